This is an optimization exercise on Yosys and OpenROAD, whose aim is small area, not a production implementation. At most, simulation tests tie the RTL to the original design; equivalence was not proved. The runs stand in the order in which they began. Some may have run side by side, so a run need not build on the results above it, and the first need not be the original design. Some runs may be left out. An edit can pass the tests and still lose a function that they never use. Only the layout flow was run in run 2; the RTL was not checked for function there. In runs 5 and 6 the design's own scripts or RTL, not TritonCTS, make the clock network. The clock input has no modelled driver; a real chip could not lean on it and would need a root buffer or a full tree. Power is estimated from default activity; no workload was simulated.

==> run.sh <==
#!/bin/bash
# synth_recipe.tcl (not shown) runs the flow's synth.tcl, then flattens the netlist and writes it again
# the make line also repeats each setting of config.mk as NAME=value (left out here)
make -C /OpenROAD-flow-scripts/flow DESIGN_CONFIG=/design/flow/config.mk WORK_HOME=/design/flow/orfs CLKGATE_MAP_FILE= SYNTH_SCRIPT=/design/flow/synth_recipe.tcl finish
==> config.mk <==
export PLATFORM = sky130hd
export DESIGN_NAME = cosim_top
export DESIGN_NICKNAME = cosim_top
export VERILOG_FILES = /design/flow/design.v
export SDC_FILE = /design/flow/constraint.sdc
export NUM_CORES = 4
export LEC_CHECK = 0
export CAP_MARGIN = 20
export CORE_MARGIN = 2
export CORE_UTILIZATION = 40
export SLEW_MARGIN = 20
==> constraint.sdc <==
create_clock -name core_clock -period 4.0 [get_ports {clk}]
set_input_delay 0.8000 -clock core_clock [delete_from_list [all_inputs] [get_ports {clk}]]
set_output_delay 0.8000 -clock core_clock [all_outputs]
set_load 0.01 [all_outputs]
==> design.v <==
module link_monitor #(
    parameter int FAILS_TO_DOWN = 4,   
    parameter int PASSES_TO_UP = 8,    
    parameter int CNT_WIDTH = 16       
)(
    input  logic        clk,
    input  logic        rst_n,
    input  logic        valid,         
    input  logic        crc_fail,      
    output logic        link_up,       
    output logic [CNT_WIDTH-1:0] total_frames,
    output logic [CNT_WIDTH-1:0] total_crc_fails,
    output logic [CNT_WIDTH-1:0] consec_fails,
    output logic [CNT_WIDTH-1:0] consec_passes
);
    always_ff @(posedge clk) begin
        if (!rst_n) begin
            link_up          <= 1'b1;
            total_frames     <= '0;
            total_crc_fails  <= '0;
            consec_fails     <= '0;
            consec_passes    <= '0;
        end else if (valid) begin
            total_frames <= total_frames + 1'b1;
            if (crc_fail) begin
                total_crc_fails <= total_crc_fails + 1'b1;
                consec_fails    <= consec_fails + 1'b1;
                consec_passes   <= '0;
                if (link_up && (({1'b0, consec_fails} + 32'd1) >= FAILS_TO_DOWN)) begin
                    link_up <= 1'b0;
                end
            end else begin
                consec_passes <= consec_passes + 1'b1;
                consec_fails  <= '0;
                if (!link_up && (({1'b0, consec_passes} + 32'd1) >= PASSES_TO_UP)) begin
                    link_up <= 1'b1;
                end
            end
        end
    end
endmodule
module cosim_top #(
    parameter int FAILS_TO_DOWN = 4,       
    parameter int PASSES_TO_UP = 8,        
    parameter int LFSR_SEED = 32'hDEADBEEF,  
    parameter int CNT_WIDTH = 16           
)(
    input  logic        clk,
    input  logic        rst_n,
    input  logic        valid,             
    input  logic [15:0] crc_fail_prob,     
    input  logic [31:0] lfsr_seed,         
    output logic        link_up,
    output logic        crc_fail,          
    output logic [CNT_WIDTH-1:0] total_frames,
    output logic [CNT_WIDTH-1:0] total_crc_fails,
    output logic [CNT_WIDTH-1:0] consec_fails,
    output logic [CNT_WIDTH-1:0] consec_passes,
    output logic [31:0] lfsr_state         
);
    logic [31:0] lfsr_reg;
    logic        lfsr_feedback;
    assign lfsr_feedback = lfsr_reg[31] ^ lfsr_reg[21] ^ lfsr_reg[1] ^ lfsr_reg[0];
    always_ff @(posedge clk) begin
        if (!rst_n) begin
            lfsr_reg <= (lfsr_seed != 32'd0) ? lfsr_seed : LFSR_SEED;
        end else if (valid) begin
            lfsr_reg <= {lfsr_reg[30:0], lfsr_feedback};
        end
    end
    assign lfsr_state = lfsr_reg;
    logic crc_fail_sampled;
    always_comb begin
        crc_fail_sampled = (lfsr_reg[31:16] < crc_fail_prob);
    end
    always_ff @(posedge clk) begin
        if (!rst_n) begin
            crc_fail <= 1'b0;
        end else if (valid) begin
            crc_fail <= crc_fail_sampled;
        end
    end
    link_monitor #(
        .FAILS_TO_DOWN(FAILS_TO_DOWN),
        .PASSES_TO_UP(PASSES_TO_UP),
        .CNT_WIDTH(CNT_WIDTH)
    ) u_link_monitor (
        .clk            (clk),
        .rst_n          (rst_n),
        .valid          (valid),
        .crc_fail       (crc_fail_sampled),   
        .link_up        (link_up),
        .total_frames   (total_frames),
        .total_crc_fails(total_crc_fails),
        .consec_fails   (consec_fails),
        .consec_passes  (consec_passes)
    );
endmodule
==> PnR_summary.wiki, run 1 <==
{| class="wikitable"
! Metric !! Value
|-
| Worst clock skew || 0.00453 ns
|-
| Top cells by area in the synthesized netlist || sky130_fd_sc_hd__dfxtp_1 25%, sky130_fd_sc_hd__edfxtp_1 18%, sky130_fd_sc_hd__ha_1 4.5%
|-
| Remaining global-route overflow || 0
|-
| 1st-iter DRT viols || 167
|-
| First-pass GRT wire length || ~23000 µm
|-
| Die Outline Area || between 0.01 and 0.015 mm²
|-
| Total number of H-tree levels || 3
|-
| Endpoint arrival time on the critical path || between 3 and 4 ns
|-
| Placed Instances || about 850
|-
| Initial antenna violation count || 0
|-
| Finished Cell Area || a little over 0.007 mm²
|-
| DRC viols || 0
|-
| Via count || approximately 4800
|-
| Row count || 41
|-
| Pre-CTS setup slack || 0.343 ns
|-
| CORE AREA || about 0.013 mm²
|-
| HPWL after detailed placement || roughly 10000 µm
|-
| Final min period || between 3 and 4 ns
|-
| Final worst slack || about 0.70 ns
|-
| Crit path max fanout || 32
|-
| Actual slew at the worst max-slew pin || between 0.6 and 0.7 ns
|-
| Post-DRT Antenna Nets || 0
|-
| Total wire length || 14300 µm
|-
| Placer Congestion || 0.835
|-
| Clock latency of the later-clocked register in the worst-skew pair || ~0.35 ns
|-
| Final cell utilization of the core || 0.567
|-
| Clock Sink Count || 98
|-
| Bufs on Longest Clock Path || 2
|-
| Post-cts gate resize count || 0
|-
| Total negative setup slack || 0 ns
|-
| Number of global-route vias before repair || ~4500
|-
| Fraction of synthesis flops using an asynchronous set or reset pin || 0
|-
| Number of buffers inserted during clock tree synthesis || 9
|-
| Most instantiated cells after synthesis || 66 x sky130_fd_sc_hd__dfxtp_1, 44 x sky130_fd_sc_hd__nand2_1, 32 x sky130_fd_sc_hd__edfxtp_1, 30 x sky130_fd_sc_hd__a21oi_1, 30 x sky130_fd_sc_hd__clkbuf_1
|-
| Largest register FFs || 32
|-
| Share of synthesized area occupied by flip-flops and latches || 0.436
|-
| Count of hold-fix buffers inserted at cts || 0
|-
| Flops & latches, synth || 98
|-
| Ports || roughly 150
|-
| Post-Syn Nets || 630
|-
| Max transition margin || 0.539
|-
| Element type at the critical path start || input pin
|-
| Number of hold violations in the final report || 0
|-
| Share of cells above drive strength 1 || 0.0630
|-
| Cell area after synthesis || 0.00523 mm²
|-
| Post-Layout Cell Count || 870
|-
| Max Fclk || just over 300 MHz
|-
| TritonCTS clock tree || yes
|-
| Areal power density over the cells || 327 mW/mm²
|-
| Maximum number of pins on one net before global-route repair || 61
|-
| Critical path class || in -> reg
|-
| Critical path endpoint category || register
|-
| Tightest Hold Check Type || reg -> reg
|-
| Post-synth EDFFs || 32
|-
| Cell type with the highest aggregate area in the netlist || sky130_fd_sc_hd__dfxtp_1
|-
| Count of buffers inserted at the top-level ports || 148
|-
| Buffers inserted by post-CTS timing repair || 0
|-
| Avg Vias per Cell || about 5.5
|-
| Max-cap violations || 0
|-
| Total inserted antenna cells || 0
|-
| Total Nets Final || 763
|-
| Share of the clock period used by the worst path || 0.826
|-
| GR Util All Layers || 0.203
|-
| Total iterations of the first detailed-routing run || 4
|-
| Leakage power || 2.48 nW
|-
| Setup repair after global routing missed its margin || no
|-
| Area after detailed placement || between 0.006 and 0.007 mm²
|-
| Max-slew violations || 0
|-
| Effective utilization at floorplan || 0.413
|-
| Die extent in y || ~120 µm
|-
| Synthesized instance count || 560
|-
| Number of distinct standard cells referenced by the synthesized netlist || 57
|-
| # setup viols final || 0
|-
| Clock root buffer master || sky130_fd_sc_hd__clkbuf_16
|-
| Area share of the largest cell type after synthesis || 0.253
|-
| Area growth, synth to finish || 37.2%
|-
| Overall die width || ~120 µm
|-
| DR WL/cell || around 16 µm
|-
| CP Data Required Time || 4.27 ns
|-
| Main synth FF type || sky130_fd_sc_hd__dfxtp_1
|-
| IR Drop Worst-Case VDD || about 0.16 mV
|-
| Clock Pin Slew Worst Setup and Hold Paths || approximately 0.07 ns
|-
| Yosys Warn Count || 2
|-
| Status || complete, no violations
|-
| Most frequently used cell type in the post-synthesis netlist || sky130_fd_sc_hd__dfxtp_1
|-
| Avg Inst Size Synth || slightly above 9 µm²
|}
-- stage by stage --
step | hold slack, ns | total power (W)
4_1_cts | 0.451 | 0.00237
5_1_grt | 0.507 | 0.00244
2_1_floorplan | 0.467 | 0.00130
3_5_place_dp | 0.437 | 0.00149
3_3_place_gp | 0.432 | 0.00149
6_report | 0.450 | 0.00235
-- report_power, final --
group	switching, W	internal [W]	total [W]
Clock	0.000378	0.000498	0.000875
Sequential	0.0000394	0.00108	0.00112
Combinational	0.000166	0.000187	0.000352
-- worst max-delay path, stage by stage --
cell                              delay (ns)
sky130_fd_sc_hd__clkdlybuf4s50_1        0.46
sky130_fd_sc_hd__inv_1                  0.05
sky130_fd_sc_hd__ha_1                   0.30
sky130_fd_sc_hd__a21oi_1                0.14
sky130_fd_sc_hd__o21ai_1                0.08
sky130_fd_sc_hd__a221oi_1               0.60
sky130_fd_sc_hd__o211ai_1               0.20
sky130_fd_sc_hd__buf_4                  0.26
sky130_fd_sc_hd__or4_1                  0.51
sky130_fd_sc_hd__a21oi_1                0.16
-- kinds of logic after synthesis --
kind of cell / after synthesis / synth area share
AND/OR/NAND/NOR: 205 / 0.214
AO/OA/AOI/OAI: 140 / 0.190
flip-flops: 98 / 0.436
buffers and inverters: 59 / 0.0438
XOR/XNOR: 26 / 0.0435
adder cells (fa/ha/maj): 19 / 0.0454
multiplexers: 13 / 0.0275
-- cell usage in the layout (no fill, tap or decap), drive strengths merged, types with 15 or more instances in the layout --
cell type	instances
a21oi	30
clkdlybuf4s50	148
dfxtp	66
edfxtp	32
ha	19
inv	25
nand2	44
nand3	21
nand4	18
nor2	28
nor4	20
o21ai	23
o22a	25
o31ai	17
xnor2	15
-- area by class of cell --
type | instances | area [µm²]
Timing Repair Buffer | 158 | 1570
Multi-Input combinational cell | 403 | 2730
Fill cell | 1168 | 5490
Clock inverter | 2 | 15.0
Tap cell | 172 | 215
Sequential cell | 98 | 2280
Clock buffer | 14 | 285
Inverter | 23 | 86.3
-- layer usage --
layer / wire (µm) / GRT usage / vias to the layer above
met4: 214 / 0.0730 / 0
met5: 0 / 0 / -
met2: 6690 / 0.328 / 115
li1: - / - / 2395
met1: 6750 / 0.271 / 2299
met3: 657 / 0.0376 / 15
-- final timing paths --
check                                       from                           endpoint  slack, ns  cells after the start
worst min register to register          crc_fail                           crc_fail       0.45                      2
worst max register to register      lfsr_reg[21]  u_link_monitor.total_crc_fails[9]       1.21                      7
worst min-delay path                    crc_fail                           crc_fail       0.45                      2
worst max-delay path            crc_fail_prob[2]  u_link_monitor.total_crc_fails[9]       0.70                     10
==> run 2: changes to the inputs <==
==> design.v (replaced) <==
module link_monitor #(
    parameter int FAILS_TO_DOWN = 4,   
    parameter int PASSES_TO_UP = 8,    
    parameter int CNT_WIDTH = 16       
)(
    input  logic        clk,
    input  logic        rst_n,
    input  logic        valid,         
    input  logic        fail,          
    output logic        link_up,       
    output logic        crc_fail,      
    output logic [CNT_WIDTH-1:0] total_frames,
    output logic [CNT_WIDTH-1:0] total_crc_fails,
    output logic [CNT_WIDTH-1:0] consec_fails,
    output logic [CNT_WIDTH-1:0] consec_passes
);
    logic [CNT_WIDTH-1:0] run_n;       
    logic [CNT_WIDTH-1:0] run;
    assign run = ~run_n;
    logic [CNT_WIDTH:0] tf_c, tcf_c, run_c;
    assign tf_c[0]  = valid;
    assign tcf_c[0] = valid & fail;
    assign run_c[0] = valid;
    for (genvar i = 0; i < CNT_WIDTH; i++) begin : g_carry
        assign tf_c[i+1]  = tf_c[i]  & total_frames[i];
        assign tcf_c[i+1] = tcf_c[i] & total_crc_fails[i];
        assign run_c[i+1] = run_c[i] & run[i];
    end
    logic restart;
    assign restart = valid & (fail ^ crc_fail);
    logic [CNT_WIDTH-1:0] run_next;
    assign run_next = restart ? CNT_WIDTH'(1) : run ^ run_c[CNT_WIDTH-1:0];
    logic go_down, go_up;
    assign go_down = fail &  crc_fail &  link_up & (run[$clog2(FAILS_TO_DOWN)-1:0] == FAILS_TO_DOWN-1);
    assign go_up   = !fail & !crc_fail & !link_up & (run[$clog2(PASSES_TO_UP)-1:0] == PASSES_TO_UP-1);
    always_ff @(posedge clk) begin
        if (!rst_n) begin
            link_up          <= 1'b1;
            crc_fail         <= 1'b0;
            total_frames     <= '0;
            total_crc_fails  <= '0;
            run_n            <= '1;
        end else begin
            total_frames    <= total_frames ^ tf_c[CNT_WIDTH-1:0];
            total_crc_fails <= total_crc_fails ^ tcf_c[CNT_WIDTH-1:0];
            run_n           <= ~run_next;
            crc_fail        <= valid ? fail : crc_fail;
            link_up         <= valid ? ((link_up & !go_down) | go_up) : link_up;
        end
    end
    assign consec_fails  = crc_fail ? run : '0;
    assign consec_passes = crc_fail ? '0 : run;
endmodule
module cosim_top #(
    parameter int FAILS_TO_DOWN = 4,       
    parameter int PASSES_TO_UP = 8,        
    parameter int LFSR_SEED = 32'hDEADBEEF,  
    parameter int CNT_WIDTH = 16           
)(
    input  logic        clk,
    input  logic        rst_n,
    input  logic        valid,             
    input  logic [15:0] crc_fail_prob,     
    input  logic [31:0] lfsr_seed,         
    output logic        link_up,
    output logic        crc_fail,          
    output logic [CNT_WIDTH-1:0] total_frames,
    output logic [CNT_WIDTH-1:0] total_crc_fails,
    output logic [CNT_WIDTH-1:0] consec_fails,
    output logic [CNT_WIDTH-1:0] consec_passes,
    output logic [31:0] lfsr_state         
);
    logic [31:0] lfsr_reg;
    logic [31:0] shifted;
    logic        load, shift, hold, load_default;
    assign shifted      = {lfsr_reg[30:0], lfsr_reg[31] ^ lfsr_reg[21] ^ lfsr_reg[1] ^ lfsr_reg[0]};
    assign load         = !rst_n;
    assign shift        = rst_n & valid;
    assign hold         = rst_n & !valid;
    assign load_default = load & (lfsr_seed == 32'd0);
    always_ff @(posedge clk)
        lfsr_reg <= (shifted & {32{shift}}) | (lfsr_reg & {32{hold}}) |
                    (lfsr_seed & {32{load}}) | (LFSR_SEED & {32{load_default}});
    assign lfsr_state = lfsr_reg;
    logic fail;
    assign fail = (lfsr_reg[31:16] < crc_fail_prob);
    link_monitor #(
        .FAILS_TO_DOWN(FAILS_TO_DOWN),
        .PASSES_TO_UP(PASSES_TO_UP),
        .CNT_WIDTH(CNT_WIDTH)
    ) u_link_monitor (
        .clk            (clk),
        .rst_n          (rst_n),
        .valid          (valid),
        .fail           (fail),
        .link_up        (link_up),
        .crc_fail       (crc_fail),
        .total_frames   (total_frames),
        .total_crc_fails(total_crc_fails),
        .consec_fails   (consec_fails),
        .consec_passes  (consec_passes)
    );
endmodule
==> flow/run.sh (new file) <==
#!/bin/bash
# Layout flow: the standard ORFS flow (standard.sh) with
#  - the synthesis script flow/synth.tcl (area-oriented combinational mapping),
#  - port buffers of the smallest buffer cell,
#  - a clock tree without dummy loads.
set -o pipefail
here=$(pwd)
sed "s#SYNTH_SCRIPT=[^ ]*#SYNTH_SCRIPT=$here/flow/synth.tcl#" standard.sh > my_standard.sh
export BUFFER_PORTS_ARGS="-buffer_cell sky130_fd_sc_hd__buf_1"
export CTS_ARGS="-sink_clustering_enable -repair_clock_nets -dont_use_dummy_load"
bash my_standard.sh > flow.log 2>&1
==> flow/abc_area.script (new file) <==
&get -n
&st
&dch -f
&nf -p -a
&put
topo
stime -c
==> flow/synth.tcl (new file) <==
# Synthesis: the standard synthesis script (synth_recipe.tcl), with two
# changes to the combinational mapping only (registers are untouched):
#  - no half/full adder extraction, so ABC maps the counters itself;
#  - an area-oriented ABC script.
set flow_dir [file dirname [file normalize [info script]]]
proc extract_fa {args} { puts "extract_fa skipped" }
proc abc {args} {
  set i [lsearch $args -script]
  if {$i >= 0} { lset args [expr {$i+1}] $::flow_dir/abc_area.script }
  puts "abc $args"
  yosys abc {*}$args
}
source [file dirname $flow_dir]/synth_recipe.tcl
==> standard.sh (new file) <==
#!/bin/bash
# synth_recipe.tcl (not shown) runs the flow's synth.tcl, then flattens the netlist and writes it again
# the make line also repeats each setting of config.mk as NAME=value (left out here)
make -C /OpenROAD-flow-scripts/flow DESIGN_CONFIG=/design/flow/config.mk WORK_HOME=/design/flow/orfs CLKGATE_MAP_FILE= SYNTH_SCRIPT=/design/flow/synth_recipe.tcl "${@:-finish}"
removed: run.sh
==> run 2 against run 1 <==
  * Still clean on timing, DRC and antenna
  * Critical path depth up 3
  * Power down 31%
  * Wire length down 34%
  * Global-route usage down 0.52 points
  * Area after synthesis down 33%
  * Register-to-register slack worse by 0.56 ns
  * Flip-flop and latch count down 16
  * Count of clock-buffer cells in the layout down 5
  * Final cell count down 22%
  * Non-clock buffer count down 2
  * Die area down 32%
  * Utilization down 5.7 points
  * Largest power group unchanged
  * Highest routed layer unchanged
==> PnR_summary.wiki, run 2 <==
{| class="wikitable"
! Metric !! Value
|-
| Clock Sink Count || 82 (-16%)
|-
| Total number of H-tree levels || 3 (unchanged)
|-
| Top cells by area in the synthesized netlist || sky130_fd_sc_hd__dfxtp_1 47%, sky130_fd_sc_hd__a222oi_1 6.5%, sky130_fd_sc_hd__o21ai_0 4.7%
|-
| Number of distinct standard cells referenced by the synthesized netlist || 36 (-37%)
|-
| Number of hold violations in the final report || 0 (unchanged)
|-
| Total wire length || 9420 µm (-34%)
|-
| 1st-iter DRT viols || 187 (+12%)
|-
| Post-DRT Antenna Nets || 0 (unchanged)
|-
| Remaining global-route overflow || 0 (unchanged)
|-
| Final min period || 3.44 ns (+0.134 ns)
|-
| Setup repair after global routing missed its margin || no
|-
| TritonCTS clock tree || yes
|-
| Bufs on Longest Clock Path || 2 (unchanged)
|-
| Total Nets Final || 622 (-18%)
|-
| Max Fclk || 291 MHz (-3.9%)
|-
| Post-Syn Nets || 455 (-28%)
|-
| Count of hold-fix buffers inserted at cts || 0 (unchanged)
|-
| Flops & latches, synth || 82 (-16%)
|-
| Maximum number of pins on one net before global-route repair || 37 (-39%)
|-
| DR WL/cell || 13.9 µm (-15%)
|-
| IR Drop Worst-Case VDD || 0.185 mV (+16%)
|-
| Synthesized instance count || 404 (-28%)
|-
| Critical path endpoint category || register
|-
| Critical-path top delay cell || sky130_fd_sc_hd__a2111oi_1
|-
| Share of the clock period used by the worst path || 0.859 (+0.0334)
|-
| Placer Congestion || 0.822 (-1.6%)
|-
| Endpoint arrival time on the critical path || 3.66 ns (+0.08 ns)
|-
| Most common cell on crit path || sky130_fd_sc_hd__and4_1
|-
| Row count || 34 (-17%)
|-
| Avg Vias per Cell || 5.35 (-3.5%)
|-
| Buffers & Inverters on Critical Path || 2 (-1)
|-
| Via count || 3621 (-25%)
|-
| Number of buffers inserted during clock tree synthesis || 9 (unchanged)
|-
| Cell type with the highest aggregate area in the netlist || sky130_fd_sc_hd__dfxtp_1
|-
| Element type at the critical path start || input pin
|-
| Crit path max fanout || 7 (-78%)
|-
| Area growth, synth to finish || 25.1%
|-
| Leakage power || 1.66 nW (-33%)
|-
| Area after detailed placement || 0.00427 mm² (-38%)
|-
| Clock root buffer master || sky130_fd_sc_hd__clkbuf_8
|-
| Cell area after synthesis || 0.00352 mm² (-33%)
|-
| Total negative setup slack || 0 ns (unchanged)
|-
| Largest delay share family, worst path || simple AND/OR/NAND/NOR gates
|-
| Die Outline Area || 0.00956 mm² (-32%)
|-
| Critical path class || in -> reg
|-
| Leading cell type in the layout, fill and taps excluded || sky130_fd_sc_hd__buf_1
|-
| Commonest cells after routing, fill and taps aside || 148 x sky130_fd_sc_hd__buf_1, 82 x sky130_fd_sc_hd__dfxtp_1, 42 x sky130_fd_sc_hd__nand2_1, 40 x sky130_fd_sc_hd__nor2_1, 33 x sky130_fd_sc_hd__o21ai_0
|-
| Worst clock skew || 0.0229 ns (+0.0184 ns)
|-
| Count of buffers inserted at the top-level ports || 148 (unchanged)
|-
| DRC viols || 0 (unchanged)
|-
| Status || complete, no violations
|-
| Buffers inserted by post-CTS timing repair || 0 (unchanged)
|-
| Max-slew violations || 0 (unchanged)
|-
| Effective utilization at floorplan || 0.407 (-0.00573)
|-
| Overall die width || 97.8 µm (-17%)
|-
| Yosys Warn Count || 2 (unchanged)
|-
| Most frequently used cell type in the post-synthesis netlist || sky130_fd_sc_hd__dfxtp_1
|-
| Post-synth EDFFs || 0 (-100%)
|-
| Ordered list of cells on the worst path || buf_1, xnor2_1, a31o_1, a211oi_1, o21ai_0, a2111oi_1, buf_4, and4_1, nand4_1, and4b_1, and4_1, and4_1, nor3_1
|-
| Largest register FFs || 32 (unchanged)
|-
| Filler Cell Count || 892 (-24%)
|-
| Ports || 149 (unchanged)
|-
| Finished Cell Area || 0.00440 mm² (-39%)
|-
| Max transition margin || 0.377 (-0.163)
|-
| Main synth FF type || sky130_fd_sc_hd__dfxtp_1
|-
| Clock Pin Slew Worst Setup and Hold Paths || 0.07 ns (about the same)
|-
| Avg Inst Size Synth || 8.70 µm² (-6.8%)
|-
| Fraction of synthesis flops using an asynchronous set or reset pin || 0 (unchanged)
|-
| Max-cap violations || 0 (unchanged)
|-
| Most instantiated cells after synthesis || 82 x sky130_fd_sc_hd__dfxtp_1, 42 x sky130_fd_sc_hd__nand2_1, 42 x sky130_fd_sc_hd__nor2_1, 33 x sky130_fd_sc_hd__o21ai_0
|-
| Share of synthesized area occupied by flip-flops and latches || 0.467 (+0.0306)
|-
| Tightest Hold Check Type || reg -> reg
|-
| Total inserted antenna cells || 0 (unchanged)
|-
| CORE AREA || 0.00864 mm² (-32%)
|-
| Number of global-route vias before repair || 3231 (-29%)
|-
| CP Data Required Time || 4.23 ns (-0.04 ns)
|-
| Total iterations of the first detailed-routing run || 5 (+1)
|-
| First-pass GRT wire length || 15600 µm (-33%)
|-
| GR Util All Layers || 0.198 (-0.00519)
|-
| Delay of the slowest cell on the worst path || 0.40 ns (-0.20 ns)
|-
| Area share of the largest cell type after synthesis || 0.467 (+0.214)
|-
| Initial antenna violation count || 0 (unchanged)
|-
| Die extent in y || 97.8 µm (-17%)
|-
| Areal power density over the cells || 367 mW/mm² (+12%)
|-
| Actual slew at the worst max-slew pin || 0.934 ns (+0.243 ns)
|-
| Clock latency of the later-clocked register in the worst-skew pair || 0.36 ns (about the same)
|-
| Share of cells above drive strength 1 || 0.0334 (-0.0296)
|-
| # setup viols final || 0 (unchanged)
|-
| Post-cts gate resize count || 0 (unchanged)
|-
| HPWL after detailed placement || 6970 µm (-33%)
|}
[run 2: tightest hold or removal path, stage by stage (launching register included)]
cell and delay [ns]:
sky130_fd_sc_hd__dfxtp_1 0.33, sky130_fd_sc_hd__clkinv_1 0.05, sky130_fd_sc_hd__a21oi_1 0.04
[run 2: kinds of logic after synthesis]
logic type / count (synthesis) / synth area share
buf+inv: 20 / 0.0214
compound gates: 97 / 0.190
simple gates: 181 / 0.262
flops: 82 / 0.467
fa+ha+maj: 1 / 0.00285
xor+xnor: 23 / 0.0573
[run 2: layout make-up]
cell class | count | area, µm² | area share
Timing Repair Buffer | 156 | 616 | 0.140
Tap cell | 108 | 135 | 0.0307
Multi-Input combinational cell | 302 | 1810 | 0.411
Sequential cell | 82 | 1640 | 0.373
Inverter | 20 | 75.1 | 0.0171
Clock buffer | 9 | 124 | 0.0282
[run 2: path summary, 6_finish.rpt]
| check | from | cells past startpoint | slack, ns | to |
|---|---|---|---|---|
| max | crc_fail_prob[5] | 13 | 0.56 | u_link_monitor.total_crc_fails[15] |
| min | u_link_monitor.total_crc_fails[6] | 2 | 0.46 | u_link_monitor.total_crc_fails[6] |
| max reg2reg | lfsr_reg[21] | 12 | 0.65 | u_link_monitor.total_crc_fails[15] |
| min reg2reg | u_link_monitor.total_crc_fails[6] | 2 | 0.46 | u_link_monitor.total_crc_fails[6] |
[run 2: stage by stage]
| step | hold WS, ns | utilization | power [W] | setup WS [ns] | instances |
|---|---|---|---|---|---|
| floorplan | 0.470 | - | 0.00106 | 0.277 | 404 |
| global placement | 0.450 | 0.495 | 0.00117 | 0.225 | 668 |
| detailed placement | 0.452 | 0.495 | 0.00117 | 0.202 | 668 |
| CTS | 0.464 | 0.509 | 0.00163 | 0.543 | 677 |
| global route | 0.495 | 0.509 | 0.00171 | 0.235 | 677 |
| finish | 0.461 | 0.509 | 0.00161 | 0.564 | 677 |
[run 2: where the power goes]
group          internal [W]  switching (W)  leakage [nW]  total [W]
clock              0.000201       0.000258        0.0647   0.000460
sequential         0.000859      0.0000579         0.674   0.000917
combinational      0.000103       0.000134         0.922   0.000237
[run 2: metal layers]
layer  up-vias  routed length [µm]  global-route usage
met3        10                 549              0.0508
met1      1697                4270               0.264
li1       1809                   -                   -
met2       105                4490               0.318
met5         -                   0                   0
met4         0                 113              0.0588
==> run 3: changes to the inputs <==
--- a/design.v
+++ b/design.v
@@ -31,8 +31,8 @@
     logic [CNT_WIDTH-1:0] run_next;
     assign run_next = restart ? CNT_WIDTH'(1) : run ^ run_c[CNT_WIDTH-1:0];
     logic go_down, go_up;
-    assign go_down = fail &  crc_fail &  link_up & (run[$clog2(FAILS_TO_DOWN)-1:0] == FAILS_TO_DOWN-1);
-    assign go_up   = !fail & !crc_fail & !link_up & (run[$clog2(PASSES_TO_UP)-1:0] == PASSES_TO_UP-1);
+    assign go_down = fail &  crc_fail &  link_up & (run[1:0] == 2'(FAILS_TO_DOWN-1));
+    assign go_up   = !fail & !crc_fail & !link_up & (run[2:0] == 3'(PASSES_TO_UP-1));
     always_ff @(posedge clk) begin
         if (!rst_n) begin
             link_up          <= 1'b1;
==> run 3 against run 2 <==
  * Area after synthesis is the same
  * Final cell count did not move
  * Clock power hardly changed
  * Via count stayed put
  * Die area stayed put
  * Power unchanged
  * Largest cell class unchanged
  * Maximum frequency did not move
  * Utilization unchanged
  * Critical endpoint unchanged
  * Critical path depth stayed put
==> PnR_summary.wiki, run 3 <==
{| class="wikitable"
! Metric !! Value
|-
| Status || complete, no violations
|-
| Maximum number of pins on one net before global-route repair || 37 (unchanged)
|-
| Endpoint arrival time on the critical path || 3.66 ns (about the same)
|-
| Post-DRT Antenna Nets || 0 (unchanged)
|-
| Leading cell type in the layout, fill and taps excluded || sky130_fd_sc_hd__buf_1
|-
| Post-cts gate resize count || 0 (unchanged)
|-
| TritonCTS clock tree || yes
|-
| Buffers inserted by post-CTS timing repair || 0 (unchanged)
|-
| Post-synth EDFFs || 0 (unchanged)
|-
| Max transition margin || 0.377 (unchanged)
|-
| Met2 Wirelength || 4490 µm (unchanged)
|-
| Crit path max fanout || 7 (unchanged)
|-
| Max Fclk || 291 MHz (unchanged)
|-
| Cell area after synthesis || 0.00352 mm² (unchanged)
|-
| Number of buffers inserted during clock tree synthesis || 9 (unchanged)
|-
| HPWL after detailed placement || 6970 µm (unchanged)
|-
| Tightest Hold Check Type || reg -> reg
|-
| Total negative setup slack || 0 ns (unchanged)
|-
| Row count || 34 (unchanged)
|-
| Net switching power of the design || 0.000450 W (unchanged)
|-
| Placer Congestion || 0.822 (unchanged)
|-
| Area share of the largest cell type after synthesis || 0.467 (unchanged)
|-
| Leakage power || 1.66 nW (unchanged)
|-
| First-pass GRT wire length || 15600 µm (unchanged)
|-
| Fraction of synthesis flops using an asynchronous set or reset pin || 0 (unchanged)
|-
| Critical path endpoint category || register
|-
| Max-slew violations || 0 (unchanged)
|-
| Critical-path top delay cell || sky130_fd_sc_hd__a2111oi_1
|-
| Most frequently used cell type in the post-synthesis netlist || sky130_fd_sc_hd__dfxtp_1
|-
| Avg Inst Size Synth || 8.70 µm² (unchanged)
|-
| 1st-iter DRT viols || 187 (unchanged)
|-
| Worst clock skew || 0.0229 ns (unchanged)
|-
| CORE AREA || 0.00864 mm² (unchanged)
|-
| Share of cells above drive strength 1 || 0.0334 (unchanged)
|-
| Total iterations of the first detailed-routing run || 5 (unchanged)
|-
| Most common cell on crit path || sky130_fd_sc_hd__and4_1
|-
| Top cells by area in the synthesized netlist || sky130_fd_sc_hd__dfxtp_1 47%, sky130_fd_sc_hd__a222oi_1 6.5%, sky130_fd_sc_hd__o21ai_0 4.7%
|-
| Area growth, synth to finish || 25.1% (unchanged)
|-
| Remaining global-route overflow || 0 (unchanged)
|-
| Clock Sink Count || 82 (unchanged)
|-
| Worst hold-check slack || 0.461 ns (unchanged)
|-
| Count of hold-fix buffers inserted at cts || 0 (unchanged)
|-
| Commonest cells after routing, fill and taps aside || 148 x sky130_fd_sc_hd__buf_1, 82 x sky130_fd_sc_hd__dfxtp_1, 42 x sky130_fd_sc_hd__nand2_1, 40 x sky130_fd_sc_hd__nor2_1, 33 x sky130_fd_sc_hd__o21ai_0
|-
| Avg Vias per Cell || 5.35 (unchanged)
|-
| Overall die width || 97.8 µm (unchanged)
|-
| WL met1 || 4270 µm (unchanged)
|-
| Part of the power in registers || 0.568 (about the same)
|-
| Finished Cell Area || 0.00440 mm² (unchanged)
|-
| Delay of the slowest cell on the worst path || 0.40 ns (about the same)
|-
| GR Util All Layers || 0.198 (unchanged)
|-
| Total power of the final layout || 0.00161 W (unchanged)
|-
| Element type at the critical path start || input pin
|-
| Share of synthesized area occupied by flip-flops and latches || 0.467 (unchanged)
|-
| Final min period || 3.44 ns (unchanged)
|-
| Met3 WL || 549 µm (unchanged)
|-
| Filler Cell Count || 892 (unchanged)
|-
| Via count || 3621 (unchanged)
|-
| Ordered list of cells on the worst path || buf_1, xnor2_1, a31o_1, a211oi_1, o21ai_0, a2111oi_1, buf_4, and4_1, nand4_1, and4b_1, and4_1, and4_1, nor3_1
|-
| DR WL/cell || 13.9 µm (unchanged)
|-
| Largest register FFs || 32 (unchanged)
|-
| Share of the clock period used by the worst path || 0.859 (unchanged)
|-
| Total inserted antenna cells || 0 (unchanged)
|-
| Flops & latches, synth || 82 (unchanged)
|-
| Actual slew at the worst max-slew pin || 0.934 ns (unchanged)
|-
| Number of distinct standard cells referenced by the synthesized netlist || 36 (unchanged)
|-
| Ports || 149 (unchanged)
|-
| Top layer used by detailed routing || met4
|-
| Total wire length || 9420 µm (unchanged)
|-
| Total Nets Final || 622 (unchanged)
|-
| Areal power density over the cells || 367 mW/mm² (unchanged)
|-
| DRC viols || 0 (unchanged)
|-
| Post-Syn Nets || 455 (unchanged)
|-
| Effective utilization at floorplan || 0.407 (unchanged)
|-
| Clock Pin Slew Worst Setup and Hold Paths || 0.07 ns (about the same)
|-
| Internal power component || 0.00116 W (unchanged)
|-
| Initial antenna violation count || 0 (unchanged)
|-
| Number of hold violations in the final report || 0 (unchanged)
|-
| Synthesized instance count || 404 (unchanged)
|-
| CP Data Required Time || 4.23 ns (about the same)
|-
| Total number of H-tree levels || 3 (unchanged)
|-
| Number of global-route vias before repair || 3231 (unchanged)
|-
| Count of buffers inserted at the top-level ports || 148 (unchanged)
|-
| Max-cap violations || 0 (unchanged)
|-
| Main synth FF type || sky130_fd_sc_hd__dfxtp_1
|-
| Die Outline Area || 0.00956 mm² (unchanged)
|-
| Die extent in y || 97.8 µm (unchanged)
|-
| Yosys Warn Count || 2 (unchanged)
|-
| Switching share of total power || 0.279 (unchanged)
|-
| Most instantiated cells after synthesis || 82 x sky130_fd_sc_hd__dfxtp_1, 42 x sky130_fd_sc_hd__nand2_1, 42 x sky130_fd_sc_hd__nor2_1, 33 x sky130_fd_sc_hd__o21ai_0
|-
| Clock root buffer master || sky130_fd_sc_hd__clkbuf_8
|-
| Critical path class || in -> reg
|-
| Cell type with the highest aggregate area in the netlist || sky130_fd_sc_hd__dfxtp_1
|-
| Combinational Power Share || 0.147 (about the same)
|-
| Area after detailed placement || 0.00427 mm² (unchanged)
|-
| Bufs on Longest Clock Path || 2 (unchanged)
|-
| # setup viols final || 0 (unchanged)
|-
| Clock network fraction of design power || 0.285 (about the same)
|-
| IR Drop Worst-Case VDD || 0.185 mV (unchanged)
|-
| Setup repair after global routing missed its margin || no
|-
| Clock latency of the later-clocked register in the worst-skew pair || 0.36 ns (about the same)
|}
-- run 3: power groups by stage --
stage / clock network, W / logic (W) / registers (W)
after floorplan: 0 / 0.000122 / 0.000941
after global placement: 0 / 0.000234 / 0.000933
after detailed placement: 0 / 0.000238 / 0.000935
after CTS: 0.000475 / 0.000239 / 0.000917
after global routing: 0.000519 / 0.000266 / 0.000925
final: 0.000460 / 0.000237 / 0.000917
-- run 3: final timing paths --
kind,cells past startpoint,slack [ns],endpoint,start
worst max-delay path,13,0.56,u_link_monitor.total_crc_fails[15],crc_fail_prob[5]
worst min-delay path,2,0.46,u_link_monitor.total_crc_fails[6],u_link_monitor.total_crc_fails[6]
worst max register to register,12,0.65,u_link_monitor.total_crc_fails[15],lfsr_reg[21]
worst min register to register,2,0.46,u_link_monitor.total_crc_fails[6],u_link_monitor.total_crc_fails[6]
-- run 3: layer usage --
layer / vias to the layer above / track usage
met5: - / 0
met4: 0 / 0.0588
met3: 10 / 0.0508
met2: 105 / 0.318
met1: 1697 / 0.264
li1: 1809 / -
-- run 3: area by class of cell --
type / instances / area [µm²] / area share
well taps: 108 / 135 / 0.0307
repair buffers: 156 / 616 / 0.140
flip-flops and latches: 82 / 1640 / 0.373
inverters: 20 / 75.1 / 0.0171
clock buffers: 9 / 124 / 0.0282
multi-input cells: 302 / 1810 / 0.411
-- run 3: per-stage QoR --
stage | util | instances | setup slack, ns
after CTS | 0.509 | 677 | 0.543
final | 0.509 | 677 | 0.564
after detailed placement | 0.495 | 668 | 0.202
after global placement | 0.495 | 668 | 0.225
after global routing | 0.509 | 677 | 0.235
after floorplan | - | 404 | 0.277
-- run 3: logic make-up (layout without fill, tap and decap cells) --
| group | after synthesis | in the layout | share of synthesized area |
|---|---|---|---|
| compound gates | 97 | 97 | 0.190 |
| xor+xnor | 23 | 23 | 0.0573 |
| fa+ha+maj | 1 | 1 | 0.00285 |
| buf+inv | 20 | 185 | 0.0214 |
| flops | 82 | 82 | 0.467 |
| simple gates | 181 | 181 | 0.262 |
-- run 3: worst max-delay path, delay by kind of cell --
kind / cells / cell delay [ns]
simple gates: 6 / 1.35
compound gates: 4 / 1.06
buf+inv: 2 / 0.30
xor+xnor: 1 / 0.14
==> run 4: changes to the inputs <==
==> flow/abc_area.script (replaced) <==
&get -n
&st
&deepsyn -T 20 -S 7
&b
&dch -f
&nf -p -a
&put
--- a/config.mk
+++ b/config.mk
@@ -7,5 +7,7 @@
 export LEC_CHECK = 0
 export CAP_MARGIN = 20
 export CORE_MARGIN = 2
-export CORE_UTILIZATION = 40
+export CORE_UTILIZATION = 65
+export PLACE_DENSITY = 0.75
+export SETUP_SLACK_MARGIN = 0.15
 export SLEW_MARGIN = 20
==> run 4 against run 3 <==
  * Non-clock buffer count up 6
  * Power down 1.5%
  * Die area down 41%
  * Clock skew down 0.0057 ns
  * Maximum frequency down 8.3%
  * Clock power down 0.9%
  * Wire length up 6.0%
  * Flip-flop and latch count unchanged
  * Via count up 4.9%
==> PnR_summary.wiki, run 4 <==
{| class="wikitable"
! Metric !! Value
|-
| Clock Pin Slew Worst Setup and Hold Paths || 0.08 ns (about the same)
|-
| Global Route met3 Usage || 0.0870 (+0.0362)
|-
| Share of cells above drive strength 1 || 0.0520 (+0.0186)
|-
| Post-DRT Antenna Nets || 0 (unchanged)
|-
| Delay of the slowest cell on the worst path || 0.33 ns (-0.07 ns)
|-
| DR WL/cell || 15.5 µm (+11%)
|-
| Cell type with the highest aggregate area in the netlist || sky130_fd_sc_hd__dfxtp_1
|-
| Hold path cells || 1 (-1)
|-
| # setup viols final || 0 (unchanged)
|-
| Number of cell instances on the worst register-to-register path || 17 (+5)
|-
| Clock Sink Count || 82 (unchanged)
|-
| Register Area || 0.00164 mm² (unchanged)
|-
| Yosys Warn Count || 2 (unchanged)
|-
| Worst clock skew || 0.0171 ns (-0.00575 ns)
|-
| Clock network fraction of design power || 0.287 (+0.002)
|-
| Areal power density over the cells || 379 mW/mm² (+3.4%)
|-
| Leakage power || 1.57 nW (-5.7%)
|-
| Main synth FF type || sky130_fd_sc_hd__dfxtp_1
|-
| Met2 track demand over resource in global routing || 0.573 (+0.255)
|-
| Ordered list of cells on the worst path || clkbuf_2, nor2b_4, o221ai_2, a222oi_1, o2bb2ai_1, a21oi_1, o22ai_1, a222oi_1, o2bb2ai_1, a21o_1, a21oi_2, o2111a_1, nand4_1, and4b_1, nand4_1, nand4b_1, o31ai_1, a21oi_1
|-
| TritonCTS clock tree || yes
|-
| Clock root buffer master || sky130_fd_sc_hd__clkbuf_8
|-
| Status || complete, no violations
|-
| Combinational Power Share || 0.142 (-0.005)
|-
| GR Util All Layers || 0.335 (+0.138)
|-
| Most instantiated cells after synthesis || 92 x sky130_fd_sc_hd__nor2_1, 82 x sky130_fd_sc_hd__dfxtp_1, 36 x sky130_fd_sc_hd__o22ai_1, 32 x sky130_fd_sc_hd__o21ai_0, 28 x sky130_fd_sc_hd__a21oi_1
|-
| Met1 routing resource usage after global routing || 0.382 (+0.118)
|-
| Critical-path top delay cell || sky130_fd_sc_hd__and4b_1
|-
| Tightest Hold Check Type || reg -> reg
|-
| Cell area after synthesis || 0.00329 mm² (-6.5%)
|-
| Clock latency of the later-clocked register in the worst-skew pair || 0.35 ns (about the same)
|-
| Area share of the largest cell type after synthesis || 0.499 (+0.0325)
|-
| Number of hold violations in the final report || 0 (unchanged)
|-
| CORE AREA || 0.00479 mm² (-45%)
|-
| Commonest cells after routing, fill and taps aside || 146 x sky130_fd_sc_hd__buf_1, 92 x sky130_fd_sc_hd__nor2_1, 82 x sky130_fd_sc_hd__dfxtp_1, 36 x sky130_fd_sc_hd__o22ai_1, 31 x sky130_fd_sc_hd__o21ai_0
|-
| Synthesized instance count || 406 (+0.50%)
|-
| Row count || 25 (-26%)
|-
| Part of the power in registers || 0.571 (+0.003)
|-
| Net switching power of the design || 0.000445 W (-1.1%)
|-
| Share of synthesized area occupied by flip-flops and latches || 0.499 (+0.0325)
|-
| Total power of the final layout || 0.00159 W (-1.5%)
|-
| Overall die width || 75.1 µm (-23%)
|-
| Final min period || 3.75 ns (+0.310 ns)
|-
| Top cells by area in the synthesized netlist || sky130_fd_sc_hd__dfxtp_1 50%, sky130_fd_sc_hd__nor2_1 11%, sky130_fd_sc_hd__o22ai_1 6.9%
|-
| Internal power component || 0.00114 W (-1.7%)
|-
| HPWL after detailed placement || 6680 µm (-4.2%)
|-
| Max Fclk || 267 MHz (-8.3%)
|-
| Maximum number of pins on one net before global-route repair || 32 (-14%)
|-
| Max-cap violations || 0 (unchanged)
|-
| Bufs on Longest Clock Path || 2 (unchanged)
|-
| 1st-iter DRT viols || 348 (+86%)
|-
| Number of buffers inserted during clock tree synthesis || 9 (unchanged)
|-
| Most frequently used cell type in the post-synthesis netlist || sky130_fd_sc_hd__nor2_1
|-
| Max-slew violations || 0 (unchanged)
|-
| Flops & latches, synth || 82 (unchanged)
|-
| Post-synth EDFFs || 0 (unchanged)
|-
| Crit path max fanout || 5 (-2)
|-
| Number of global-route vias before repair || 3362 (+4.1%)
|-
| Via count || 3799 (+4.9%)
|-
| Total iterations of the first detailed-routing run || 5 (unchanged)
|-
| Ports || 149 (unchanged)
|-
| Number of distinct standard cells referenced by the synthesized netlist || 32 (-11%)
|-
| Setup repair after global routing missed its margin || no
|-
| Filler Cell Count || 286 (-68%)
|-
| Total wire length || 9980 µm (+6.0%)
|-
| Max transition margin || 0.404 (+0.0276)
|-
| Count of buffers inserted at the top-level ports || 148 (unchanged)
|-
| Avg Inst Size Synth || 8.10 µm² (-7.0%)
|-
| Endpoint arrival time on the critical path || 3.99 ns (+0.33 ns)
|-
| Share of the clock period used by the worst path || 0.937 (+0.0775)
|-
| Largest register FFs || 32 (unchanged)
|-
| Total inserted antenna cells || 0 (unchanged)
|-
| Worst hold-check slack || 0.488 ns (+0.0271 ns)
|-
| Leading cell type in the layout, fill and taps excluded || sky130_fd_sc_hd__buf_1
|-
| Post-Syn Nets || 457 (+0.44%)
|-
| Critical path endpoint category || register
|-
| Avg Vias per Cell || 5.90 (+10%)
|-
| Switching share of total power || 0.280 (+0.00108)
|-
| Total number of H-tree levels || 3 (unchanged)
|-
| First-pass GRT wire length || 14500 µm (-6.9%)
|-
| Critical path class || in -> reg
|-
| Area growth, synth to finish || 27.4%
|-
| Placer Congestion || 0.918 (+12%)
|-
| Actual slew at the worst max-slew pin || 0.892 ns (-0.0423 ns)
|-
| Element type at the critical path start || input pin
|-
| Total negative setup slack || 0 ns (unchanged)
|-
| Total Nets Final || 630 (+1.3%)
|-
| Most crowded layer after global routing || met2
|-
| Fraction of synthesis flops using an asynchronous set or reset pin || 0 (unchanged)
|-
| DRC viols || 0 (unchanged)
|-
| Initial antenna violation count || 0 (unchanged)
|-
| Area of combinational cells with multiple inputs || 0.00159 mm² (-12%)
|-
| Remaining global-route overflow || 0 (unchanged)
|-
| IR Drop Worst-Case VDD || 0.294 mV (+59%)
|-
| CP Data Required Time || 4.24 ns (about the same)
|-
| Die Outline Area || 0.00564 mm² (-41%)
|-
| Die extent in y || 75.1 µm (-23%)
|-
| Effective utilization at floorplan || 0.687 (+0.280)
|}
run 4: changes by cell type after synthesis, moves of 13 or more:
| cell | before | now |
|---|---|---|
| sky130_fd_sc_hd__a222oi_1 | 23 | 2 |
| sky130_fd_sc_hd__o22ai_1 | 0 | 36 |
| sky130_fd_sc_hd__nor2_1 | 42 | 92 |
| sky130_fd_sc_hd__nor2b_1 | 23 | 7 |
| sky130_fd_sc_hd__nand2_1 | 42 | 21 |
| sky130_fd_sc_hd__xnor2_1 | 15 | 2 |
run 4: path summary, 6_finish.rpt:
kind,start,slack [ns],end
max,crc_fail_prob[1],0.25,u_link_monitor.total_crc_fails[15]
min,u_link_monitor.total_crc_fails[4],0.49,u_link_monitor.total_crc_fails[4]
max reg2reg,lfsr_reg[17],0.42,u_link_monitor.total_crc_fails[15]
min reg2reg,u_link_monitor.total_crc_fails[4],0.49,u_link_monitor.total_crc_fails[4]
run 4: what timing repair did:
item                                    CTS  global route
gates resized for setup                   0             8
endpoints found under the hold margin     0             0
endpoints found under the setup margin    0             5
buffers inserted                          0             4
hold buffers                              0             0
run 4: power by group through the flow:
stage          Combinational (W)  Sequential (W)  Clock [W]
3_3_place_gp            0.000207        0.000920          0
6_report                0.000226        0.000908   0.000456
3_5_place_dp            0.000214        0.000922          0
4_1_cts                 0.000217        0.000904   0.000455
5_1_grt                 0.000250        0.000912   0.000489
2_1_floorplan           0.000103        0.000933          0
run 4: logic make-up (layout without fill, tap and decap cells):
family	after synthesis	after routing	synth area share
buffers and inverters	23	194	0.0263
AO/OA/AOI/OAI	116	116	0.208
AND/OR/NAND/NOR	178	178	0.247
XOR/XNOR	7	7	0.0187
flip-flops	82	82	0.499
run 4: layout make-up:
type | count | share of cell area
repair buffers | 162 | 0.159
clock buffers | 9 | 0.0296
inverters | 23 | 0.0206
flip-flops and latches | 82 | 0.392
multi-input cells | 301 | 0.379
well taps | 67 | 0.0200
run 4: metrics by stage:
step	instances	cell area, µm²	util	setup WS, ns
detailed placement	630	4000	0.835	0.0313
floorplan	406	3290	-	0.258
global placement	630	4000	0.835	0.205
CTS	639	4120	0.861	0.298
global route	644	4190	0.875	0.0550
finish	644	4190	0.875	0.254
run 4: critical path: cells and delay by family:
family                 cells  cell delay (ns)
AO/OA/AOI/OAI             12             2.03
buffers and inverters      1             0.09
AND/OR/NAND/NOR            5             1.05
run 4: per-layer routing:
| metal | share of wire | vias up |
|---|---|---|
| met5 | 0 | - |
| met4 | 0.034 | 0 |
| met3 | 0.079 | 34 |
| met2 | 0.50 | 211 |
| met1 | 0.39 | 1757 |
| li1 | - | 1797 |
==> run 5: changes to the inputs <==
==> flow/run.sh (replaced) <==
#!/bin/bash
# Layout flow: the standard ORFS flow (standard.sh) with
#  - the synthesis script flow/synth.tcl (area-oriented combinational mapping),
#  - port buffers of the smallest buffer cell,
#  - a hand-built one-level clock tree (flow/cts.tcl) in place of ORFS's CTS.
set -o pipefail
here=$(pwd)
sed "s#SYNTH_SCRIPT=[^ ]*#SYNTH_SCRIPT=$here/flow/synth.tcl#" standard.sh > my_standard.sh
export BUFFER_PORTS_ARGS="-buffer_cell sky130_fd_sc_hd__buf_1"
bash my_standard.sh place > flow_place.log 2>&1 || exit 1
R=$here/orfs/results/sky130hd/cosim_top/base
PLATFORM_DIR=$FLOW_HOME/platforms/sky130hd RESULTS_DIR=$R \
CTS_NBUF=3 CTS_CELL=sky130_fd_sc_hd__clkbuf_16 SETUP_SLACK_MARGIN=0.15 HOLD_SLACK_MARGIN=0 \
  openroad -no_init -exit flow/cts.tcl > cts.log 2>&1 || exit 1
cp $R/4_1_cts.odb $R/4_cts.odb
touch $R/4_cts.sdc
bash my_standard.sh finish > flow_finish.log 2>&1
==> flow/cts.tcl (new file) <==
# Clock tree built by hand, in place of ORFS's CTS step (4_1_cts).
# The clock port drives NBUF clock buffers directly; each buffer sits at the
# centre of a k-means cluster of flip-flops and drives that cluster, so every
# flip-flop gets its clock through exactly one buffer of the same kind.
# Then the same timing repair and detailed placement as ORFS's cts.tcl.
set P $::env(PLATFORM_DIR)
set R $::env(RESULTS_DIR)
read_lef $P/lef/sky130_fd_sc_hd.tlef
read_lef $P/lef/sky130_fd_sc_hd_merged.lef
read_liberty $P/lib/sky130_fd_sc_hd__tt_025C_1v80.lib
read_db $R/3_place.odb
read_sdc $R/3_place.sdc
source $P/setRC.tcl
set_dont_use {sky130_fd_sc_hd__probe_p_8 sky130_fd_sc_hd__probec_p_8 sky130_fd_sc_hd__lpflow_*}
set nbuf $::env(CTS_NBUF)
set bufcell $::env(CTS_CELL)
set block [ord::get_db_block]
set clknet [$block findNet clk]
set sinks {}
foreach it [$clknet getITerms] {
  set inst [$it getInst]
  if {[[$inst getMaster] isSequential]} {
    set bb [$inst getBBox]
    lappend sinks [list $it [expr {([$bb xMin]+[$bb xMax])/2.0}] [expr {([$bb yMin]+[$bb yMax])/2.0}]]
  }
}
puts "clock sinks: [llength $sinks]"
set sorted [lsort -real -index 1 $sinks]
set n [llength $sorted]
set cents {}
for {set k 0} {$k < $nbuf} {incr k} {
  set s [lindex $sorted [expr {int(($k+0.5)*$n/$nbuf)}]]
  lappend cents [list [lindex $s 1] [lindex $s 2]]
}
for {set iter 0} {$iter < 100} {incr iter} {
  set sums {}
  for {set k 0} {$k < $nbuf} {incr k} { lappend sums {0 0 0} }
  set assign {}
  foreach s $sinks {
    set best -1; set bd 1e30
    for {set k 0} {$k < $nbuf} {incr k} {
      set c [lindex $cents $k]
      set d [expr {abs([lindex $s 1]-[lindex $c 0]) + abs([lindex $s 2]-[lindex $c 1])}]
      if {$d < $bd} {set bd $d; set best $k}
    }
    lappend assign $best
    set o [lindex $sums $best]
    lset sums $best [list [expr {[lindex $o 0]+[lindex $s 1]}] [expr {[lindex $o 1]+[lindex $s 2]}] [expr {[lindex $o 2]+1}]]
  }
  for {set k 0} {$k < $nbuf} {incr k} {
    set o [lindex $sums $k]
    if {[lindex $o 2] > 0} { lset cents $k [list [expr {[lindex $o 0]/[lindex $o 2]}] [expr {[lindex $o 1]/[lindex $o 2]}]] }
  }
}
set master [[ord::get_db] findMaster $bufcell]
for {set k 0} {$k < $nbuf} {incr k} {
  set inst [odb::dbInst_create $block $master "clkbuf_leaf_$k"]
  set net [odb::dbNet_create $block "clknet_leaf_$k"]
  $net setSigType CLOCK
  set c [lindex $cents $k]
  $inst setLocation [expr {int([lindex $c 0])}] [expr {int([lindex $c 1])}]
  $inst setPlacementStatus PLACED
  [$inst findITerm A] connect $clknet
  [$inst findITerm X] connect $net
  set cnt 0
  foreach s $sinks a $assign {
    if {$a == $k} { set it [lindex $s 0]; $it disconnect; $it connect $net; incr cnt }
  }
  puts "clock buffer $k ($bufcell) at $c drives $cnt flip-flops"
}
set_placement_padding -global -left 0 -right 0
detailed_placement
set_propagated_clock [all_clocks]
estimate_parasitics -placement
report_clock_skew
set mx 0
foreach p [get_pins -hier */CLK] { set s [get_property $p slew_max]; if {$s > $mx} {set mx $s} }
puts "largest flip-flop clock slew (placement estimate): $mx"
repair_timing -setup_margin $::env(SETUP_SLACK_MARGIN) -hold_margin $::env(HOLD_SLACK_MARGIN) -repair_tns 100 -verbose
detailed_placement
check_placement -verbose
report_worst_slack -max
report_worst_slack -min
write_db $R/4_1_cts.odb
write_sdc $R/4_cts.sdc
--- a/config.mk
+++ b/config.mk
@@ -8,6 +8,7 @@
 export CAP_MARGIN = 20
 export CORE_MARGIN = 2
 export CORE_UTILIZATION = 65
+export GPL_TIMING_DRIVEN = 0
 export PLACE_DENSITY = 0.75
 export SETUP_SLACK_MARGIN = 0.15
 export SLEW_MARGIN = 20
==> run 5 against run 4 <==
  * First-iteration DRC count shrank 26%
  * Synthesized cell count is the same
  * Register-to-register slack gained 0.09 ns
  * Clock power shrank 25%
==> PnR_summary.wiki, run 5 <==
{| class="wikitable"
! Metric !! Value
|-
| Fraction of synthesis flops using an asynchronous set or reset pin || 0 (unchanged)
|-
| Max transition margin || 0.294 (-0.111)
|-
| Area of combinational cells with multiple inputs || 0.00162 mm² (+2.3%)
|-
| Post-Syn Nets || 457 (unchanged)
|-
| Avg Inst Size Synth || 8.10 µm² (unchanged)
|-
| Endpoint arrival time on the critical path || 3.89 ns (-0.10 ns)
|-
| Met2 track demand over resource in global routing || 0.514 (-0.0595)
|-
| Main synth FF type || sky130_fd_sc_hd__dfxtp_1
|-
| CORE AREA || 0.00479 mm² (unchanged)
|-
| Total inserted antenna cells || 0 (unchanged)
|-
| DR WL/cell || 14.1 µm (-8.9%)
|-
| Areal power density over the cells || 353 mW/mm² (-7.0%)
|-
| Max Fclk || 261 MHz (-2.2%)
|-
| Share of synthesized area occupied by flip-flops and latches || 0.499 (unchanged)
|-
| Largest register FFs || 32 (unchanged)
|-
| Commonest cells after routing, fill and taps aside || 146 x sky130_fd_sc_hd__buf_1, 92 x sky130_fd_sc_hd__nor2_1, 82 x sky130_fd_sc_hd__dfxtp_1, 36 x sky130_fd_sc_hd__o22ai_1, 29 x sky130_fd_sc_hd__o21ai_0
|-
| Ports || 149 (unchanged)
|-
| Via count || 3651 (-3.9%)
|-
| Share of cells above drive strength 1 || 0.0548 (+0.00278)
|-
| Leading cell type in the layout, fill and taps excluded || sky130_fd_sc_hd__buf_1
|-
| Post-DRT Antenna Nets || 0 (unchanged)
|-
| Status || complete, no violations
|-
| Global Route met3 Usage || 0.0388 (-0.0482)
|-
| GR Util All Layers || 0.291 (-0.0441)
|-
| Top cells by area in the synthesized netlist || sky130_fd_sc_hd__dfxtp_1 50%, sky130_fd_sc_hd__nor2_1 11%, sky130_fd_sc_hd__o22ai_1 6.9%
|-
| Worst hold-check slack || 0.486 ns (-0.00229 ns)
|-
| Number of hold violations in the final report || 0 (unchanged)
|-
| Synthesized instance count || 406 (unchanged)
|-
| Number of global-route vias before repair || 3053 (-9.2%)
|-
| Max-cap violations || 0 (unchanged)
|-
| Total Nets Final || 619 (-1.7%)
|-
| Worst clock skew || 0.0290 ns (+0.0119 ns)
|-
| Total negative setup slack || 0 ns (unchanged)
|-
| Number of distinct standard cells referenced by the synthesized netlist || 32 (unchanged)
|-
| Count of buffers inserted at the top-level ports || 148 (unchanged)
|-
| Cell area after synthesis || 0.00329 mm² (unchanged)
|-
| Number of cell instances on the worst register-to-register path || 17 (unchanged)
|-
| Leakage power || 1.53 nW (-2.4%)
|-
| 1st-iter DRT viols || 256 (-26%)
|-
| Die extent in y || 75.1 µm (unchanged)
|-
| Hold path cells || 2 (+1)
|-
| Row count || 25 (unchanged)
|-
| Effective utilization at floorplan || 0.687 (unchanged)
|-
| Register Area || 0.00164 mm² (unchanged)
|-
| Filler Cell Count || 292 (+2.1%)
|-
| # setup viols final || 0 (unchanged)
|-
| Element type at the critical path start || input pin
|-
| Area growth, synth to finish || 26.2%
|-
| Critical path class || in -> reg
|-
| Remaining global-route overflow || 0 (unchanged)
|-
| Overall die width || 75.1 µm (unchanged)
|-
| Flops & latches, synth || 82 (unchanged)
|-
| Placer Congestion || 0.922 (+0.45%)
|-
| Max-slew violations || 0 (unchanged)
|-
| HPWL after detailed placement || 6230 µm (-6.8%)
|-
| Post-synth EDFFs || 0 (unchanged)
|-
| CP Data Required Time || 4.05 ns (-0.19 ns)
|-
| Area share of the largest cell type after synthesis || 0.499 (unchanged)
|-
| Area after detailed placement || 0.00395 mm² (-1.2%)
|-
| Total iterations of the first detailed-routing run || 5 (unchanged)
|-
| Cell type with the highest aggregate area in the netlist || sky130_fd_sc_hd__dfxtp_1
|-
| Die Outline Area || 0.00564 mm² (unchanged)
|-
| DRC viols || 0 (unchanged)
|-
| First-pass GRT wire length || 13300 µm (-8.2%)
|-
| Most frequently used cell type in the post-synthesis netlist || sky130_fd_sc_hd__nor2_1
|-
| Total wire length || 8940 µm (-10%)
|-
| Maximum number of pins on one net before global-route repair || 45 (+41%)
|-
| Setup repair after global routing missed its margin || yes
|-
| Clock Pin Slew Worst Setup and Hold Paths || 0.10 ns (+0.02 ns)
|-
| Yosys Warn Count || 2 (unchanged)
|-
| Critical path endpoint category || register
|-
| Crit path max fanout || 5 (unchanged)
|-
| Share of the clock period used by the worst path || 0.958 (+0.0214)
|-
| Initial antenna violation count || 0 (unchanged)
|-
| Most instantiated cells after synthesis || 92 x sky130_fd_sc_hd__nor2_1, 82 x sky130_fd_sc_hd__dfxtp_1, 36 x sky130_fd_sc_hd__o22ai_1, 32 x sky130_fd_sc_hd__o21ai_0, 28 x sky130_fd_sc_hd__a21oi_1
|-
| Actual slew at the worst max-slew pin || 1.06 ns (+0.165 ns)
|-
| Tightest Hold Check Type || reg -> reg
|-
| Clock latency of the later-clocked register in the worst-skew pair || 0.18 ns (-0.17 ns)
|-
| Finished Cell Area || 0.00415 mm² (-0.96%)
|-
| Met1 routing resource usage after global routing || 0.380 (-0.00206)
|-
| Most crowded layer after global routing || met2
|-
| Avg Vias per Cell || 5.77 (-2.2%)
|-
| IR Drop Worst-Case VDD || 0.310 mV (+5.3%)
|-
| Final min period || 3.83 ns (+0.0857 ns)
|}
-- run 5: cell counts after synthesis --
No cell type changed its count.
-- run 5: routing by layer --
layer | share of wire | routed length, µm | vias to the layer above
met5 | 0 | 0 | -
met4 | 0.029 | 255 | 0
met3 | 0.074 | 665 | 33
met2 | 0.48 | 4320 | 181
met1 | 0.41 | 3700 | 1657
li1 | - | - | 1780
-- run 5: through the flow --
stage	total power [W]	worst slack (ns)	util	cells
after floorplan	0.00104	0.258	-	406
after global placement	0.00112	-0.544	0.820	621
after detailed placement	0.00113	-0.605	0.825	622
after global routing	0.00152	-0.121	0.867	633
final	0.00146	0.168	0.867	633
-- run 5: report_power, final --
group / total (W) / internal [W] / switching (W) / leakage [nW]
registers: 0.000904 / 0.000859 / 0.0000454 / 0.674
clock network: 0.000341 / 0.000139 / 0.000202 / 0.0370
logic: 0.000220 / 0.0000813 / 0.000138 / 0.817
total: 0.00146 / 0.00108 / 0.000386 / 1.53
-- run 5: layout make-up --
| class | instances | area share |
|---|---|---|
| buffer | 3 | 0.0181 |
| inverter | 23 | 0.0208 |
| multi-input combinational | 301 | 0.391 |
| sequential | 82 | 0.396 |
| tap | 67 | 0.0202 |
| timing repair buffer | 157 | 0.154 |
-- run 5: kinds of logic (layout without fill, tap and decap cells) --
family	Yosys count	count (layout)	synth area share
xor+xnor	7	7	0.0187
buf+inv	23	183	0.0263
simple gates	178	178	0.247
compound gates	116	116	0.208
flops	82	82	0.499
-- run 5: final timing paths --
check | from | endpoint | slack [ns]
max reg2reg | lfsr_reg[17] | u_link_monitor.total_crc_fails[15] | 0.51
min reg2reg | u_link_monitor.total_crc_fails[15] | u_link_monitor.total_crc_fails[15] | 0.49
min | u_link_monitor.total_crc_fails[15] | u_link_monitor.total_crc_fails[15] | 0.49
max | crc_fail_prob[1] | u_link_monitor.total_crc_fails[15] | 0.17
-- run 5: critical path: stages --
cell and delay, ns:
sky130_fd_sc_hd__buf_1 0.08, sky130_fd_sc_hd__nor2b_1 0.13, sky130_fd_sc_hd__o221ai_1 0.14, sky130_fd_sc_hd__a222oi_1 0.26, sky130_fd_sc_hd__o2bb2ai_1 0.10, sky130_fd_sc_hd__a21oi_1 0.13
sky130_fd_sc_hd__o22ai_1 0.08, sky130_fd_sc_hd__a222oi_1 0.25, sky130_fd_sc_hd__o2bb2ai_1 0.14, sky130_fd_sc_hd__a21o_1 0.18, sky130_fd_sc_hd__a21oi_2 0.13, sky130_fd_sc_hd__o2111a_2 0.21
sky130_fd_sc_hd__nand4_1 0.15, sky130_fd_sc_hd__and4b_2 0.33, sky130_fd_sc_hd__nand4_1 0.11, sky130_fd_sc_hd__nand4b_1 0.32, sky130_fd_sc_hd__o31ai_2 0.27, sky130_fd_sc_hd__a21oi_1 0.06
==> run 6: changes to the inputs <==
==> flow/abc_area.script (replaced) <==
&get -n
&st
&deepsyn -T 20 -S 3
&b -d
&b
&dch -f
&nf -p -a
&put
--- a/flow/cts.tcl
+++ b/flow/cts.tcl
@@ -32,20 +32,34 @@
   set s [lindex $sorted [expr {int(($k+0.5)*$n/$nbuf)}]]
   lappend cents [list [lindex $s 1] [lindex $s 2]]
 }
-for {set iter 0} {$iter < 100} {incr iter} {
+# k-means with a capacity per cluster, so that no buffer drives many more
+# flip-flops than the others: each round assigns sink/cluster pairs in order
+# of distance, skipping full clusters.
+set cap [expr {int(ceil(1.08 * $n / $nbuf))}]
+for {set iter 0} {$iter < 60} {incr iter} {
+  set pairs {}
+  set si 0
+  foreach s $sinks {
+    for {set k 0} {$k < $nbuf} {incr k} {
+      set c [lindex $cents $k]
+      lappend pairs [list [expr {abs([lindex $s 1]-[lindex $c 0]) + abs([lindex $s 2]-[lindex $c 1])}] $si $k]
+    }
+    incr si
+  }
+  set pairs [lsort -real -index 0 $pairs]
+  set assign [lrepeat $n -1]
+  set count [lrepeat $nbuf 0]
+  foreach pr $pairs {
+    lassign $pr d si k
+    if {[lindex $assign $si] >= 0 || [lindex $count $k] >= $cap} continue
+    lset assign $si $k
+    lset count $k [expr {[lindex $count $k] + 1}]
+  }
   set sums {}
   for {set k 0} {$k < $nbuf} {incr k} { lappend sums {0 0 0} }
-  set assign {}
-  foreach s $sinks {
-    set best -1; set bd 1e30
-    for {set k 0} {$k < $nbuf} {incr k} {
-      set c [lindex $cents $k]
-      set d [expr {abs([lindex $s 1]-[lindex $c 0]) + abs([lindex $s 2]-[lindex $c 1])}]
-      if {$d < $bd} {set bd $d; set best $k}
-    }
-    lappend assign $best
-    set o [lindex $sums $best]
-    lset sums $best [list [expr {[lindex $o 0]+[lindex $s 1]}] [expr {[lindex $o 1]+[lindex $s 2]}] [expr {[lindex $o 2]+1}]]
+  foreach s $sinks a $assign {
+    set o [lindex $sums $a]
+    lset sums $a [list [expr {[lindex $o 0]+[lindex $s 1]}] [expr {[lindex $o 1]+[lindex $s 2]}] [expr {[lindex $o 2]+1}]]
   }
   for {set k 0} {$k < $nbuf} {incr k} {
     set o [lindex $sums $k]
==> run 6 against run 5 <==
  * First-iteration DRC count down 2.3%
  * Still clean on timing, DRC and antenna
  * Maximum frequency up 1.3%
  * Global-route usage down 0.58 points
  * Final cell count up 1.3%
  * Wire length up 1.7%
  * Flip-flop and latch count unchanged
  * Synthesized cell count up 2.0%
  * Clock skew down 0.012 ns
  * Sequential share of layout area up 0.096 points
  * Utilization down 0.77 points
  * Worst hold slack worse by 0.0049 ns
  * Area after synthesis up 0.23%
==> PnR_summary.wiki, run 6 <==
{| class="wikitable"
! Metric !! Value
|-
| Yosys Warn Count || 2 (unchanged)
|-
| Areal power density over the cells || 353 mW/mm² (about the same)
|-
| Number of distinct standard cells referenced by the synthesized netlist || 33 (+3.1%)
|-
| Tightest Hold Check Type || reg -> reg
|-
| Total negative setup slack || 0 ns (unchanged)
|-
| Actual slew at the worst max-slew pin || 1.15 ns (+0.0931 ns)
|-
| Clock Pin Slew Worst Setup and Hold Paths || 0.11 ns (about the same)
|-
| Largest register FFs || 32 (unchanged)
|-
| Max Fclk || 264 MHz (+1.3%)
|-
| Max transition margin || 0.231 (-0.0622)
|-
| Total inserted antenna cells || 0 (unchanged)
|-
| Leading cell type in the layout, fill and taps excluded || sky130_fd_sc_hd__buf_1
|-
| Placer Congestion || 0.932 (+1.0%)
|-
| Cell area after synthesis || 0.00329 mm² (+0.23%)
|-
| Avg Inst Size Synth || 7.96 µm² (-1.7%)
|-
| Initial antenna violation count || 0 (unchanged)
|-
| Met2 track demand over resource in global routing || 0.547 (+0.0331)
|-
| Worst clock skew || 0.0169 ns (-0.0121 ns)
|-
| Top cells by area in the synthesized netlist || sky130_fd_sc_hd__dfxtp_1 50%, sky130_fd_sc_hd__nor2_1 12%, sky130_fd_sc_hd__o22ai_1 6.6%
|-
| Critical path endpoint category || register
|-
| Most crowded layer after global routing || met2
|-
| Synthesized instance count || 414 (+2.0%)
|-
| Area after detailed placement || 0.00395 mm² (+0.19%)
|-
| CP Data Required Time || 4.10 ns (+0.05 ns)
|-
| Endpoint arrival time on the critical path || 3.88 ns (about the same)
|-
| Placed Instances || 630 (+1.3%)
|-
| Post-DRT Antenna Nets || 0 (unchanged)
|-
| Fraction of synthesis flops using an asynchronous set or reset pin || 0 (unchanged)
|-
| Share of cells above drive strength 1 || 0.0470 (-0.00773)
|-
| First-pass GRT wire length || 13100 µm (-2.0%)
|-
| Final min period || 3.78 ns (-0.0480 ns)
|-
| Area growth, synth to finish || 25.6%
|-
| Status || complete, no violations
|-
| Clock latency of the later-clocked register in the worst-skew pair || 0.17 ns (about the same)
|-
| # setup viols final || 0 (unchanged)
|-
| Number of hold violations in the final report || 0 (unchanged)
|-
| Count of buffers inserted at the top-level ports || 148 (unchanged)
|-
| Share of synthesized area occupied by flip-flops and latches || 0.498 (-0.00114)
|-
| Ordered list of cells on the worst path || clkbuf_2, inv_2, a221oi_2, o221ai_1, a222oi_1, o221ai_1, a222oi_1, o2bb2ai_1, a21o_1, a21oi_2, o2111a_2, nand4_1, and4b_1, nand4_1, nor2b_1, o21ai_0, a21oi_1
|-
| Max-cap violations || 0 (unchanged)
|-
| Setup repair after global routing missed its margin || yes
|-
| Main synth FF type || sky130_fd_sc_hd__dfxtp_1
|-
| Number of global-route vias before repair || 3064 (+0.36%)
|-
| Most instantiated cells after synthesis || 108 x sky130_fd_sc_hd__nor2_1, 82 x sky130_fd_sc_hd__dfxtp_1, 35 x sky130_fd_sc_hd__o22ai_1, 30 x sky130_fd_sc_hd__o21ai_0, 27 x sky130_fd_sc_hd__a21oi_1
|-
| Via count || 3640 (-0.30%)
|-
| Total Nets Final || 627 (+1.3%)
|-
| Delay of the slowest cell on the worst path || 0.33 ns (about the same)
|-
| CORE AREA || 0.00482 mm² (+0.65%)
|-
| 1st-iter DRT viols || 250 (-2.3%)
|-
| Avg Vias per Cell || 5.68 (-1.5%)
|-
| Critical path class || in -> reg
|-
| Leakage power || 1.54 nW (+0.45%)
|-
| Die extent in y || 75.2 µm (+0.11%)
|-
| Buffers & Inverters on Critical Path || 2 (+1)
|-
| Post-Syn Nets || 465 (+1.8%)
|-
| Cell type with the highest aggregate area in the netlist || sky130_fd_sc_hd__dfxtp_1
|-
| Maximum number of pins on one net before global-route repair || 40 (-11%)
|-
| Commonest cells after routing, fill and taps aside || 145 x sky130_fd_sc_hd__buf_1, 106 x sky130_fd_sc_hd__nor2_1, 82 x sky130_fd_sc_hd__dfxtp_1, 35 x sky130_fd_sc_hd__o22ai_1, 28 x sky130_fd_sc_hd__o21ai_0
|-
| Global Route met3 Usage || 0.0308 (-0.00803)
|-
| Critical-path top delay cell || sky130_fd_sc_hd__nor2b_1
|-
| Ports || 149 (unchanged)
|-
| Row count || 25 (unchanged)
|-
| Element type at the critical path start || input pin
|-
| Total wire length || 9090 µm (+1.7%)
|-
| Max-slew violations || 0 (unchanged)
|-
| Remaining global-route overflow || 0 (unchanged)
|-
| HPWL after detailed placement || 6340 µm (+1.8%)
|-
| Worst hold-check slack || 0.481 ns (-0.00487 ns)
|-
| Share of the clock period used by the worst path || 0.946 (-0.0120)
|-
| GR Util All Layers || 0.286 (-0.00582)
|-
| DR WL/cell || 14.2 µm (+0.40%)
|-
| Area share of the largest cell type after synthesis || 0.498 (-0.00114)
|-
| Effective utilization at floorplan || 0.684 (-0.00290)
|-
| Largest delay share family, worst path || compound AO/OA/AOI/OAI gates
|-
| Total iterations of the first detailed-routing run || 4 (-1)
|-
| Post-synth EDFFs || 0 (unchanged)
|-
| IR Drop Worst-Case VDD || 0.322 mV (+3.7%)
|-
| Post-Layout Cell Count || 641 (+1.3%)
|-
| Overall die width || 75.2 µm (+0.11%)
|-
| Flops & latches, synth || 82 (unchanged)
|-
| Met1 routing resource usage after global routing || 0.340 (-0.0396)
|-
| Most frequently used cell type in the post-synthesis netlist || sky130_fd_sc_hd__nor2_1
|-
| Finished Cell Area || 0.00414 mm² (-0.24%)
|-
| DRC viols || 0 (unchanged)
|-
| Die Outline Area || 0.00565 mm² (+0.21%)
|-
| Crit path max fanout || 4 (-1)
|-
| Filler Cell Count || 301 (+3.1%)
|}
==> run 6: tightest hold or removal path, cell delays in order (launching register included) <==
cell and delay [ns]:
sky130_fd_sc_hd__dfxtp_1 0.33, sky130_fd_sc_hd__clkinv_1 0.06, sky130_fd_sc_hd__a21oi_1 0.05
==> run 6: cell families after synthesis <==
group / count (synthesis) / share of synthesized area
XOR/XNOR: 7 / 0.0186
buffers and inverters: 23 / 0.0262
AO/OA/AOI/OAI: 108 / 0.194
AND/OR/NAND/NOR: 194 / 0.263
flip-flops: 82 / 0.498
==> run 6: path summary, 6_finish.rpt <==
| check | depth (start not counted) | endpoint | slack, ns | startpoint |
|---|---|---|---|---|
| min reg2reg | 2 | u_link_monitor.total_crc_fails[15] | 0.48 | u_link_monitor.total_crc_fails[15] |
| min | 2 | u_link_monitor.total_crc_fails[15] | 0.48 | u_link_monitor.total_crc_fails[15] |
| max | 17 | u_link_monitor.total_crc_fails[12] | 0.22 | crc_fail_prob[2] |
| max reg2reg | 16 | u_link_monitor.total_crc_fails[12] | 0.49 | lfsr_reg[16] |
==> run 6: per-stage QoR <==
step                      total power, W  utilization  worst slack, ns
after floorplan                  0.00103            -            0.267
after global placement           0.00112        0.817           -0.474
after detailed placement         0.00113        0.821           -0.365
after global routing             0.00152        0.859          -0.0859
final                            0.00146        0.859            0.216
==> run 6: power breakdown <==
group	internal [W]	total, W	switching (W)
Sequential	0.000859	0.000906	0.0000468
Clock	0.000139	0.000339	0.000201
Combinational	0.0000800	0.000218	0.000138
==> run 6: cell type report <==
cell class / instances / area (µm²) / area share
repair buffers: 157 / 637 / 0.154
flip-flops and latches: 82 / 1640 / 0.397
multi-input cells: 309 / 1620 / 0.390
inverters: 23 / 86.3 / 0.0209
plain buffers: 3 / 75.1 / 0.0181
well taps: 67 / 83.8 / 0.0203
==> run 6: routing by layer <==
layer  up-vias  part of all wire
met2       157              0.50
met1      1671              0.41
met3        18             0.068
met4         0             0.020
met5         -                 0
li1       1794                 -
==> run 7: changes to the inputs <==
--- a/config.mk
+++ b/config.mk
@@ -7,8 +7,8 @@
 export LEC_CHECK = 0
 export CAP_MARGIN = 20
 export CORE_MARGIN = 2
-export CORE_UTILIZATION = 65
+export CORE_UTILIZATION = 80
 export GPL_TIMING_DRIVEN = 0
-export PLACE_DENSITY = 0.75
+export PLACE_DENSITY = 0.88
 export SETUP_SLACK_MARGIN = 0.15
 export SLEW_MARGIN = 20
==> run 7 against run 6 <==
  * Synthesized cell count is the same
  * Area after synthesis is the same
  * The run now fails in global placement (3_3_place_gp)
==> PnR_summary.wiki, run 7 <==
{| class="wikitable"
! Metric !! Value
|-
| Most frequently used cell type in the post-synthesis netlist || sky130_fd_sc_hd__nor2_1
|-
| Stopped at || global placement (3_3_place_gp)
|-
| Effective utilization at floorplan || 0.830 (+0.146)
|-
| Most instantiated cells after synthesis || 108 x sky130_fd_sc_hd__nor2_1, 82 x sky130_fd_sc_hd__dfxtp_1, 35 x sky130_fd_sc_hd__o22ai_1, 30 x sky130_fd_sc_hd__o21ai_0, 27 x sky130_fd_sc_hd__a21oi_1
|-
| Flops & latches, synth || 82 (unchanged)
|-
| Ports || 149 (unchanged)
|-
| Cell area after synthesis || 0.00329 mm² (unchanged)
|-
| Overall die width || 68.2 µm (-9.3%)
|-
| Status || did not finish
|-
| Die extent in y || 68.2 µm (-9.3%)
|-
| Top cells by area in the synthesized netlist || sky130_fd_sc_hd__dfxtp_1 50%, sky130_fd_sc_hd__nor2_1 12%, sky130_fd_sc_hd__o22ai_1 6.6%
|-
| Cell type with the highest aggregate area in the netlist || sky130_fd_sc_hd__dfxtp_1
|-
| Row count || 23 (-8.0%)
|-
| Count of buffers inserted at the top-level ports || 148 (unchanged)
|-
| Avg Inst Size Synth || 7.96 µm² (unchanged)
|-
| Share of synthesized area occupied by flip-flops and latches || 0.498 (unchanged)
|-
| Post-synth EDFFs || 0 (unchanged)
|-
| Main synth FF type || sky130_fd_sc_hd__dfxtp_1
|-
| Yosys Warn Count || 2 (unchanged)
|-
| Area share of the largest cell type after synthesis || 0.498 (unchanged)
|-
| Number of distinct standard cells referenced by the synthesized netlist || 33 (unchanged)
|-
| Tool error || [ERROR GPL-0301] Utilization 109.653 % exceeds 100%.
|-
| Post-Syn Nets || 465 (unchanged)
|-
| Synthesized instance count || 414 (unchanged)
|-
| Fraction of synthesis flops using an asynchronous set or reset pin || 0 (unchanged)
|}
## run 7: cells by family after synthesis
kind of cell           after synthesis  share of synthesized area
flip-flops                          82                      0.498
XOR/XNOR                             7                     0.0186
AO/OA/AOI/OAI                      108                      0.194
buffers and inverters               23                     0.0262
AND/OR/NAND/NOR                    194                      0.263

==> what the ideal ports hide <==
In the flow no input, the clock included, has a driving cell. The finished layouts below were timed again as built, in two steps.
Step 1 assumes that a clkbuf_16 drives the clock port and a buf_2 every other input.
Step 2 moves the port delays by t, midway between the first and last clock arrival at a register: inputs arrive t later, outputs are due t later. That takes back most of the time a late clock gives input paths.
a / b / c = ideal / step 1 / step 2; a / b = the first two.
run	t (ns)	setup slack, ns	worst data-port slew with drivers (ns)	cell pins on the clock port's net
run 1	0.382	0.697 / 0.709 / 0.327	0.09	1
run 2	0.375	0.564 / 0.574 / 0.199	0.04	1
run 3	0.375	0.564 / 0.574 / 0.199	0.04	1
run 4	0.370	0.254 / 0.260 / -0.111	0.05	1
run 5	0.224	0.168 / 0.204 / -0.021	0.05	3
run 6	0.224	0.216 / 0.255 / 0.031	0.04	3
With both steps, setup timing fails in run 4 and run 5, where it was met with ideal ports. For run 1, which loses most, drivers alone change the setup slack by +0.012 ns; drivers and shift together by -0.370 ns.
